This design comes from an exercise in tuning for small area and a short achievable clock period on the open sky130 flow, not from production work. Where RTL was checked, it was by simulation tests only, not by an equivalence proof against the original. The runs stand in the order in which they began. Some may have run side by side, so a run need not build on the results above it, and the first need not be the original design. The series may have gaps, and a smaller design here may also do less where the tests do not look. For runs 2, 4 and 6, only the layout was checked, not whether the RTL still works.

==> flow/design.v <==
module floatMult 
(
	input wire [15:0] a,
	input wire [15:0] b,
	output reg [15:0] product
);
reg sign; 
reg signed [5:0] exponent; 
reg [9:0] mantissa; 
reg [10:0] fractionA, fractionB;	 
reg [21:0] fraction; 
always @ (*) 
begin
	sign = 1'b0;
	exponent = 6'd0;
	mantissa = 10'd0;
	fractionA = 11'd0;
	fractionB = 11'd0;
	fraction = 22'd0;
	if (a == 0 || b == 0) 
		product = 0;				
	else 
	begin
		sign = a[15] ^ b[15]; 
		exponent = a[14:10] + b[14:10] - 5'd15 + 5'd2;
		fractionA = {1'b1,a[9:0]};
		fractionB = {1'b1,b[9:0]}; 
		fraction = fractionA * fractionB;
		if (fraction[21] == 1'b1) 
		begin
			fraction = fraction << 1;
			exponent = exponent - 1; 
		end 
		else if (fraction[20] == 1'b1) 
		begin
			fraction = fraction << 2;
			exponent = exponent - 2;
		end 
		else if (fraction[19] == 1'b1) 
		begin
			fraction = fraction << 3;
			exponent = exponent - 3;
		end 
		else if (fraction[18] == 1'b1) 
		begin
			fraction = fraction << 4;
			exponent = exponent - 4;
		end 
		else if (fraction[17] == 1'b1) 
		begin
			fraction = fraction << 5;
			exponent = exponent - 5;
		end 
		else if (fraction[16] == 1'b1) 
		begin
			fraction = fraction << 6;
			exponent = exponent - 6;
		end 
		else if (fraction[15] == 1'b1) 
		begin
			fraction = fraction << 7;
			exponent = exponent - 7;
		end 
		else if (fraction[14] == 1'b1) 
		begin
			fraction = fraction << 8;
			exponent = exponent - 8;
		end 
		else if (fraction[13] == 1'b1) 
		begin
			fraction = fraction << 9;
			exponent = exponent - 9;
		end 
		else if (fraction[12] == 1'b0) 
		begin
			fraction = fraction << 10;
			exponent = exponent - 10;
		end 
		mantissa = fraction[21:12];
		if(exponent[5]==1'b1) begin 
			product=16'b0000000000000000;
		end
		else begin
			product = {sign,exponent[4:0],mantissa}; 
		end
	end
end
endmodule
module floatAdd (
	input wire [15:0] floatA,
	input wire [15:0] floatB,
	output reg [15:0] sum
);
reg sign;
reg signed [5:0] exponent;  
reg [9:0] mantissa;
reg [4:0] exponentA, exponentB;
reg [10:0] fractionA, fractionB, fraction;	 
reg [7:0] shiftAmount;
reg cout;
always @ (*) begin
	sign = 1'b0;
	mantissa = 10'd0;
	fraction = 11'd0;
	shiftAmount = 8'd0;
	cout = 1'b0;
	exponentA = floatA[14:10];
	exponentB = floatB[14:10];
	fractionA = {1'b1,floatA[9:0]};
	fractionB = {1'b1,floatB[9:0]};
	exponent = exponentA;
	if (floatA == 0) begin						 
		sum = floatB;
	end else if (floatB == 0) begin					 
		sum = floatA;
	end else if (floatA[14:0] == floatB[14:0] && floatA[15]^floatB[15]==1'b1) begin
		sum=0;
	end else begin
		if (exponentB > exponentA) begin
			shiftAmount = exponentB - exponentA;
			fractionA = fractionA >> (shiftAmount);
			exponent = exponentB;
		end else if (exponentA > exponentB) begin 
			shiftAmount = exponentA - exponentB;
			fractionB = fractionB >> (shiftAmount);
			exponent = exponentA;
		end
		if (floatA[15] == floatB[15]) begin			 
			{cout,fraction} = fractionA + fractionB;
			if (cout == 1'b1) begin
				{cout,fraction} = {cout,fraction} >> 1;
				exponent = exponent + 1;
			end
			sign = floatA[15];
		end else begin						 
			if (floatA[15] == 1'b1) begin
				{cout,fraction} = fractionB - fractionA;
			end else begin
				{cout,fraction} = fractionA - fractionB;
			end
			sign = cout;
			if (cout == 1'b1) begin
				fraction = -fraction;
			end else begin
			end
			if (fraction [10] == 0) begin
				if (fraction[9] == 1'b1) begin
					fraction = fraction << 1;
					exponent = exponent - 1;
				end else if (fraction[8] == 1'b1) begin
					fraction = fraction << 2;
					exponent = exponent - 2;
				end else if (fraction[7] == 1'b1) begin
					fraction = fraction << 3;
					exponent = exponent - 3;
				end else if (fraction[6] == 1'b1) begin
					fraction = fraction << 4;
					exponent = exponent - 4;
				end else if (fraction[5] == 1'b1) begin
					fraction = fraction << 5;
					exponent = exponent - 5;
				end else if (fraction[4] == 1'b1) begin
					fraction = fraction << 6;
					exponent = exponent - 6;
				end else if (fraction[3] == 1'b1) begin
					fraction = fraction << 7;
					exponent = exponent - 7;
				end else if (fraction[2] == 1'b1) begin
					fraction = fraction << 8;
					exponent = exponent - 8;
				end else if (fraction[1] == 1'b1) begin
					fraction = fraction << 9;
					exponent = exponent - 9;
				end else if (fraction[0] == 1'b1) begin
					fraction = fraction << 10;
					exponent = exponent - 10;
				end 
			end
		end
		mantissa = fraction[9:0];
		if(exponent[5]==1'b1) begin  
			sum = 16'b0000000000000000;
		end
		else begin
			sum = {sign,exponent[4:0],mantissa};
		end		
	end		
end
endmodule
module fp16_mac (
    input clk,
    input rst,
    input clear,
    input en,
    input [15:0] a,
    input [15:0] b,
    output reg [15:0] acc
);
wire [15:0] product;
wire [15:0] sum;
floatMult mul (
    .a(a),
    .b(b),
    .product(product)
);
floatAdd add (
    .floatA(acc),
    .floatB(product),
    .sum(sum)
);
always @(posedge clk) begin
    if (rst || clear)
        acc <= 16'd0;
    else if (en)
        acc <= sum;
end
endmodule
==> flow/run.sh <==
#!/bin/bash
# synth_recipe.tcl (not shown) runs the flow's synth.tcl, then flattens the netlist and writes it again
# the make line also repeats each setting of config.mk as NAME=value (left out here)
make -C /OpenROAD-flow-scripts/flow DESIGN_CONFIG=/design/flow/config.mk WORK_HOME=/design/flow/orfs CLKGATE_MAP_FILE= SYNTH_SCRIPT=/design/flow/synth_recipe.tcl finish
==> flow/config.mk <==
export PLATFORM = sky130hd
export DESIGN_NAME = fp16_mac
export DESIGN_NICKNAME = fp16_mac
export VERILOG_FILES = /design/flow/design.v
export SDC_FILE = /design/flow/constraint.sdc
export NUM_CORES = 4
export LEC_CHECK = 0
export CAP_MARGIN = 20
export CORE_MARGIN = 2
export CORE_UTILIZATION = 40
export PLACE_DENSITY = 0.6
export SLEW_MARGIN = 20
==> flow/constraint.sdc <==
create_clock -name core_clock -period 18.0 [get_ports {clk}]
set_input_delay 3.6000 -clock core_clock [delete_from_list [all_inputs] [get_ports {clk}]]
set_output_delay 3.6000 -clock core_clock [all_outputs]
set_load 0.01 [all_outputs]
==> flow_metrics.py, run 1 <==
metrics = {
    "status": {
        "outcome": "no timing/DRC/antenna violations",
    },
    "finish": {
        "top_register": "acc",
        "final_util_pct": 44.4,
        "multi_input_area_sq_um": 11800,
        "finalNetCount": 2103,
        "drive_gt1_share_pct": 7.35,
        "largest_reg_flops": 16,
        "seqCellArea_sq_um": 320,
        "antenna_cells": 0,
        "reg_top3": "acc: 16 flops",
        "final_common_cell": "inv_1",
        "final_cell_mix": "inv_1, nand2_1, ha_1",
        "syn_to_final_growth_pct": 9.04,
        "fillers": 3352,
    },
    "placed_design": {
        "hpwl_microns": 36600,
        "gp_congestion": 0.993,
        "port_buffers": 51,
    },
    "cts": {
        "cts_hold_buf": 0,
        "ctsRootBufferMaster": "clkbuf_16",
        "insertion_delay_ns": 0.25,
        "ctsHtreeMaxLevel": 1,
        "cts_inserted_buffers": 3,
        "clock_sinks": 16,
        "clock_path_buffers": 2,
        "cts_tree": "done",
        "clkTransAtPathRegs_ns": 0.05,
    },
    "sta": {
        "finalClockSkew_ns": 0.00248,
        "fin_crit_ns": 16.94,
        "hold_viol_final": 0,
        "slew_headroom_pct": 33.1,
        "timing.final.crit_share_pct": 94.1,
        "tightest_slew_ns": 1.00,
        "fin_setup_tns_ns": 0,
        "fmax_mhz": 59.0,
        "maxSlewViolCount": 0,
        "setup_viol": 0,
        "hold-worst-slack_ns": 0.662,
    },
    "logic_synthesis": {
        "syn-cell-area_sq_um": 13200,
        "ys_ff_latch": 16,
        "avgSynthCellArea_sq_um": 7.20,
        "synth_edf_count": 0,
        "yosys.area.top_type": "ha_1",
        "yosysWarningCount": 3,
        "ys_async_sr_fraction_pct": 0,
        "yosys.area.top_type_share_pct": 13.4,
        "synth.distinct_cells": 108,
        "seq_area_frac_synth_pct": 2.42,
        "synthesis.nets": 2102,
        "synth_cells": 1838,
        "ys.flop_type": "dfxtp_1",
        "yosys-top-cells-area": "ha_1, fa_1, inv_1",
    },
    "hold_path": {
        "hold_path_class": "reg -> reg",
        "min_from": "acc[9]",
        "min_path_cells": 2,
        "holdPathEnd": "acc[9]",
    },
    "grt": {
        "grt_pass1_vias": 13300,
        "grt_max_degree": 33,
        "grt.total_usage_pct": 26.8,
        "grt_first_pass_wirelength_microns": 73900,
        "grt_overflow_total": 0,
        "antenna_found_initial": 0,
    },
    "critical_path": {
        "cpPeakStageDelay_ns": 0.68,
        "crit_slowest_cell": "clkdlybuf4s50_1",
        "rr_startpoint": "acc[12]",
        "crit_fanout": 13,
        "path_class": "in -> reg",
        "r2r_setup_slack_ns": 10.53,
        "cp.required_ns": 18.08,
        "rr_worst_depth": 30,
        "start_kind": "input port",
        "cp_common_cell": "fa_1",
        "r2r-end": "acc[10]",
        "critPathArrivalTime_ns": 17.02,
        "end_kind": "register",
    },
    "detailed_routing": {
        "dr.pass1.iters": 6,
        "ant_nets": 0,
        "routed_via_density": 6.18,
        "routedWlPerCell_microns": 20.4,
        "wirelength_microns": 46400,
        "drtIter0Drc": 1527,
        "drcViolationCount": 0,
        "vias": 14100,
    },
    "floorplanning": {
        "rows": 66,
        "fp.coreArea_sq_um": 32500,
        "die_w_microns": 186,
        "die_area_sq_um": 34600,
        "ios": 52,
        "initial_core_util_pct": 40.7,
        "die_height_microns": 186,
    },
    "run": {
        "maxCapViolations": 0,
    },
}
how the worst max path moves through the flow:
stage,from,to,cells after the start
floorplan,b[4],acc[0],56
global placement,a[3],acc[12],50
detailed placement,a[3],acc[13],51
CTS,a[3],acc[13],51
global route,a[3],acc[10],52
finish,a[3],acc[10],51
worst max-delay path: cells and delay by family:
family,cells,cell delay (ns)
buffers and inverters,9,1.69
adder cells (fa/ha/maj),8,3.81
XOR/XNOR,1,0.13
AO/OA/AOI/OAI,19,4.41
AND/OR/NAND/NOR,14,3.38
synthesized netlist by cell type, types with 36 or more instances:
cell type,n
clkbuf_1,80
fa_1,86
ha_1,142
a21oi_1,130
xnor2_1,54
inv_1,204
nand2_1,179
and2_1,72
o21ai_0,100
nor2_1,112
nand3_1,38
nor3_1,36
timing repair:
item	CTS	global route
endpoints found under the setup margin	0	16
resized for setup	0	16
buffers inserted	0	1
cell families (layout without fill, tap and decap cells):
logic type | after synthesis | count (layout) | synth area share, %
AO/OA/AOI/OAI | 587 | 587 | 31.8
multiplexers | 26 | 26 | 2.31
flip-flops | 16 | 16 | 2.42
buffers and inverters | 319 | 318 | 9.32
AND/OR/NAND/NOR | 576 | 576 | 21.8
XOR/XNOR | 86 | 86 | 5.86
adder cells (fa/ha/maj) | 228 | 228 | 26.4
per-stage QoR:
step	setup WS, ns	instance area (sq um)	std cells
CTS	0.545	14300	2278
global placement	0.665	14300	2275
global route	-0.00116	14400	2279
detailed placement	0.322	14300	2275
floorplan	2.53	13200	1838
finish	1.06	14400	2279
final cells by class:
| class | instances | share of cell area (%) |
|---|---|---|
| flip-flops and latches | 16 | 2.22 |
| repair buffers | 108 | 6.50 |
| well taps | 442 | 3.83 |
| clock buffers | 3 | 0.520 |
| inverters | 207 | 5.40 |
| multi-input cells | 1503 | 81.5 |
metal layers:
metal  wire length (microns)  track usage [%]  part of all wire, %  vias to the layer above
met3                    3670             2.60                  7.9                       92
met1                   21200             38.8                   46                     6726
met2                   20300             42.3                   44                      705
li1                        -                -                    -                     6571
met5                       0                0                    0                        -
met4                    1260             6.87                  2.7                        0
Power of run 1 is left out: the tool's default activity adds up to more than one toggle a clock period on the data nets, which glitch-free logic cannot reach.
==> run 2, diff against run 1 <==
==> flow/design.v (replaced) <==
module floatMult
(
	input wire [15:0] a,
	input wire [15:0] b,
	output wire [15:0] product
);
wire [10:0] fa = {1'b1, a[9:0]};
wire [10:0] fb = {1'b1, b[9:0]};
wire [21:0] f = fa * fb;
wire [5:0] es = {1'b0, a[14:10]} + {1'b0, b[14:10]};    
wire [5:0] eh = es - 6'd14;                               
wire [5:0] el = es - 6'd15;                               
wire vh = (es >= 6'd14) && (es <= 6'd45);
wire vl = (es >= 6'd15) && (es <= 6'd46);
wire nz = (a != 16'd0) && (b != 16'd0);
wire [4:0] e = f[21] ? eh[4:0] : el[4:0];
wire [9:0] m = f[21] ? f[20:11] : f[19:10];
wire v = f[21] ? vh : vl;
assign product = (nz && v) ? {a[15] ^ b[15], e, m} : 16'd0;
endmodule
module floatAdd (
	input wire [15:0] floatA,
	input wire [15:0] floatB,
	output wire [15:0] sum
);
wire az = (floatA == 16'd0);
wire bz = (floatB == 16'd0);
wire agt = (floatA[14:0] > floatB[14:0]);
wire [14:0] l = agt ? floatA[14:0] : floatB[14:0];
wire [14:0] s = agt ? floatB[14:0] : floatA[14:0];
wire sign = agt ? floatA[15] : floatB[15];
wire sub = floatA[15] ^ floatB[15];
wire cancel = sub && (floatA[14:0] == floatB[14:0]);
wire [4:0] d = l[14:10] - s[14:10];
wire [10:0] fl = {1'b1, l[9:0]};
wire [10:0] fs = {1'b1, s[9:0]} >> d;
wire [11:0] t = {1'b0, fl} + {1'b0, fs};
wire [5:0] ea = {1'b0, l[14:10]} + {5'd0, t[11]};
wire [9:0] ma = t[11] ? t[10:1] : t[9:0];
wire [10:0] u = fl - fs;
reg [3:0] lz;
always @(*) begin
	casez (u)
		11'b1??????????: lz = 4'd0;
		11'b01?????????: lz = 4'd1;
		11'b001????????: lz = 4'd2;
		11'b0001???????: lz = 4'd3;
		11'b00001??????: lz = 4'd4;
		11'b000001?????: lz = 4'd5;
		11'b0000001????: lz = 4'd6;
		11'b00000001???: lz = 4'd7;
		11'b000000001??: lz = 4'd8;
		11'b0000000001?: lz = 4'd9;
		default:         lz = 4'd10;
	endcase
end
wire [10:0] un = u << lz;
wire [5:0] eb = {1'b0, l[14:10]} - {2'b0, lz};
wire [9:0] mb = un[9:0];
wire [5:0] e = sub ? eb : ea;
wire [9:0] m = sub ? mb : ma;
assign sum = az ? floatB :
             bz ? floatA :
             (cancel || e[5]) ? 16'd0 :
             {sign, e[4:0], m};
endmodule
module fp16_mac (
    input clk,
    input rst,
    input clear,
    input en,
    input [15:0] a,
    input [15:0] b,
    output [15:0] acc
);
wire [15:0] product;
reg  [15:0] s;
reg  [15:0] p;
floatMult mul (
    .a(a),
    .b(b),
    .product(product)
);
floatAdd add (
    .floatA(s),
    .floatB(p),
    .sum(acc)
);
always @(posedge clk) begin
    if (rst || clear) begin
        s <= 16'd0;
        p <= 16'd0;
    end else begin
        s <= acc;
        p <= en ? product : 16'd0;
    end
end
endmodule
==> flow_metrics.py, run 2 <==
metrics = {
    "placed_design": {
        "place_area_sq_um": 9660,
        "gp_congestion": 0.955,
        "port_buffers": 51,
        "dp.cells": 1429,
        "hpwl_microns": 21800,
    },
    "critical_path": {
        "end_kind": "output port",
        "cp_common_cell": "o21ai_0",
        "crit_fanout": 47,
        "path_class": "reg -> out",
        "crit_slowest_cell": "a2111oi_0",
        "cpPeakStageDelay_ns": 0.60,
        "cp.required_ns": 14.40,
        "critPathArrivalTime_ns": 10.93,
        "start_kind": "register",
    },
    "grt": {
        "grt_max_degree": 48,
        "grt_first_pass_wirelength_microns": 42500,
        "antenna_found_initial": 0,
        "grt_overflow_total": 0,
        "grt.total_usage_pct": 22.1,
        "grt_pass1_vias": 8130,
    },
    "finish": {
        "antenna_cells": 0,
        "final_cell_area_sq_um": 9850,
        "drive_gt1_share_pct": 4.24,
        "syn_to_final_growth_pct": 9.67,
        "finalNetCount": 1382,
        "final_common_cell": "nand2_1",
        "reg_top3": "p: 16 flops, s: 16 flops",
        "layout.cells.non_filler": 1437,
        "final_util_pct": 44.8,
        "final_cell_mix": "nand2_1, inv_1, ha_1",
    },
    "logic_synthesis": {
        "yosys.area.top_type_share_pct": 18.5,
        "avgSynthCellArea_sq_um": 7.82,
        "synth.most_common_cell": "nand2_1",
        "ys_ff_latch": 32,
        "synth_edf_count": 0,
        "syn-cell-area_sq_um": 8980,
        "seq_area_frac_synth_pct": 7.13,
        "synth.distinct_cells": 83,
        "yosys.area.top_type": "fa_1",
        "synth_cells": 1149,
        "synthesis.nets": 1375,
        "yosys-top-cells-count": "nand2_1, inv_1, ha_1",
        "yosysWarningCount": 2,
        "yosys-top-cells-area": "fa_1, ha_1, dfxtp_1",
        "ys_async_sr_fraction_pct": 0,
        "ys.flop_type": "dfxtp_1",
    },
    "floorplanning": {
        "die_height_microns": 154,
        "initial_core_util_pct": 40.9,
        "die_area_sq_um": 23700,
        "rows": 54,
        "fp.coreArea_sq_um": 22000,
        "ios": 52,
        "die_w_microns": 154,
    },
    "sta": {
        "fin_setup_tns_ns": 0,
        "hold_viol_final": 0,
        "fmax_mhz": 68.8,
        "rsz0062_at_grt": "no",
        "slew_headroom_pct": 36.4,
        "maxSlewViolCount": 0,
        "fin_crit_ns": 14.53,
        "tightest_slew_ns": 0.949,
        "setup_viol": 0,
        "timing.final.crit_share_pct": 80.7,
        "finalClockSkew_ns": 0.0171,
    },
    "detailed_routing": {
        "dr.pass1.iters": 6,
        "drtIter0Drc": 612,
        "drcViolationCount": 0,
        "routed_via_density": 5.86,
        "ant_nets": 0,
        "vias": 8418,
        "wirelength_microns": 26200,
        "routedWlPerCell_microns": 18.2,
    },
    "cts": {
        "cts_inserted_buffers": 5,
        "cts_resized": 0,
        "cts_hold_buf": 0,
        "ctsHtreeMaxLevel": 2,
        "insertion_delay_ns": 0.29,
        "postCtsSetupBuffers": 0,
        "ctsRootBufferMaster": "clkbuf_16",
        "clock_sinks": 32,
        "clock_path_buffers": 2,
        "cts_tree": "done",
        "clkTransAtPathRegs_ns": 0.05,
    },
    "status": {
        "outcome": "no timing/DRC/antenna violations",
    },
    "hold_path": {
        "hold_path_class": "reg -> reg",
    },
    "run": {
        "maxCapViolations": 0,
    },
}
## run 2: path summary, 6_finish.rpt
path / startpoint / endpoint / slack [ns] / cells past startpoint
worst min register to register: p[10] / s[10] / 0.66 / 2
worst max-delay path: p[10] / acc[8] / 3.47 / 38
worst max register to register: p[10] / s[15] / 7.63 / 37
worst min-delay path: p[10] / s[10] / 0.66 / 2
## run 2: area by class of cell
class                           instances  area (sq um)
Sequential cell                        32           641
Inverter                              114           428
Tap cell                              280           350
Clock inverter                          1          30.0
Timing Repair Buffer                   59           571
Clock buffer                            7           153
Fill cell                            2236         12100
Multi-Input combinational cell        944          7680
## run 2: layer usage
| layer | wire length (microns) | share of wire (%) | track usage (%) |
|---|---|---|---|
| met1 | 11500 | 44 | 29.8 |
| met2 | 12400 | 47 | 38.3 |
| met3 | 1510 | 5.8 | 1.32 |
| met4 | 762 | 2.9 | 6.28 |
| met5 | 0 | 0 | 0 |
## run 2: worst max-delay path, delay by kind of cell (launching register included)
family | cells | cell delay [ns]
buf+inv | 4 | 1.07
compound gates | 14 | 3.39
simple gates | 16 | 4.47
flops | 1 | 0.45
mux | 1 | 0.24
fa+ha+maj | 3 | 1.00
## run 2: logic make-up after synthesis
logic type	after synthesis	share of synthesized area [%]
buf+inv	173	7.52
mux	41	4.79
flops	32	7.13
simple gates	409	23.2
compound gates	269	20.5
fa+ha+maj	190	33.4
xor+xnor	35	3.41
## run 2: through the flow
step	hold slack (ns)	setup slack [ns]
4_1_cts	0.654	3.46
2_1_floorplan	0.547	5.14
3_3_place_gp	0.651	4.04
3_5_place_dp	0.639	3.75
6_report	0.661	3.47
5_1_grt	0.702	2.53
Power of run 2 is left out for the same reason.
==> run 3, diff against run 2 <==
==> flow/design.v (replaced) <==
module floatMult
(
	input wire [15:0] a,
	input wire [15:0] b,
	output wire [15:0] product
);
wire [10:0] fa = {1'b1, a[9:0]};
wire [10:0] fb = {1'b1, b[9:0]};
wire [21:0] f;
mul11 mul (.ma(a[9:0]), .mb(b[9:0]), .f(f));
wire [5:0] es = {1'b0, a[14:10]} + {1'b0, b[14:10]};    
wire [5:0] eh = es - 6'd14;                               
wire [5:0] el = es - 6'd15;                               
wire vh = (es >= 6'd14) && (es <= 6'd45);
wire vl = (es >= 6'd15) && (es <= 6'd46);
wire nz = (a != 16'd0) && (b != 16'd0);
wire [4:0] e = f[21] ? eh[4:0] : el[4:0];
wire [9:0] m = f[21] ? f[20:11] : f[19:10];
wire v = f[21] ? vh : vl;
assign product = (nz && v) ? {a[15] ^ b[15], e, m} : 16'd0;
endmodule
module mul11 (input wire [9:0] ma, input wire [9:0] mb, output wire [21:0] f);
wire pp0_0 = ma[0] & mb[0];
wire pp0_1 = ma[0] & mb[1];
wire pp0_2 = ma[0] & mb[2];
wire pp0_3 = ma[0] & mb[3];
wire pp0_4 = ma[0] & mb[4];
wire pp0_5 = ma[0] & mb[5];
wire pp0_6 = ma[0] & mb[6];
wire pp0_7 = ma[0] & mb[7];
wire pp0_8 = ma[0] & mb[8];
wire pp0_9 = ma[0] & mb[9];
wire pp1_0 = ma[1] & mb[0];
wire pp1_1 = ma[1] & mb[1];
wire pp1_2 = ma[1] & mb[2];
wire pp1_3 = ma[1] & mb[3];
wire pp1_4 = ma[1] & mb[4];
wire pp1_5 = ma[1] & mb[5];
wire pp1_6 = ma[1] & mb[6];
wire pp1_7 = ma[1] & mb[7];
wire pp1_8 = ma[1] & mb[8];
wire pp1_9 = ma[1] & mb[9];
wire pp2_0 = ma[2] & mb[0];
wire pp2_1 = ma[2] & mb[1];
wire pp2_2 = ma[2] & mb[2];
wire pp2_3 = ma[2] & mb[3];
wire pp2_4 = ma[2] & mb[4];
wire pp2_5 = ma[2] & mb[5];
wire pp2_6 = ma[2] & mb[6];
wire pp2_7 = ma[2] & mb[7];
wire pp2_8 = ma[2] & mb[8];
wire pp2_9 = ma[2] & mb[9];
wire pp3_0 = ma[3] & mb[0];
wire pp3_1 = ma[3] & mb[1];
wire pp3_2 = ma[3] & mb[2];
wire pp3_3 = ma[3] & mb[3];
wire pp3_4 = ma[3] & mb[4];
wire pp3_5 = ma[3] & mb[5];
wire pp3_6 = ma[3] & mb[6];
wire pp3_7 = ma[3] & mb[7];
wire pp3_8 = ma[3] & mb[8];
wire pp3_9 = ma[3] & mb[9];
wire pp4_0 = ma[4] & mb[0];
wire pp4_1 = ma[4] & mb[1];
wire pp4_2 = ma[4] & mb[2];
wire pp4_3 = ma[4] & mb[3];
wire pp4_4 = ma[4] & mb[4];
wire pp4_5 = ma[4] & mb[5];
wire pp4_6 = ma[4] & mb[6];
wire pp4_7 = ma[4] & mb[7];
wire pp4_8 = ma[4] & mb[8];
wire pp4_9 = ma[4] & mb[9];
wire pp5_0 = ma[5] & mb[0];
wire pp5_1 = ma[5] & mb[1];
wire pp5_2 = ma[5] & mb[2];
wire pp5_3 = ma[5] & mb[3];
wire pp5_4 = ma[5] & mb[4];
wire pp5_5 = ma[5] & mb[5];
wire pp5_6 = ma[5] & mb[6];
wire pp5_7 = ma[5] & mb[7];
wire pp5_8 = ma[5] & mb[8];
wire pp5_9 = ma[5] & mb[9];
wire pp6_0 = ma[6] & mb[0];
wire pp6_1 = ma[6] & mb[1];
wire pp6_2 = ma[6] & mb[2];
wire pp6_3 = ma[6] & mb[3];
wire pp6_4 = ma[6] & mb[4];
wire pp6_5 = ma[6] & mb[5];
wire pp6_6 = ma[6] & mb[6];
wire pp6_7 = ma[6] & mb[7];
wire pp6_8 = ma[6] & mb[8];
wire pp6_9 = ma[6] & mb[9];
wire pp7_0 = ma[7] & mb[0];
wire pp7_1 = ma[7] & mb[1];
wire pp7_2 = ma[7] & mb[2];
wire pp7_3 = ma[7] & mb[3];
wire pp7_4 = ma[7] & mb[4];
wire pp7_5 = ma[7] & mb[5];
wire pp7_6 = ma[7] & mb[6];
wire pp7_7 = ma[7] & mb[7];
wire pp7_8 = ma[7] & mb[8];
wire pp7_9 = ma[7] & mb[9];
wire pp8_0 = ma[8] & mb[0];
wire pp8_1 = ma[8] & mb[1];
wire pp8_2 = ma[8] & mb[2];
wire pp8_3 = ma[8] & mb[3];
wire pp8_4 = ma[8] & mb[4];
wire pp8_5 = ma[8] & mb[5];
wire pp8_6 = ma[8] & mb[6];
wire pp8_7 = ma[8] & mb[7];
wire pp8_8 = ma[8] & mb[8];
wire pp8_9 = ma[8] & mb[9];
wire pp9_0 = ma[9] & mb[0];
wire pp9_1 = ma[9] & mb[1];
wire pp9_2 = ma[9] & mb[2];
wire pp9_3 = ma[9] & mb[3];
wire pp9_4 = ma[9] & mb[4];
wire pp9_5 = ma[9] & mb[5];
wire pp9_6 = ma[9] & mb[6];
wire pp9_7 = ma[9] & mb[7];
wire pp9_8 = ma[9] & mb[8];
wire pp9_9 = ma[9] & mb[9];
wire s0, c0;
wire s1, c1;
wire s2, c2;
wire s3, c3;
wire s4, c4;
wire s5, c5;
wire s6, c6;
wire s7, c7;
wire s8, c8;
wire s9, c9;
wire s10, c10;
wire s11, c11;
wire s12, c12;
wire s13, c13;
wire s14, c14;
wire s15, c15;
wire s16, c16;
wire s17, c17;
wire s18, c18;
wire s19, c19;
wire s20, c20;
wire s21, c21;
wire s22, c22;
wire s23, c23;
wire s24, c24;
wire s25, c25;
wire s26, c26;
wire s27, c27;
wire s28, c28;
wire s29, c29;
wire s30, c30;
wire s31, c31;
wire s32, c32;
wire s33, c33;
wire s34, c34;
wire s35, c35;
wire s36, c36;
wire s37, c37;
wire s38, c38;
wire s39, c39;
wire s40, c40;
wire s41, c41;
wire s42, c42;
wire s43, c43;
wire s44, c44;
wire s45, c45;
wire s46, c46;
wire s47, c47;
wire s48, c48;
wire s49, c49;
wire s50, c50;
wire s51, c51;
wire s52, c52;
wire s53, c53;
wire s54, c54;
wire s55, c55;
wire s56, c56;
wire s57, c57;
wire s58, c58;
wire s59, c59;
wire s60, c60;
wire s61, c61;
wire s62, c62;
wire s63, c63;
wire s64, c64;
wire s65, c65;
wire s66, c66;
wire s67, c67;
wire s68, c68;
wire s69, c69;
wire s70, c70;
wire s71, c71;
wire s72, c72;
wire s73, c73;
wire s74, c74;
wire s75, c75;
wire s76, c76;
wire s77, c77;
wire s78, c78;
wire s79, c79;
wire s80, c80;
wire s81, c81;
wire s82, c82;
wire s83, c83;
wire s84, c84;
wire s85, c85;
wire s86, c86;
wire s87, c87;
wire s88, c88;
wire s89, c89;
ha_cell u1 (.a(pp0_9), .b(pp1_8), .s(s0), .co(c0));
fa_cell u2 (.a(ma[0]), .b(pp1_9), .c(pp2_8), .s(s1), .co(c1));
ha_cell u3 (.a(pp3_7), .b(pp4_6), .s(s2), .co(c2));
fa_cell u4 (.a(ma[1]), .b(pp2_9), .c(pp3_8), .s(s3), .co(c3));
ha_cell u5 (.a(pp4_7), .b(pp5_6), .s(s4), .co(c4));
fa_cell u6 (.a(ma[2]), .b(pp3_9), .c(pp4_8), .s(s5), .co(c5));
ha_cell u7 (.a(pp0_6), .b(pp1_5), .s(s6), .co(c6));
fa_cell u8 (.a(pp0_7), .b(pp1_6), .c(pp2_5), .s(s7), .co(c7));
ha_cell u9 (.a(pp3_4), .b(pp4_3), .s(s8), .co(c8));
fa_cell u10 (.a(pp0_8), .b(pp1_7), .c(pp2_6), .s(s9), .co(c9));
fa_cell u11 (.a(pp3_5), .b(pp4_4), .c(pp5_3), .s(s10), .co(c10));
ha_cell u12 (.a(pp6_2), .b(pp7_1), .s(s11), .co(c11));
fa_cell u13 (.a(pp2_7), .b(pp3_6), .c(pp4_5), .s(s12), .co(c12));
fa_cell u14 (.a(pp5_4), .b(pp6_3), .c(pp7_2), .s(s13), .co(c13));
fa_cell u15 (.a(pp8_1), .b(pp9_0), .c(s0), .s(s14), .co(c14));
fa_cell u16 (.a(pp5_5), .b(pp6_4), .c(pp7_3), .s(s15), .co(c15));
fa_cell u17 (.a(pp8_2), .b(pp9_1), .c(mb[0]), .s(s16), .co(c16));
fa_cell u18 (.a(c0), .b(s1), .c(s2), .s(s17), .co(c17));
fa_cell u19 (.a(pp6_5), .b(pp7_4), .c(pp8_3), .s(s18), .co(c18));
fa_cell u20 (.a(pp9_2), .b(mb[1]), .c(c1), .s(s19), .co(c19));
fa_cell u21 (.a(c2), .b(s3), .c(s4), .s(s20), .co(c20));
fa_cell u22 (.a(pp5_7), .b(pp6_6), .c(pp7_5), .s(s21), .co(c21));
fa_cell u23 (.a(pp8_4), .b(pp9_3), .c(mb[2]), .s(s22), .co(c22));
fa_cell u24 (.a(c3), .b(c4), .c(s5), .s(s23), .co(c23));
fa_cell u25 (.a(ma[3]), .b(pp4_9), .c(pp5_8), .s(s24), .co(c24));
fa_cell u26 (.a(pp6_7), .b(pp7_6), .c(pp8_5), .s(s25), .co(c25));
fa_cell u27 (.a(pp9_4), .b(mb[3]), .c(c5), .s(s26), .co(c26));
fa_cell u28 (.a(ma[4]), .b(pp5_9), .c(pp6_8), .s(s27), .co(c27));
fa_cell u29 (.a(pp7_7), .b(pp8_6), .c(pp9_5), .s(s28), .co(c28));
fa_cell u30 (.a(ma[5]), .b(pp6_9), .c(pp7_8), .s(s29), .co(c29));
ha_cell u31 (.a(pp0_4), .b(pp1_3), .s(s30), .co(c30));
fa_cell u32 (.a(pp0_5), .b(pp1_4), .c(pp2_3), .s(s31), .co(c31));
ha_cell u33 (.a(pp3_2), .b(pp4_1), .s(s32), .co(c32));
fa_cell u34 (.a(pp2_4), .b(pp3_3), .c(pp4_2), .s(s33), .co(c33));
fa_cell u35 (.a(pp5_1), .b(pp6_0), .c(s6), .s(s34), .co(c34));
fa_cell u36 (.a(pp5_2), .b(pp6_1), .c(pp7_0), .s(s35), .co(c35));
fa_cell u37 (.a(c6), .b(s7), .c(s8), .s(s36), .co(c36));
fa_cell u38 (.a(pp8_0), .b(c7), .c(c8), .s(s37), .co(c37));
fa_cell u39 (.a(s9), .b(s10), .c(s11), .s(s38), .co(c38));
fa_cell u40 (.a(c9), .b(c10), .c(c11), .s(s39), .co(c39));
fa_cell u41 (.a(s12), .b(s13), .c(s14), .s(s40), .co(c40));
fa_cell u42 (.a(c12), .b(c13), .c(c14), .s(s41), .co(c41));
fa_cell u43 (.a(s15), .b(s16), .c(s17), .s(s42), .co(c42));
fa_cell u44 (.a(c15), .b(c16), .c(c17), .s(s43), .co(c43));
fa_cell u45 (.a(s18), .b(s19), .c(s20), .s(s44), .co(c44));
fa_cell u46 (.a(c18), .b(c19), .c(c20), .s(s45), .co(c45));
fa_cell u47 (.a(s21), .b(s22), .c(s23), .s(s46), .co(c46));
fa_cell u48 (.a(c21), .b(c22), .c(c23), .s(s47), .co(c47));
fa_cell u49 (.a(s24), .b(s25), .c(s26), .s(s48), .co(c48));
fa_cell u50 (.a(mb[4]), .b(c24), .c(c25), .s(s49), .co(c49));
fa_cell u51 (.a(c26), .b(s27), .c(s28), .s(s50), .co(c50));
fa_cell u52 (.a(pp8_7), .b(pp9_6), .c(mb[5]), .s(s51), .co(c51));
fa_cell u53 (.a(c27), .b(c28), .c(s29), .s(s52), .co(c52));
fa_cell u54 (.a(ma[6]), .b(pp7_9), .c(pp8_8), .s(s53), .co(c53));
fa_cell u55 (.a(pp9_7), .b(mb[6]), .c(c29), .s(s54), .co(c54));
fa_cell u56 (.a(ma[7]), .b(pp8_9), .c(pp9_8), .s(s55), .co(c55));
ha_cell u57 (.a(pp0_3), .b(pp1_2), .s(s56), .co(c56));
fa_cell u58 (.a(pp2_2), .b(pp3_1), .c(pp4_0), .s(s57), .co(c57));
fa_cell u59 (.a(pp5_0), .b(c30), .c(s31), .s(s58), .co(c58));
fa_cell u60 (.a(c31), .b(c32), .c(s33), .s(s59), .co(c59));
fa_cell u61 (.a(c33), .b(c34), .c(s35), .s(s60), .co(c60));
fa_cell u62 (.a(c35), .b(c36), .c(s37), .s(s61), .co(c61));
fa_cell u63 (.a(c37), .b(c38), .c(s39), .s(s62), .co(c62));
fa_cell u64 (.a(c39), .b(c40), .c(s41), .s(s63), .co(c63));
fa_cell u65 (.a(c41), .b(c42), .c(s43), .s(s64), .co(c64));
fa_cell u66 (.a(c43), .b(c44), .c(s45), .s(s65), .co(c65));
fa_cell u67 (.a(c45), .b(c46), .c(s47), .s(s66), .co(c66));
fa_cell u68 (.a(c47), .b(c48), .c(s49), .s(s67), .co(c67));
fa_cell u69 (.a(c49), .b(c50), .c(s51), .s(s68), .co(c68));
fa_cell u70 (.a(c51), .b(c52), .c(s53), .s(s69), .co(c69));
fa_cell u71 (.a(mb[7]), .b(c53), .c(c54), .s(s70), .co(c70));
fa_cell u72 (.a(ma[8]), .b(pp9_9), .c(mb[8]), .s(s71), .co(c71));
ha_cell u73 (.a(pp0_2), .b(pp1_1), .s(s72), .co(c72));
fa_cell u74 (.a(pp2_1), .b(pp3_0), .c(s56), .s(s73), .co(c73));
fa_cell u75 (.a(s30), .b(c56), .c(s57), .s(s74), .co(c74));
fa_cell u76 (.a(s32), .b(c57), .c(s58), .s(s75), .co(c75));
fa_cell u77 (.a(s34), .b(c58), .c(s59), .s(s76), .co(c76));
fa_cell u78 (.a(s36), .b(c59), .c(s60), .s(s77), .co(c77));
fa_cell u79 (.a(s38), .b(c60), .c(s61), .s(s78), .co(c78));
fa_cell u80 (.a(s40), .b(c61), .c(s62), .s(s79), .co(c79));
fa_cell u81 (.a(s42), .b(c62), .c(s63), .s(s80), .co(c80));
fa_cell u82 (.a(s44), .b(c63), .c(s64), .s(s81), .co(c81));
fa_cell u83 (.a(s46), .b(c64), .c(s65), .s(s82), .co(c82));
fa_cell u84 (.a(s48), .b(c65), .c(s66), .s(s83), .co(c83));
fa_cell u85 (.a(s50), .b(c66), .c(s67), .s(s84), .co(c84));
fa_cell u86 (.a(s52), .b(c67), .c(s68), .s(s85), .co(c85));
fa_cell u87 (.a(s54), .b(c68), .c(s69), .s(s86), .co(c86));
fa_cell u88 (.a(s55), .b(c69), .c(s70), .s(s87), .co(c87));
fa_cell u89 (.a(c55), .b(c70), .c(s71), .s(s88), .co(c88));
fa_cell u90 (.a(ma[9]), .b(mb[9]), .c(c71), .s(s89), .co(c89));
wire [21:0] r0 = {1'b0, 1'b1, c88, c87, c86, c85, c84, c83, c82, c81, c80, c79, c78, c77, c76, c75, c74, c73, c72, pp2_0, pp0_1, pp0_0};
wire [21:0] r1 = {1'b0, c89, s89, s88, s87, s86, s85, s84, s83, s82, s81, s80, s79, s78, s77, s76, s75, s74, s73, s72, pp1_0, 1'b0};
assign f = r0 + r1;
endmodule
module fa_cell (input wire a, input wire b, input wire c, output wire s, output wire co);
assign {co, s} = a + b + c;
endmodule
module ha_cell (input wire a, input wire b, output wire s, output wire co);
assign {co, s} = a + b;
endmodule
module floatAdd (
	input wire [15:0] floatA,
	input wire [15:0] floatB,
	output wire [15:0] sum
);
wire az = (floatA == 16'd0);
wire bz = (floatB == 16'd0);
wire agt = (floatA[14:0] > floatB[14:0]);
wire sub = floatA[15] ^ floatB[15];
wire cancel = sub && (floatA[14:0] == floatB[14:0]);
wire sign = agt ? floatA[15] : floatB[15];
wire [5:0] dab = {1'b0, floatA[14:10]} - {1'b0, floatB[14:10]};
wire [4:0] dba = floatB[14:10] - floatA[14:10];
wire [4:0] d = dab[5] ? dba : dab[4:0];
wire [4:0] el = agt ? floatA[14:10] : floatB[14:10];
wire [10:0] fl = {1'b1, agt ? floatA[9:0] : floatB[9:0]};
wire [10:0] fsa = {1'b1, floatA[9:0]} ^ {11{sub}};
wire [10:0] fsb = {1'b1, floatB[9:0]} ^ {11{sub}};
wire [10:0] fs = agt ? fsb : fsa;
wire [10:0] fs1 = d[0] ? {sub, fs[10:1]} : fs;
wire [10:0] fs2 = d[1] ? {{2{sub}}, fs1[10:2]} : fs1;
wire [10:0] fs3 = d[2] ? {{4{sub}}, fs2[10:4]} : fs2;
wire [10:0] fs4 = (d[4] || (d[3] && (d[2:0] >= 3'd3))) ? {11{sub}} :
                  d[3] ? {{8{sub}}, fs3[10:8]} : fs3;
wire [11:0] t = {1'b0, fl} + {1'b0, fs4} + {11'd0, sub};
wire ovf = t[11] && !sub;
wire [9:0] ma = t[11] ? t[10:1] : t[9:0];
wire [5:0] ea = {1'b0, el} + 6'd1;
wire [10:0] u = t[10:0];
wire [3:0] lz;
assign lz[3] = (u[10:3] == 8'd0);
wire [10:0] u3 = lz[3] ? {u[2:0], 8'd0} : u;
assign lz[2] = (u3[10:7] == 4'd0);
wire [10:0] u2 = lz[2] ? {u3[6:0], 4'd0} : u3;
assign lz[1] = (u2[10:9] == 2'd0);
wire [10:0] u1 = lz[1] ? {u2[8:0], 2'd0} : u2;
assign lz[0] = !u1[10];
wire [10:0] un = lz[0] ? {u1[9:0], 1'b0} : u1;
wire [5:0] eb = {1'b0, el} - {2'b0, lz};
wire [4:0] e = sub ? eb[4:0] : (t[11] ? ea[4:0] : el);
wire [9:0] m = sub ? un[9:0] : ma;
wire zero = cancel || (sub ? eb[5] : (t[11] && el == 5'd31));
assign sum = az ? floatB :
             bz ? floatA :
             zero ? 16'd0 :
             {sign, e, m};
endmodule
module fp16_mac (
    input clk,
    input rst,
    input clear,
    input en,
    input [15:0] a,
    input [15:0] b,
    output [15:0] acc
);
wire [15:0] product;
reg  [15:0] s;
reg  [15:0] p;
floatMult mul (
    .a(a),
    .b(b),
    .product(product)
);
floatAdd add (
    .floatA(s),
    .floatB(p),
    .sum(acc)
);
always @(posedge clk) begin
    if (rst || clear) begin
        s <= 16'd0;
        p <= 16'd0;
    end else begin
        s <= acc;
        p <= en ? product : 16'd0;
    end
end
endmodule
--- a/flow/config.mk
+++ b/flow/config.mk
@@ -10,3 +10,5 @@
 export CORE_UTILIZATION = 40
 export PLACE_DENSITY = 0.6
 export SLEW_MARGIN = 20
+export SYNTH_HIERARCHICAL = 1
+export SYNTH_MINIMUM_KEEP_SIZE = 0
==> flow_metrics.py, run 3 <==
metrics = {
    "status": {
        "outcome": "no timing/DRC/antenna violations",
    },
    "critical_path": {
        "cp.required_ns": 14.40,
        "critPathArrivalTime_ns": 9.93,
        "crit_fanout": 27,
        "start_kind": "register",
        "cpPeakStageDelay_ns": 0.87,
        "cp_common_cell": "ha_1",
        "end_kind": "output port",
        "crit_slowest_cell": "ha_1",
        "path_class": "reg -> out",
    },
    "finish": {
        "multi_input_area_sq_um": 7730,
        "final_common_cell": "and2_1",
        "seqCellArea_sq_um": 641,
        "reg_top3": "p: 16 flops, s: 16 flops",
        "final_cell_mix": "and2_1, fa_1, ha_1",
        "final_util_pct": 44.2,
        "antenna_cells": 0,
        "drive_gt1_share_pct": 7.53,
        "finalNetCount": 1206,
        "fillers": 2100,
        "syn_to_final_growth_pct": 9.43,
    },
    "cts": {
        "cts_hold_buf": 0,
        "ctsHtreeMaxLevel": 2,
        "cts_inserted_buffers": 5,
        "insertion_delay_ns": 0.28,
        "cts_tree": "done",
        "clkTransAtPathRegs_ns": 0.05,
        "clock_path_buffers": 2,
        "ctsRootBufferMaster": "clkbuf_16",
        "clock_sinks": 32,
        "cts_resized": 0,
        "postCtsSetupBuffers": 0,
    },
    "floorplanning": {
        "initial_core_util_pct": 40.4,
        "die_height_microns": 152,
        "die_area_sq_um": 23100,
        "ios": 52,
        "fp.coreArea_sq_um": 21700,
        "die_w_microns": 152,
        "rows": 54,
    },
    "hold_path": {
        "hold_path_class": "reg -> reg",
    },
    "sta": {
        "finalClockSkew_ns": 0.00842,
        "timing.final.crit_share_pct": 75.2,
        "setup_viol": 0,
        "rsz0062_at_grt": "no",
        "tightest_slew_ns": 1.06,
        "fin_setup_tns_ns": 0,
        "slew_headroom_pct": 28.2,
        "fin_ws_ns": 4.47,
        "maxSlewViolCount": 0,
        "hold-worst-slack_ns": 0.728,
        "hold_viol_final": 0,
        "fmax_mhz": 73.9,
        "fin_crit_ns": 13.53,
    },
    "placed_design": {
        "place_ws_ns": 4.85,
        "hpwl_microns": 19400,
        "port_buffers": 51,
        "gp_congestion": 0.940,
    },
    "detailed_routing": {
        "drtIter0Drc": 643,
        "routedWlPerCell_microns": 18.9,
        "wirelength_microns": 24400,
        "ant_nets": 0,
        "vias": 7705,
        "routed_via_density": 5.98,
        "dr.pass1.iters": 7,
        "drcViolationCount": 0,
    },
    "logic_synthesis": {
        "avgSynthCellArea_sq_um": 8.85,
        "yosysWarningCount": 7,
        "synth_cells": 991,
        "synthesis.nets": 1188,
        "syn-cell-area_sq_um": 8770,
    },
    "grt": {
        "grt_first_pass_wirelength_microns": 41000,
        "grt.total_usage_pct": 21.4,
        "grt_overflow_total": 0,
        "antenna_found_initial": 0,
        "grt_pass1_vias": 7650,
        "grt_max_degree": 43,
    },
    "run": {
        "maxCapViolations": 0,
    },
}
-- run 3: routing by layer --
metal / track usage [%] / routed length (microns) / vias to the layer above
li1: - / - / 3683
met1: 31.5 / 11800 / 3789
met2: 35.3 / 11300 / 221
met3: 1.80 / 1140 / 12
met4: 2.71 / 142 / 0
met5: 0 / 0 / -
-- run 3: metrics by stage --
stage	instances	instance area (sq um)
after global placement	1282	9440
final	1289	9600
after global routing	1289	9600
after detailed placement	1282	9440
after CTS	1289	9600
after floorplan	991	8770
-- run 3: critical path: cells and delay by family, from the launching register on --
kind                     cells  cell delay [ns]
AO/OA/AOI/OAI               12             3.99
XOR/XNOR                     2             0.64
adder cells (fa/ha/maj)      3             1.47
buffers and inverters        4             0.93
flip-flops                   1             0.42
multiplexers                 2             0.96
AND/OR/NAND/NOR              6             1.23
-- run 3: path summary, 6_finish.rpt --
kind,cells after the start,from,endpoint,slack [ns]
setup / recovery,29,s[10],acc[7],4.47
hold / removal,3,p[14],s[14],0.73
setup reg to reg,29,s[10],s[7],8.56
hold reg to reg,3,p[14],s[14],0.73
-- run 3: area by class of cell --
type                            count  area share, %
Multi-Input combinational cell    871           80.6
Timing Repair Buffer               58           5.87
Sequential cell                    32           6.68
Tap cell                          280           3.65
Clock buffer                        7           1.59
Inverter                           41           1.63
Power of run 3 is left out for the same reason.
==> run 4, diff against run 3 <==
--- a/flow/design.v
+++ b/flow/design.v
@@ -2,10 +2,10 @@
 (
 	input wire [15:0] a,
 	input wire [15:0] b,
-	output wire [15:0] product
+	output wire [15:0] product_h,    
+	output wire [15:0] product_l,    
+	output wire f21
 );
-wire [10:0] fa = {1'b1, a[9:0]};
-wire [10:0] fb = {1'b1, b[9:0]};
 wire [21:0] f;
 mul11 mul (.ma(a[9:0]), .mb(b[9:0]), .f(f));
 wire [5:0] es = {1'b0, a[14:10]} + {1'b0, b[14:10]};    
@@ -14,10 +14,10 @@
 wire vh = (es >= 6'd14) && (es <= 6'd45);
 wire vl = (es >= 6'd15) && (es <= 6'd46);
 wire nz = (a != 16'd0) && (b != 16'd0);
-wire [4:0] e = f[21] ? eh[4:0] : el[4:0];
-wire [9:0] m = f[21] ? f[20:11] : f[19:10];
-wire v = f[21] ? vh : vl;
-assign product = (nz && v) ? {a[15] ^ b[15], e, m} : 16'd0;
+wire sign = a[15] ^ b[15];
+assign f21 = f[21];
+assign product_h = (nz && vh) ? {sign, eh[4:0], f[20:11]} : 16'd0;
+assign product_l = (nz && vl) ? {sign, el[4:0], f[19:10]} : 16'd0;
 endmodule
 module mul11 (input wire [9:0] ma, input wire [9:0] mb, output wire [21:0] f);
 wire pp0_0 = ma[0] & mb[0];
@@ -313,45 +313,55 @@
 module floatAdd (
 	input wire [15:0] floatA,
 	input wire [15:0] floatB,
+	input wire dn,
+	input wire [4:0] dm,
 	output wire [15:0] sum
 );
 wire az = (floatA == 16'd0);
 wire bz = (floatB == 16'd0);
-wire agt = (floatA[14:0] > floatB[14:0]);
 wire sub = floatA[15] ^ floatB[15];
-wire cancel = sub && (floatA[14:0] == floatB[14:0]);
-wire sign = agt ? floatA[15] : floatB[15];
-wire [5:0] dab = {1'b0, floatA[14:10]} - {1'b0, floatB[14:10]};
-wire [4:0] dba = floatB[14:10] - floatA[14:10];
-wire [4:0] d = dab[5] ? dba : dab[4:0];
-wire [4:0] el = agt ? floatA[14:10] : floatB[14:10];
-wire [10:0] fl = {1'b1, agt ? floatA[9:0] : floatB[9:0]};
-wire [10:0] fsa = {1'b1, floatA[9:0]} ^ {11{sub}};
-wire [10:0] fsb = {1'b1, floatB[9:0]} ^ {11{sub}};
-wire [10:0] fs = agt ? fsb : fsa;
-wire [10:0] fs1 = d[0] ? {sub, fs[10:1]} : fs;
-wire [10:0] fs2 = d[1] ? {{2{sub}}, fs1[10:2]} : fs1;
-wire [10:0] fs3 = d[2] ? {{4{sub}}, fs2[10:4]} : fs2;
-wire [10:0] fs4 = (d[4] || (d[3] && (d[2:0] >= 3'd3))) ? {11{sub}} :
-                  d[3] ? {{8{sub}}, fs3[10:8]} : fs3;
-wire [11:0] t = {1'b0, fl} + {1'b0, fs4} + {11'd0, sub};
-wire ovf = t[11] && !sub;
+wire [15:0] x = dn ? floatB : floatA;
+wire [15:0] y = dn ? floatA : floatB;
+wire d0 = (dm == 5'd0);
+wire swap = d0 && (y[9:0] > x[9:0]);
+wire cancel = sub && d0 && (x[9:0] == y[9:0]);
+wire sign = swap ? y[15] : x[15];
+wire [4:0] ex = x[14:10];
+wire [10:0] fx = {1'b1, x[9:0]};
+wire [10:0] fyi = {1'b1, y[9:0]} ^ {11{sub}};
+wire [10:0] fxi = fx ^ {11{sub}};
+wire [10:0] s1 = dm[0] ? {sub, fyi[10:1]} : fyi;
+wire [10:0] s2 = dm[1] ? {{2{sub}}, s1[10:2]} : s1;
+wire [10:0] s3 = dm[2] ? {{4{sub}}, s2[10:4]} : s2;
+wire big = dm[4] || (dm[3] && (dm[2:0] >= 3'd3));
+wire [10:0] s4 = big ? {11{sub}} : dm[3] ? {{8{sub}}, s3[10:8]} : s3;
+wire [10:0] opa = swap ? {1'b1, y[9:0]} : fx;
+wire [10:0] opb = swap ? fxi : s4;
+wire [11:0] t = {1'b0, opa} + {1'b0, opb} + {11'd0, sub};
 wire [9:0] ma = t[11] ? t[10:1] : t[9:0];
-wire [5:0] ea = {1'b0, el} + 6'd1;
+wire [4:0] ea = ex + 5'd1;
 wire [10:0] u = t[10:0];
-wire [3:0] lz;
-assign lz[3] = (u[10:3] == 8'd0);
-wire [10:0] u3 = lz[3] ? {u[2:0], 8'd0} : u;
-assign lz[2] = (u3[10:7] == 4'd0);
-wire [10:0] u2 = lz[2] ? {u3[6:0], 4'd0} : u3;
-assign lz[1] = (u2[10:9] == 2'd0);
-wire [10:0] u1 = lz[1] ? {u2[8:0], 2'd0} : u2;
-assign lz[0] = !u1[10];
-wire [10:0] un = lz[0] ? {u1[9:0], 1'b0} : u1;
-wire [5:0] eb = {1'b0, el} - {2'b0, lz};
-wire [4:0] e = sub ? eb[4:0] : (t[11] ? ea[4:0] : el);
+reg [3:0] lz;
+always @(*) begin
+	casez (u)
+		11'b1??????????: lz = 4'd0;
+		11'b01?????????: lz = 4'd1;
+		11'b001????????: lz = 4'd2;
+		11'b0001???????: lz = 4'd3;
+		11'b00001??????: lz = 4'd4;
+		11'b000001?????: lz = 4'd5;
+		11'b0000001????: lz = 4'd6;
+		11'b00000001???: lz = 4'd7;
+		11'b000000001??: lz = 4'd8;
+		11'b0000000001?: lz = 4'd9;
+		default:         lz = 4'd10;
+	endcase
+end
+wire [10:0] un = u << lz;
+wire [5:0] eb = {1'b0, ex} - {2'b0, lz};
+wire [4:0] e = sub ? eb[4:0] : (t[11] ? ea : ex);
 wire [9:0] m = sub ? un[9:0] : ma;
-wire zero = cancel || (sub ? eb[5] : (t[11] && el == 5'd31));
+wire zero = cancel || (sub ? eb[5] : (t[11] && ex == 5'd31));
 assign sum = az ? floatB :
              bz ? floatA :
              zero ? 16'd0 :
@@ -366,26 +376,46 @@
     input [15:0] b,
     output [15:0] acc
 );
-wire [15:0] product;
+wire [15:0] prod_h, prod_l;    
+wire        f21;
 reg  [15:0] s;
 reg  [15:0] p;
+reg         dn;                
+reg  [4:0]  dm;                
 floatMult mul (
     .a(a),
     .b(b),
-    .product(product)
+    .product_h(prod_h),
+    .product_l(prod_l),
+    .f21(f21)
 );
 floatAdd add (
     .floatA(s),
     .floatB(p),
+    .dn(dn),
+    .dm(dm),
     .sum(acc)
 );
+wire [5:0] xh = {1'b0, acc[14:10]} - {1'b0, prod_h[14:10]};
+wire [5:0] yh = {1'b0, prod_h[14:10]} - {1'b0, acc[14:10]};
+wire [5:0] xl = {1'b0, acc[14:10]} - {1'b0, prod_l[14:10]};
+wire [5:0] yl = {1'b0, prod_l[14:10]} - {1'b0, acc[14:10]};
+wire load = en && !rst && !clear;
 always @(posedge clk) begin
-    if (rst || clear) begin
+    if (rst || clear)
         s <= 16'd0;
+    else
+        s <= acc;
+    if (!load)
         p <= 16'd0;
+    else
+        p <= f21 ? prod_h : prod_l;
+    if (f21) begin
+        dn <= xh[5];
+        dm <= xh[5] ? yh[4:0] : xh[4:0];
     end else begin
-        s <= acc;
-        p <= en ? product : 16'd0;
+        dn <= xl[5];
+        dm <= xl[5] ? yl[4:0] : xl[4:0];
     end
 end
 endmodule
==> flow/flow/run.sh (new file) <==
#!/bin/bash
# Standard synthesis and layout; repair_timing aims for extra setup slack.
set -euo pipefail
bash standard.sh synth > synth.log 2>&1
bash standard.sh SETUP_SLACK_MARGIN=9 finish > layout.log 2>&1
==> flow/standard.sh (new file) <==
#!/bin/bash
# synth_recipe.tcl (not shown) runs the flow's synth.tcl, then flattens the netlist and writes it again
# the make line also repeats each setting of config.mk as NAME=value (left out here)
make -C /OpenROAD-flow-scripts/flow DESIGN_CONFIG=/design/flow/config.mk WORK_HOME=/design/flow/orfs CLKGATE_MAP_FILE= SYNTH_SCRIPT=/design/flow/synth_recipe.tcl "${@:-finish}"
removed: flow/run.sh
==> flow_metrics.py, run 4 <==
metrics = {
    "critical_path": {
        "r2r_setup_slack_ns": 9.65,
        "start_kind": "register",
        "cpPeakStageDelay_ns": 0.56,
        "path_class": "reg -> out",
        "cp.required_ns": 14.40,
        "crit_fanout": 12,
        "end_kind": "output port",
        "crit_slowest_cell": "dfxtp_2",
        "critPathArrivalTime_ns": 6.72,
    },
    "grt": {
        "grt.total_usage_pct": 24.1,
        "grt_overflow_total": 0,
        "grt_max_degree": 39,
        "grt_first_pass_wirelength_microns": 50700,
        "antenna_found_initial": 0,
        "grt_pass1_vias": 9642,
    },
    "logic_synthesis": {
        "syn-cell-area_sq_um": 9830,
        "yosysWarningCount": 8,
        "synth_cells": 1177,
        "avgSynthCellArea_sq_um": 8.35,
        "synthesis.nets": 1374,
    },
    "sta": {
        "slew_headroom_pct": 40.3,
        "setup_viol": 0,
        "fmax_mhz": 96.9,
        "fin_crit_ns": 10.32,
        "rsz0062_at_grt": "yes",
        "tightest_slew_ns": 0.895,
        "timing.final.crit_share_pct": 57.4,
        "maxSlewViolCount": 0,
        "hold_viol_final": 0,
        "finalClockSkew_ns": 0.00561,
        "fin_setup_tns_ns": 0,
    },
    "run": {
        "maxCapViolations": 0,
    },
    "floorplanning": {
        "initial_core_util_pct": 40.5,
        "die_area_sq_um": 25800,
        "die_w_microns": 161,
        "rows": 57,
        "ios": 52,
        "fp.coreArea_sq_um": 24200,
        "die_height_microns": 161,
    },
    "finish": {
        "final_common_cell": "and2_1",
        "final_cell_mix": "and2_1, fa_1, buf_4",
        "final_cell_area_sq_um": 12000,
        "antenna_cells": 0,
        "fillers": 2341,
        "final_util_pct": 49.4,
        "syn_to_final_growth_pct": 22.0,
        "finalNetCount": 1452,
        "drive_gt1_share_pct": 23.3,
        "reg_top3": "p: 16 flops, s: 16 flops, dm: 5 flops",
    },
    "placed_design": {
        "port_buffers": 51,
        "gp_congestion": 0.924,
        "hpwl_microns": 22700,
        "place_area_sq_um": 10800,
    },
    "cts": {
        "ctsHtreeMaxLevel": 2,
        "clock_path_buffers": 2,
        "clock_sinks": 38,
        "cts_inserted_buffers": 5,
        "insertion_delay_ns": 0.29,
        "clkTransAtPathRegs_ns": 0.06,
        "ctsRootBufferMaster": "clkbuf_16",
        "cts_tree": "done",
        "cts_hold_buf": 0,
    },
    "detailed_routing": {
        "vias": 9572,
        "drcViolationCount": 0,
        "wirelength_microns": 31500,
        "ant_nets": 0,
        "drtIter0Drc": 741,
        "dr.pass1.iters": 5,
        "routedWlPerCell_microns": 19.9,
        "routed_via_density": 6.06,
    },
    "hold_path": {
        "hold_path_class": "reg -> reg",
    },
    "status": {
        "outcome": "no timing/DRC/antenna violations",
    },
}
[run 4: cell types whose count changed in the layout (fill, tap and decap cells not counted), sizes merged, moves of 10 or more]
| cell | delta |
|---|---|
| o21ai | +14 |
| and2 | +24 |
| nor2 | +27 |
| clkdlybuf4s50 | -26 |
| mux2 | +16 |
| nor4bb | -16 |
| buf | +91 |
| a211oi | -14 |
| a221oi | +10 |
| nand2 | +26 |
| nor3 | +13 |
[run 4: final timing paths]
path                            cells after the start  start  endpoint
worst max register to register                     39   s[5]     dm[2]
worst min register to register                      3   p[0]      s[0]
worst max-delay path                               28   s[5]   acc[12]
worst min-delay path                                3   p[0]      s[0]
[run 4: per-layer routing]
layer  wire [microns]  vias to the layer above  global-route usage (%)
met3             2290                       97                    3.54
met5                0                        -                       0
met2            14600                      433                    40.3
met1            13600                     4605                    32.1
met4             1010                        0                    7.59
li1                 -                     4437                       -
[run 4: timing repair]
item | CTS | global route
buffers inserted | 52 | 26
pin swaps | 44 | 44
resized for setup | 130 | 66
cloned | 2 | 0
endpoints found under the setup margin | 20 | 21
hold endpoints to repair | 0 | 0
[run 4: worst max-delay path: cells and delay by family (launching register included)]
family	cells	cell delay (ns)
AOI/OAI and AO/OA	10	2.10
and+or+nand+nor	6	1.28
buffers and inverters	5	0.83
adders and majority gates	3	0.81
DFF	1	0.56
xor gates and xnor gates	3	0.53
muxes	1	0.30
[run 4: cell type report]
class | instances | area (sq um) | area share [%]
multi-input combinational | 1027 | 9280 | 77.4
inverter | 46 | 179 | 1.49
clock buffer | 6 | 139 | 1.16
clock inverter | 2 | 12.5 | 0.104
timing repair buffer | 137 | 1170 | 9.76
sequential | 38 | 805 | 6.71
tap | 324 | 405 | 3.38
[run 4: stage by stage]
stage / cells / hold WS [ns] / worst slack (ns)
2_1_floorplan: 1177 / 0.644 / 8.49
3_3_place_gp: 1492 / 0.720 / 6.22
3_5_place_dp: 1492 / 0.729 / 6.04
4_1_cts: 1554 / 0.789 / 7.78
5_1_grt: 1580 / 0.823 / 7.42
6_report: 1580 / 0.772 / 7.68
Power of run 4 is not shown: the default activity estimate is doubtful for this run.
==> run 5, diff against run 4 <==
==> flow/design.v: back to that of run 3 <==
==> flow_metrics.py, run 5 <==
metrics = {
    "logic_synthesis": {
        "avgSynthCellArea_sq_um": 8.85,
        "syn-cell-area_sq_um": 8770,
        "synthesis.nets": 1188,
        "yosysWarningCount": 7,
        "synth_cells": 991,
    },
    "placed_design": {
        "hpwl_microns": 19700,
        "port_buffers": 51,
        "gp_congestion": 0.916,
    },
    "grt": {
        "grt_max_degree": 45,
        "grt.total_usage_pct": 22.8,
        "grt_overflow_total": 0,
        "antenna_found_initial": 0,
        "grt_pass1_vias": 8003,
        "grt_first_pass_wirelength_microns": 43300,
    },
    "sta": {
        "setup_viol": 0,
        "timing.final.crit_share_pct": 61.1,
        "rsz0062_at_grt": "yes",
        "finalClockSkew_ns": 0.00327,
        "slew_headroom_pct": 33.6,
        "fin_setup_tns_ns": 0,
        "fmax_mhz": 90.9,
        "maxSlewViolCount": 0,
        "hold-worst-slack_ns": 0.708,
        "fin_crit_ns": 11.00,
        "tightest_slew_ns": 0.996,
        "hold_viol_final": 0,
    },
    "critical_path": {
        "cp.required_ns": 14.40,
        "r2r-end": "s[7]",
        "rr_startpoint": "p[8]",
        "critPathArrivalTime_ns": 7.40,
        "crit_fanout": 6,
        "start_kind": "register",
        "rr_worst_depth": 34,
        "r2r_setup_slack_ns": 10.65,
        "path_class": "reg -> out",
        "cpPeakStageDelay_ns": 0.54,
        "cp_common_cell": "a21o_1",
        "end_kind": "output port",
        "crit_slowest_cell": "mux4_2",
    },
    "detailed_routing": {
        "drcViolationCount": 0,
        "routed_via_density": 5.96,
        "wirelength_microns": 27000,
        "drtIter0Drc": 640,
        "routedWlPerCell_microns": 19.9,
        "ant_nets": 0,
        "vias": 8090,
        "dr.pass1.iters": 5,
    },
    "hold_path": {
        "hold_path_class": "reg -> reg",
        "min_from": "p[14]",
        "holdPathEnd": "s[14]",
        "min_path_cells": 3,
    },
    "cts": {
        "cts_inserted_buffers": 5,
        "cts_tree": "done",
        "insertion_delay_ns": 0.29,
        "ctsHtreeMaxLevel": 2,
        "clock_sinks": 32,
        "clkTransAtPathRegs_ns": 0.06,
        "ctsRootBufferMaster": "clkbuf_16",
        "clock_path_buffers": 2,
    },
    "finish": {
        "finalNetCount": 1272,
        "final_cell_mix": "and2_1, fa_1, buf_4",
        "reg_top3": "p: 16 flops, s: 16 flops",
        "final_common_cell": "and2_1",
        "syn_to_final_growth_pct": 24.0,
        "drive_gt1_share_pct": 28.0,
    },
    "floorplanning": {
        "die_area_sq_um": 23100,
        "fp.coreArea_sq_um": 21700,
        "die_height_microns": 152,
        "ios": 52,
        "die_w_microns": 152,
        "rows": 54,
        "initial_core_util_pct": 40.4,
    },
    "status": {
        "outcome": "no timing/DRC/antenna violations",
    },
    "run": {
        "maxCapViolations": 0,
    },
}
## run 5: cell count changes in the layout (fill, tap and decap cells not counted), sizes merged, moves of 9 or more
cell,delta
nor4bb,+16
mux2,-16
clkdlybuf4s50,-9
nand2,-25
a211oi,+14
nor2,-27
o21ai,-14
nor3,-13
and2,-24
a221oi,-10
## run 5: cell type report
cell class                      instances  area, sq um
Inverter                               41          164
Tap cell                              280          350
Timing Repair Buffer                  123          978
Sequential cell                        32          689
Multi-Input combinational cell        872         8520
Fill cell                            2022        10800
Clock buffer                            5          125
Clock inverter                          3         45.0
Antenna cell                            1         2.50
## run 5: worst max-delay path: cells and delay by family, from the launching register on
kind / cells / cell delay [ns]
buf+inv: 5 / 0.52
mux: 2 / 0.73
compound gates: 12 / 3.05
fa+ha+maj: 4 / 1.18
flops: 1 / 0.37
simple gates: 9 / 1.07
xor+xnor: 1 / 0.18
## run 5: per-layer routing
| layer | routed length (microns) | up-vias | global-route usage [%] |
|---|---|---|---|
| met5 | 0 | - | 0 |
| met4 | 444 | 0 | 4.36 |
| met3 | 1390 | 33 | 2.68 |
| met2 | 12500 | 246 | 37.3 |
| met1 | 12600 | 3990 | 32.7 |
| li1 | - | 3821 | - |
## run 5: what timing repair did
item                                    CTS  global route
hold buffers                              0             0
endpoints found under the setup margin   32            32
pin swaps                                51            41
buffers inserted                         52            14
gates cloned                              1             0
gates resized for setup                 219            66
## run 5: how the worst max path moves through the flow
stage	from	end	slack (ns)	cells past startpoint
2_1_floorplan	p[7]	acc[7]	7.63	33
4_1_cts	p[8]	acc[8]	7.17	32
6_report	p[8]	acc[8]	7.00	33
3_5_place_dp	s[10]	acc[7]	5.32	31
3_3_place_gp	s[10]	acc[7]	5.51	31
5_1_grt	p[0]	acc[8]	6.77	34
## run 5: through the flow
step           util [%]  std cells  cell area, sq um  setup WS, ns
6_report           50.1       1357             10900          7.00
5_1_grt            50.1       1356             10900          6.77
4_1_cts            48.9       1342             10600          7.17
3_5_place_dp       44.8       1281              9710          5.32
3_3_place_gp       44.8       1281              9710          5.51
2_1_floorplan         -        991              9080          7.63
Power of run 5 is left out: the tool's default activity adds up to more than one toggle a clock period on the data nets, which glitch-free logic cannot reach.
==> run 6, diff against run 5 <==
==> flow/design.v: back to that of run 4 <==
==> flow/flow/run.sh (replaced) <==
#!/bin/bash
# Standard synthesis and layout; repair_timing aims for extra setup slack.
set -euo pipefail
bash standard.sh synth > synth.log 2>&1
bash standard.sh SETUP_SLACK_MARGIN=7.5 finish > layout.log 2>&1
==> flow_metrics.py, run 6 <==
metrics = {
    "grt": {
        "grt_first_pass_wirelength_microns": 50100,
        "grt_overflow_total": 0,
        "grt_pass1_vias": 9199,
        "grt.total_usage_pct": 23.8,
        "grt_max_degree": 40,
        "antenna_found_initial": 0,
    },
    "cts": {
        "ctsRootBufferMaster": "clkbuf_16",
        "cts_tree": "done",
        "clkTransAtPathRegs_ns": 0.06,
        "ctsHtreeMaxLevel": 2,
        "cts_hold_buf": 0,
        "insertion_delay_ns": 0.28,
        "clock_sinks": 38,
        "clock_path_buffers": 2,
        "cts_inserted_buffers": 5,
    },
    "hold_path": {
        "min_from": "p[0]",
        "hold_path_class": "reg -> reg",
        "min_path_cells": 3,
        "holdPathEnd": "s[0]",
    },
    "critical_path": {
        "start_kind": "register",
        "critPathArrivalTime_ns": 6.86,
        "crit_fanout": 8,
        "r2r-end": "dm[1]",
        "crit_slowest_cell": "dfxtp_4",
        "rr_startpoint": "s[2]",
        "cp_common_cell": "buf_6",
        "end_kind": "output port",
        "r2r_setup_slack_ns": 9.94,
        "cpPeakStageDelay_ns": 0.42,
        "cp.required_ns": 14.40,
        "rr_worst_depth": 36,
        "path_class": "reg -> out",
    },
    "detailed_routing": {
        "wirelength_microns": 32100,
        "drtIter0Drc": 1045,
        "vias": 9529,
        "ant_nets": 0,
        "routedWlPerCell_microns": 20.5,
        "routed_via_density": 6.07,
        "drcViolationCount": 0,
        "dr.pass1.iters": 5,
    },
    "sta": {
        "rsz0062_at_grt": "yes",
        "fin_crit_ns": 10.46,
        "fin_setup_tns_ns": 0,
        "finalClockSkew_ns": 0.00949,
        "maxSlewViolCount": 0,
        "slew_headroom_pct": 48.2,
        "timing.final.crit_share_pct": 58.1,
        "tightest_slew_ns": 0.767,
        "setup_viol": 0,
        "fmax_mhz": 95.6,
        "hold_viol_final": 0,
    },
    "status": {
        "outcome": "no timing/DRC/antenna violations",
    },
    "finish": {
        "final_common_cell": "and2_1",
        "antenna_cells": 0,
        "final_cell_mix": "and2_1, fa_1, nand2_1, nor2_1, buf_4",
        "finalNetCount": 1441,
        "syn_to_final_growth_pct": 21.6,
        "fillers": 2321,
        "drive_gt1_share_pct": 20.6,
        "reg_top3": "p: 16 flops, s: 16 flops, dm: 5 flops",
    },
    "floorplanning": {
        "die_area_sq_um": 25800,
        "die_height_microns": 161,
        "fp.coreArea_sq_um": 24200,
        "initial_core_util_pct": 40.5,
        "ios": 52,
        "rows": 57,
        "die_w_microns": 161,
    },
    "placed_design": {
        "gp_congestion": 0.986,
        "hpwl_microns": 23000,
        "port_buffers": 51,
    },
    "logic_synthesis": {
        "avgSynthCellArea_sq_um": 8.35,
        "synthesis.nets": 1374,
        "synth_cells": 1177,
        "yosysWarningCount": 8,
        "syn-cell-area_sq_um": 9830,
    },
    "run": {
        "maxCapViolations": 0,
    },
}
[run 6: through the flow]
stage / instance area [sq um] / setup WS (ns) / std cells / hold WS, ns / utilization, %
6_report: 11900 / 7.54 / 1569 / 0.785 / 49.3
5_1_grt: 11900 / 7.30 / 1569 / 0.830 / 49.3
4_1_cts: 11400 / 7.44 / 1544 / 0.765 / 47.0
3_5_place_dp: 10500 / 5.73 / 1495 / 0.789 / 43.3
3_3_place_gp: 10500 / 5.84 / 1495 / 0.789 / 43.3
2_1_floorplan: 9830 / 7.72 / 1177 / 0.678 / -
[run 6: repair_timing]
item | in CTS | in global routing
cloned | 2 | 1
setup endpoints to repair | 16 | 16
gates resized for setup | 124 | 68
setup buffers | 39 | 24
pin swaps | 38 | 38
[run 6: how the worst max path moves through the flow]
stage	startpoint	endpoint	slack [ns]	cells past startpoint
final	s[2]	acc[7]	7.54	30
after global routing	s[6]	acc[7]	7.30	30
after CTS	p[7]	acc[7]	7.44	27
after detailed placement	s[3]	acc[7]	5.73	31
after global placement	s[3]	acc[7]	5.84	31
after floorplan	s[2]	acc[11]	7.72	30
[run 6: layout make-up]
class | instances | area [sq um] | share of cell area [%]
clock buffers | 5 | 125 | 1.05
clock inverters | 3 | 45.0 | 0.377
inverters | 46 | 178 | 1.49
multi-input cells | 1027 | 9230 | 77.2
flip-flops and latches | 38 | 812 | 6.80
well taps | 324 | 405 | 3.39
repair buffers | 126 | 1160 | 9.70
[run 6: per-layer routing]
layer | wire (microns) | global-route usage (%)
met3 | 2300 | 3.41
met2 | 14800 | 38.5
met5 | 0 | 0.947
met1 | 14400 | 34.1
met4 | 646 | 4.46
[run 6: critical path: cells and delay by family (launching register included)]
kind | cells | cell delay [ns]
AO/OA/AOI/OAI | 13 | 2.84
AND/OR/NAND/NOR | 6 | 1.22
buffers and inverters | 6 | 0.90
adder cells (fa/ha/maj) | 2 | 0.53
flip-flops | 1 | 0.42
XOR/XNOR | 2 | 0.33
multiplexers | 1 | 0.31
Power of run 6 is not shown: the default activity estimate is doubtful for this run.

==> separate check: timing with driven ports <==
No port has a modelled driver above. Below, the same layouts with a new extraction and two added sets of constraints.
Step 1: set_driving_cell puts a clkbuf_16 on clk and a buf_2 on each other input, an assumption about the parent block.
Step 2 moves the port delays by t, midway between the first and last clock arrival at a register: inputs arrive t later, outputs are due t later. That takes back most of the time a late clock gives input paths.
Three values: no drivers, after step 1, after step 2; two values: the first two.
| run | t (ns) | setup WS [ns] | hold WS [ns] | worst slew at a driven data input, ns | cell pins on the clock port's net |
|---|---|---|---|---|---|
| run 1 | 0.284 | 1.057 / 1.073 / 0.789 | 0.662 / 0.662 / 0.662 | 0.04 | 1 |
| run 2 | 0.319 | 3.473 / 3.436 / 3.755 | 0.661 / 0.661 / 0.661 | 0.04 | 1 |
| run 3 | 0.308 | 4.466 / 4.436 / 4.744 | 0.728 / 0.728 / 0.728 | 0.06 | 1 |
| run 4 | 0.322 | 7.677 / 7.639 / 7.961 | 0.772 / 0.772 / 0.772 | 0.03 | 1 |
| run 5 | 0.323 | 7.000 / 6.961 / 7.284 | 0.708 / 0.708 / 0.708 | 0.04 | 1 |
| run 6 | 0.312 | 7.537 / 7.501 / 7.813 | 0.785 / 0.785 / 0.785 | 0.04 | 1 |
After both steps setup and hold are still met in every run listed. The setup slack of run 1, which loses most, moves by +0.016 ns with the drivers and by -0.268 ns with both steps.
